Source: an optimization exercise on an open RTL-to-GDS flow (aim: small area). Production flows keep margins and buffers that such runs may drop.
Function was checked by simulation only, so behaviour that the tests miss may differ from the original.
Order is by start time. A run may have started before the one above it ended, and the first run may already hold edits.
Not every run is shown, and edits may drop behaviour that the tests do not exercise.
In runs 6 to 12, 15 and 16 the design's own scripts or RTL, not TritonCTS, make the clock network.
The clock port is modelled as an ideal driver, which makes a skipped or thinned clock tree look cheaper than it is; a real chip needs a root buffer or a tree.
Power and IR drop assume default switching activity.

**flow/run.sh**
```bash
#!/bin/bash
# synth_recipe.tcl (not shown) runs the flow's synth.tcl, then flattens the netlist and writes it again
# the make line also repeats each setting of config.mk as NAME=value (left out here)
make -C /OpenROAD-flow-scripts/flow DESIGN_CONFIG=/design/flow/config.mk WORK_HOME=/design/flow/orfs CLKGATE_MAP_FILE= SYNTH_SCRIPT=/design/flow/synth_recipe.tcl finish
```
**flow/config.mk**
```make
export PLATFORM = sky130hd
export DESIGN_NAME = lowpass_pwm_uart
export DESIGN_NICKNAME = lowpass_pwm_uart
export VERILOG_FILES = /design/flow/design.v
export SDC_FILE = /design/flow/constraint.sdc
export NUM_CORES = 4
export LEC_CHECK = 0
export CAP_MARGIN = 20
export CORE_MARGIN = 2
export CORE_UTILIZATION = 40
export SLEW_MARGIN = 20
```
**flow/constraint.sdc**
```tcl
create_clock -name core_clock -period 10.0 [get_ports {CLK}]
set_input_delay 2.0000 -clock core_clock [delete_from_list [all_inputs] [get_ports {CLK}]]
set_output_delay 2.0000 -clock core_clock [all_outputs]
set_load 0.01 [all_outputs]
```
**flow/design.v**
```verilog
module lowpass_pwm_uart (
    input CLK,       
    input RST,       
    output B6,       
    output PMOD1,    
    output PMOD3,    
    output PMOD5,    
    output PMOD7,    
    output PMOD2,    
    output PMOD4,    
    output PMOD6,    
    output PMOD8     
);
    parameter CLK_FREQ = 12_000_000;
    parameter PWM_FREQ = 1000;
    parameter PWM_PERIOD = CLK_FREQ / PWM_FREQ;  
    parameter FILTER_ALPHA_SHIFT = 16;  
    reg [31:0] pwm_counter;  
    reg [7:0] duty_cycle;
    reg pwm_out;
    reg direction;
    always @(posedge CLK) begin
        if (RST) begin
            pwm_counter <= 0;
            duty_cycle <= 0;
            pwm_out <= 0;
            direction <= 0;
        end else begin
        if (pwm_counter < PWM_PERIOD - 1)
            pwm_counter <= pwm_counter + 1;
        else
            pwm_counter <= 0;
        pwm_out <= (pwm_counter < ((duty_cycle * PWM_PERIOD) >> 8));
        if (pwm_counter == 0) begin
            if (!direction) begin
                if (duty_cycle < 255) duty_cycle <= duty_cycle + 1;
                else direction <= 1;
            end else begin
                if (duty_cycle > 0) duty_cycle <= duty_cycle - 1;
                else direction <= 0;
            end
        end
        end
    end
    reg [23:0] filter_accum;
    always @(posedge CLK) begin
        if (RST)
            filter_accum <= 0;
        else
            filter_accum <= filter_accum - (filter_accum >> FILTER_ALPHA_SHIFT) + (pwm_out ? 8'd255 : 8'd0);
    end
    wire [7:0] filter_out = filter_accum >> FILTER_ALPHA_SHIFT;
    reg [31:0] led_pwm_counter;
    reg led_pwm_out;
    always @(posedge CLK) begin
        if (RST) begin
            led_pwm_counter <= 0;
            led_pwm_out <= 0;
        end else begin
        if (led_pwm_counter < PWM_PERIOD - 1)
            led_pwm_counter <= led_pwm_counter + 1;
        else
            led_pwm_counter <= 0;
        led_pwm_out <= (led_pwm_counter < ((filter_out * PWM_PERIOD) >> 8));
        end
    end
    assign B6 = led_pwm_out;
    reg [7:0] filter_sample;
    always @(posedge CLK) begin
        if (RST)
            filter_sample <= 0;
        else if (pwm_counter == 0)  
            filter_sample <= filter_out;
    end
    assign PMOD2 = (filter_sample >= 8'd32);    
    assign PMOD4 = (filter_sample >= 8'd64);    
    assign PMOD6 = (filter_sample >= 8'd96);    
    assign PMOD8 = (filter_sample >= 8'd128);   
    assign PMOD1 = (filter_sample >= 8'd160);   
    assign PMOD3 = (filter_sample >= 8'd192);   
    assign PMOD5 = (filter_sample >= 8'd224);   
    assign PMOD7 = (filter_sample >= 8'd255);   
endmodule
```
==> summary.txt, run 1 <==
outcome - finished clean
# placed instances - 1275
Avg Inst Size Synth - 9.00 um2
via count - 6259
Final Non-Filler Cells - 1291
Layout area overhead - 9.64%
Clock Tree Root - clkbuf_16
clk sinks - 107
unrepaired setup endpoints after global routing - false
Cell Chain, Critical Path - fa_1, fa_1, inv_1, fa_1, fa_1, inv_1, ha_1, or2_2, o41ai_4, o21ai_1, a21oi_1, xor2_1, ha_1, nand4_1, nor2_1, a221oi_1, o211ai_1, a31oi_1
H-tree depth - 3
CTS Hold Bufs - 0
initial drt markers - 218
Fin Setup TNS - 0 ps
Crit Path Category - register to register
final hold vios - 0
die width - 151 um
Yosys reg bits - 107
Layout Skew - 6.25 ps
row count - 53
DIE AREA - 22900 um2
Final Cycle Share - 52.9%
vias in the first global route - 6404
Post-synth top cells - inv_1, ha_1, nor2_1, dfxtp_1, fa_1
Worst slew margin - 65.0%
Finished Core Util - 45.1%
R2R Path Start - duty_cycle[4]
design area - 9530 um2
first-pass GRT wire length - 28900 um
CP bufs+invs - 2
drt first pass iters - 4
die height - 151 um
total grt overflow - 0
ranking of synthesized cells by area - dfxtp_1, ha_1, fa_1
Gate Count Post-Synth - 966
largest net degree at the start of global routing - 47
CTS tree - done
Worst-Skew Late Latency - 360 ps
Critical Path RT - 10290 ps
I/O pin count - 11
Placer Congestion - 0.808
proportion of synthesized area in mux cells - 1.42%
routed wire length - 16200 um
post-synthesis sequential area ratio - 24.6%
all-layer global routing usage - 15.8%
EDFF count, synth - 0
drt drc - 0
Top Family by Delay on Critical Path - adder cells
Yosys top cell area share - 24.6%
yosys warns - 1
DP Wirelength - 13100 um
per-cell routed wire length - 12.6 um
area leader, netlist - dfxtp_1
critical path peak fanout - 8
post-layout min period - 5290 ps
max-cap violation count - 0
Max Freq - 0.189 GHz
Slew Viols, Final - 0
ys flop type - dfxtp_1
CTS buffer count - 9
Worst Hold Class - register to register
Critical Path Source Type - register
CP endpoint kind - register
synth unique cells - 59
largest family of logic cells by synthesized area - adder cells
worst path arrival time - 5580 ps
Post-DRT Antenna Nets - 0
layout cells sized above 1 - 3.35%
clock buffer depth - 2
final-stage net count - 1212
Resize count post-CTS - 0
antenna diode count - 0
final setup vio count - 0
worst-margin pin slew - 526 ps
area of the core - 21200 um2
most used cell, CP - fa_1
Initial Util - 41.1%
post-synthesis adder-cell area fraction - 33.7%
clock-pin slew on the worst setup and hold paths - 80 ps
initial antenna violation count - 0
Worst path slowest cell - fa_1
Synth Cell Area - 8690 um2
Setup crit start - duty_cycle[4]
slowest stage delay, CP - 570 ps
worst hold start - pwm_counter[0]
Synth Area in Simple Gates - 12.8%
vias per inst - 4.85
Post-synth ARST share - 0%
area fraction in compound gates after synthesis - 12.8%
xor/xnor cell area share of the yosys netlist - 6.85%
most common cell in the netlist - inv_1
placed cell areas - 9230 um2
post-CTS setup repair buffer count - 0
input/output buffers - 10
-- logic make-up (layout without fill, tap and decap cells) --
family	after synthesis	after routing
AO/OA/AOI/OAI	160	160
adder cells (fa/ha/maj)	199	199
buffers and inverters	177	192
multiplexers	12	12
AND/OR/NAND/NOR	242	242
other	1	36
XOR/XNOR	68	68
flip-flops	107	107
-- sequential cells by signal, indices dropped and copies added, names as in the netlist --
register / flops
duty_cycle: 8
direction: 1
led_pwm_counter: 32
filter_accum: 24
filter_sample: 8
pwm_out: 1
pwm_counter: 32
led_pwm_out: 1
-- stage by stage --
step	setup WS, ps	hold WS, ps
2_1_floorplan	5090	433
3_3_place_gp	4870	463
3_5_place_dp	4750	474
4_1_cts	4730	495
5_1_grt	4370	521
6_report	4710	486
-- worst register-to-register path, stage by stage, from the launching register on --
cell and delay, ps:
dfxtp_1 540, fa_1 540, fa_1 570, inv_1 60, fa_1 510, fa_1 570, inv_1 50, ha_1 220
or2_2 330, o41ai_4 350, o21ai_1 130, a21oi_1 200, xor2_1 160, ha_1 260, nand4_1 110, nor2_1 60
a221oi_1 280, o211ai_1 140, a31oi_1 160
-- metal layers --
layer / part of all wire (%) / track usage, % / vias up
met5: 0 / 0 / -
met4: 1.1 / 3.83 / 0
met3: 2.8 / 2.71 / 12
met2: 47 / 27.5 / 44
li1: - / - / 3266
met1: 49 / 20.3 / 2937
-- cells in the final DEF (no fill, tap or decap), types with 3 or more instances in the layout --
master and n:
and3_1 8, o21ai_0 12, o21a_1 10, o2111ai_1 3, clkdlybuf4s50_1 9, nand2_1 39, inv_1 164, ha_1 140
nor4_1 10, or3_1 5, nand4_1 10, conb_1 36, nand2b_1 5, mux2i_1 9, fa_1 59, nor2b_1 8
a211oi_1 6, xnor2_1 29, and4_1 3, or2_2 3, nand3_1 19, clkbuf_16 9, nor2_1 109, a21oi_1 47
dfxtp_1 107, a21o_1 25, nor3_1 15, a31oi_1 5, and2_1 3, o211ai_1 4, xor2_1 39, mux2_1 3
a211oi_2 3, o21ai_1 16
-- final cells by class --
type	count	area, um2
repair buffers	12	110
fillers	2068	11600
clock buffers	9	225
clock inverters	7	77.6
well taps	275	344
multi-input cells	717	6020
flip-flops and latches	107	2140
inverters	164	616
-- worst paths after layout --
path | to | slack (ps) | cells past startpoint
min reg2reg | pwm_counter[0] | 490 | 1
max reg2reg | pwm_out | 4710 | 18
min | pwm_counter[0] | 490 | 1
max | pwm_out | 4710 | 18
Power of run 1 is not shown: the default activity estimate is doubtful for this run.
==> run 2, diff against run 1 <==
==> flow/design.v (replaced) <==
module lowpass_pwm_uart (
    input CLK,
    input RST,
    output B6,
    output PMOD1,
    output PMOD3,
    output PMOD5,
    output PMOD7,
    output PMOD2,
    output PMOD4,
    output PMOD6,
    output PMOD8
);
    reg [7:0] K;
    reg [5:0] r;
    reg z;             
    reg [8:0] u;
    reg p;
    reg [23:0] a;
    reg b6;
    reg [2:0] s3;
    reg sf;
    wire rw = r[5] & r[3] & r[2] & r[1];    
    wire [7:0] d = u[7:0] ^ {8{u[8]}};
    wire [7:0] f = a[23:16];
    wire [6:0] rc;
    wire [5:0] r1;
    assign rc[0] = 1'b1;
    wire [8:0] kc;
    wire [7:0] k1;
    assign kc[0] = rw;
    wire [9:0] uc;
    wire [8:0] u1;
    assign uc[0] = z;
    wire [8:0] ltd, ltf;
    assign ltd[0] = 1'b0;
    assign ltf[0] = 1'b0;
    wire [24:0] ac;
    wire [23:0] a1;
    wire [23:0] ab = {{16{~p}}, ~f};
    assign ac[0] = ~p;
    genvar i;
    generate
        for (i = 0; i < 6; i = i + 1) begin : g_r
            assign r1[i] = r[i] ^ rc[i];
            assign rc[i+1] = r[i] & rc[i];
        end
        for (i = 0; i < 8; i = i + 1) begin : g_k
            assign k1[i] = K[i] ^ kc[i];
            assign kc[i+1] = K[i] & kc[i];
            assign ltd[i+1] = (~K[i] & d[i]) | (~(K[i] ^ d[i]) & ltd[i]);
            assign ltf[i+1] = (~K[i] & f[i]) | (~(K[i] ^ f[i]) & ltf[i]);
        end
        for (i = 0; i < 9; i = i + 1) begin : g_u
            assign u1[i] = u[i] ^ uc[i];
            assign uc[i+1] = u[i] & uc[i];
        end
        for (i = 0; i < 24; i = i + 1) begin : g_a
            assign a1[i] = a[i] ^ ab[i] ^ ac[i];
            assign ac[i+1] = (a[i] & ab[i]) | (ac[i] & (a[i] ^ ab[i]));
        end
    endgenerate
    always @(posedge CLK) begin
        if (RST) begin
            K <= 8'd0;
            r <= 6'd1;
            z <= 1'b1;
            u <= 9'd0;
            p <= 1'b0;
            a <= 24'd0;
            b6 <= 1'b0;
            s3 <= 3'd0;
            sf <= 1'b0;
        end else begin
            r <= rw ? {5'd0, &K[2:0]} : r1;
            K <= k1;
            z <= kc[8];
            u <= u1;
            if (z) begin
                s3 <= f[7:5];
                sf <= &f;
            end
            p <= ltd[8];
            a <= a1;
            b6 <= ltf[8];
        end
    end
    assign B6 = b6;
    assign PMOD2 = |s3;
    assign PMOD4 = s3[2] | s3[1];
    assign PMOD6 = s3[2] | (s3[1] & s3[0]);
    assign PMOD8 = s3[2];
    assign PMOD1 = s3[2] & (s3[1] | s3[0]);
    assign PMOD3 = s3[2] & s3[1];
    assign PMOD5 = &s3;
    assign PMOD7 = sf;
endmodule
==> run 2 against run 1 <==
Compared with the run above:
- final area decreased by 69%
- sequential share of layout area increased by 14 points
- clock skew increased by 4.3 ps
- synthesized area decreased by 69%
- die area decreased by 68%
- largest cell class unchanged
- sequential cell count decreased by 53
- still clean
- register-to-register slack got worse by 4300 ps
==> summary.txt, run 2 <==
post-synthesis sequential area ratio - 39.9% (+15 points)
antenna diode count - 0 (unchanged)
outcome - finished clean
total grt overflow - 0 (unchanged)
clk sinks - 54 (-50%)
worst path arrival time - 9790 ps (+4210 ps)
Worst Hold Class - register to register
CTS tree - done
Worst path slowest cell - fa_1
post-layout min period - 9620 ps (+4330 ps)
initial drt markers - 65 (-70%)
Initial Util - 41.9% (+0.82 points)
clock buffer depth - 2 (unchanged)
flop2flop setup slack - 380 ps (-4330 ps)
M1 wire length - 2110 um (-74%)
most common cell in the netlist - dfxtp_1
largest net degree at the start of global routing - 51 (+8.5%)
initial antenna violation count - 0 (unchanged)
critical path peak fanout - 1 (-7)
row count - 29 (-45%)
Critical Path RT - 10170 ps (-120 ps)
DP Wirelength - 2980 um (-77%)
max-cap violation count - 0 (unchanged)
worst-margin pin slew - 891 ps (+365 ps)
area of the core - 6460 um2 (-69%)
final setup vio count - 0 (unchanged)
Worst slew margin - 40.6% (-24 points)
Cell Pwr Density - 230 nW/um2
Layout Skew - 10.6 ps (+4.33 ps)
I/O pin count - 11 (unchanged)
Yosys reg bits - 54 (-50%)
die width - 86.3 um (-43%)
Crit Path Category - register to register
synth unique cells - 31 (-47%)
H-tree depth - 2 (-1)
most used cell, CP - fa_1
EDFF count, synth - 0 (unchanged)
first-pass GRT wire length - 7440 um (-74%)
Final Cycle Share - 96.2% (+43 points)
reg2reg end - a[23]
routed wire length - 4000 um (-75%)
worst vdd ir - 0.0757 mV
metal3 WL - 126 um (-72%)
Clock Tree Root - clkbuf_8
DIE AREA - 7440 um2 (-68%)
Reg2Reg Depth - 27 (+9)
Leak - 1.37 nW
CP endpoint kind - register
CTS buffer count - 5 (-4)
Resize count post-CTS - 0 (unchanged)
yosys warns - 1 (unchanged)
Max Used Layer - met4
unrepaired setup endpoints after global routing - false
met2 wire length - 1700 um (-78%)
Worst Hold End - r[0]
Placer Congestion - 0.726 (-10%)
slowest stage delay, CP - 460 ps (-110 ps)
vias in the first global route - 1604 (-75%)
Critical Path Source Type - register
ys flop type - dfxtp_1
biggest regs - a x24, u x9, K x8
Max Freq - 0.104 GHz (-45%)
Gate Count Post-Synth - 249 (-74%)
layout cells sized above 1 - 7.28% (+3.9 points)
Slew Viols, Final - 0 (unchanged)
via count - 1578 (-75%)
area leader, netlist - dfxtp_1
final hold vios - 0 (unchanged)
max FFs per register - 24
Synth Cell Area - 2710 um2 (-69%)
input/output buffers - 10 (unchanged)
hold depth - 1 (unchanged)
worst hold start - r[0]
Final Non-Filler Cells - 338 (-74%)
Post-synth ARST share - 0% (unchanged)
drt drc - 0 (unchanged)
per-cell routed wire length - 11.8 um (-5.8%)
Layout area overhead - 10.1%
post-CTS setup repair buffer count - 0 (unchanged)
CTS Hold Bufs - 0 (unchanged)
Worst-Skew Late Latency - 310 ps (-50 ps)
final-stage net count - 319 (-74%)
all-layer global routing usage - 12.8% (-3.0 points)
commonest cells after routing, fill and taps aside - dfxtp_1, ha_1, inv_1
ranking of synthesized cells by area - dfxtp_1, fa_1, ha_1
vias per inst - 4.67 (-3.7%)
Post-DRT Antenna Nets - 0 (unchanged)
clock-pin slew on the worst setup and hold paths - 110 ps (+30 ps)
Yosys top cell area share - 39.9% (+15 points)
Avg Inst Size Synth - 10.9 um2 (+21%)
# placed instances - 330 (-74%)
R2R Path Start - a[0]
die height - 86.3 um (-43%)
Top reg by flops - a
Fin Setup TNS - 0 ps (unchanged)
commonest non-fill, non-tap cell in the layout - dfxtp_1
drt first pass iters - 4 (unchanged)
Post-synth top cells - dfxtp_1, ha_1, inv_1, nor2_1, fa_1
## run 2: cells by family after synthesis
logic type	Yosys count	synth area share, %
multiplexers	3	1.11
adder cells (fa/ha/maj)	57	32.7
buffers and inverters	40	5.91
XOR/XNOR	12	3.88
AND/OR/NAND/NOR	66	12.3
AO/OA/AOI/OAI	17	4.11
flip-flops	54	39.9
## run 2: worst max-delay path: cells and delay by family, from the launching register on
kind | cells | cell delay [ps]
and+or+nand+nor | 1 | 50
buffers and inverters | 1 | 50
DFF | 1 | 320
adders and majority gates | 23 | 8760
xor gates and xnor gates | 2 | 300
## run 2: metrics by stage
stage          instance area (um2)  hold slack (ps)  power, mW  setup slack (ps)  utilization (%)
2_1_floorplan                 2710              455      0.490              37.6                -
3_3_place_gp                  2870              468      0.556               290             44.4
3_5_place_dp                  2870              481      0.559              89.6             44.4
4_1_cts                       2960              505      0.688              58.7             45.9
5_1_grt                       2980              518      0.762              23.9             46.1
6_report                      2980              499      0.685               378             46.1
## run 2: cell type report
class,instances,area [um2]
Timing Repair Buffer,11,103
Tap cell,77,96.3
Clock buffer,5,68.8
Inverter,33,124
Clock inverter,3,23.8
Fill cell,611,3480
Sequential cell,54,1080
Multi-Input combinational cell,155,1480
## run 2: per-layer routing
layer	GRT usage [%]	vias up
met1	17.9	741
met2	19.2	18
li1	-	813
met3	3.43	6
met4	4.26	0
met5	0	-
## run 2: power by group
part / total, mW / switching (mW) / internal, mW
clock network: 0.126 / 0.0758 / 0.0502
registers: 0.298 / 0.0354 / 0.263
logic: 0.260 / 0.132 / 0.128
total: 0.685 / 0.243 / 0.442
## run 2: worst max-delay path by stage
stage          from  endpoint  slack (ps)  depth (start not counted)
5_1_grt        a[0]     a[23]          20                         27
2_1_floorplan     p     a[23]          40                         26
3_5_place_dp   a[0]     a[23]          90                         27
6_report       a[0]     a[23]         380                         27
4_1_cts        a[0]     a[23]          60                         27
3_3_place_gp   a[0]     a[23]         290                         27
==> run 3, diff against run 2 <==
==> flow/design.v (replaced) <==
module lowpass_pwm_uart (
    input CLK,
    input RST,
    output B6,
    output PMOD1,
    output PMOD3,
    output PMOD5,
    output PMOD7,
    output PMOD2,
    output PMOD4,
    output PMOD6,
    output PMOD8
);
    reg [7:0] K;
    reg [5:0] r;
    reg z;             
    reg [8:0] u;
    reg np;            
    reg [15:0] lo;     
    reg [7:0] nh;      
    reg b6;
    reg [2:0] ns3;     
    reg sf;            
    wire rw = r[5] & r[3] & r[2] & r[1];    
    wire [7:0] nd = ~(u[7:0] ^ {8{u[8]}});   
    wire [6:0] rc;
    wire [5:0] r1;
    assign rc[0] = 1'b1;
    wire [8:0] kc;
    wire [7:0] k1;
    assign kc[0] = rw;
    wire [9:0] uc;
    wire [8:0] u1;
    assign uc[0] = z;
    wire [8:0] n, m;
    assign n[0] = 1'b1;
    assign m[0] = 1'b1;
    wire [16:0] ac;
    wire [15:0] lo1;
    wire [15:0] ab = {{8{np}}, nh};
    assign ac[0] = np;
    wire [8:0] hc;
    wire [7:0] nh1;
    assign hc[0] = ~ac[16];
    genvar i;
    generate
        for (i = 0; i < 6; i = i + 1) begin : g_r
            assign r1[i] = r[i] ^ rc[i];
            assign rc[i+1] = r[i] & rc[i];
        end
        for (i = 0; i < 8; i = i + 1) begin : g_k
            assign k1[i] = K[i] ^ kc[i];
            assign kc[i+1] = K[i] & kc[i];
            assign n[i+1] = (K[i] & nd[i]) | (K[i] & n[i]) | (nd[i] & n[i]);
            assign m[i+1] = (K[i] & nh[i]) | (K[i] & m[i]) | (nh[i] & m[i]);
            assign nh1[i] = nh[i] ^ ~np ^ hc[i];
            assign hc[i+1] = (nh[i] & ~np) | (hc[i] & (nh[i] ^ ~np));
        end
        for (i = 0; i < 9; i = i + 1) begin : g_u
            assign u1[i] = u[i] ^ uc[i];
            assign uc[i+1] = u[i] & uc[i];
        end
        for (i = 0; i < 16; i = i + 1) begin : g_a
            assign lo1[i] = lo[i] ^ ab[i] ^ ac[i];
            assign ac[i+1] = (lo[i] & ab[i]) | (ac[i] & (lo[i] ^ ab[i]));
        end
    endgenerate
    always @(posedge CLK) begin
        if (RST) begin
            K <= 8'd0;
            r <= 6'd1;
            z <= 1'b1;
            u <= 9'd0;
            np <= 1'b1;
            lo <= 16'd0;
            nh <= 8'hff;
            b6 <= 1'b0;
            ns3 <= 3'b111;
            sf <= 1'b0;
        end else begin
            r <= rw ? {5'd0, &K[2:0]} : r1;
            K <= k1;
            z <= kc[8];
            u <= u1;
            if (z) begin
                ns3 <= nh[7:5];
                sf <= ~|nh;
            end
            np <= n[8];
            lo <= lo1;
            nh <= nh1;
            b6 <= ~m[8];
        end
    end
    assign B6 = b6;
    assign PMOD2 = ~&ns3;
    assign PMOD4 = ~(ns3[2] & ns3[1]);
    assign PMOD6 = ~(ns3[2] & (ns3[1] | ns3[0]));
    assign PMOD8 = ~ns3[2];
    assign PMOD1 = ~(ns3[2] | (ns3[1] & ns3[0]));
    assign PMOD3 = ~(ns3[2] | ns3[1]);
    assign PMOD5 = ~|ns3;
    assign PMOD7 = sf;
endmodule
==> run 3 against run 2 <==
Compared with the run above:
- clock skew hardly changed
- critical path depth is 1 lower
- first-iteration DRC count is 9.2% lower
- final cell count is 5.6% lower
- highest routed layer unchanged
- still clean on timing, DRC and antenna
- largest power group unchanged
- sequential cell count stayed put
- fmax is 0.23% lower
- via count is 3.0% lower
- die area is 3.8% lower
- final area is 4.0% lower
- critical endpoint is now nh[7]
- clock-buffer cell count is 1 higher
- synthesized cell count is 7.2% lower
- synthesized area is 4.0% lower
==> summary.txt, run 3 <==
Post-DRT Antenna Nets - 0 (unchanged)
Critical Path Source Type - register
Final Non-Filler Cells - 319 (-5.6%)
Yosys top cell area share - 41.6% (+1.7 points)
initial drt markers - 59 (-9.2%)
hold depth - 2 (+1)
final hold vios - 0 (unchanged)
most common cell in the netlist - dfxtp_1
CTS Hold Bufs - 0 (unchanged)
R2R Path Start - np
yosys warns - 1 (unchanged)
final setup vio count - 0 (unchanged)
via count - 1531 (-3.0%)
layout cells sized above 1 - 7.85% (+0.57 points)
post-layout min period - 9640 ps (+21.9 ps)
area of the core - 6310 um2 (-2.2%)
# placed instances - 312 (-5.5%)
Final Cycle Share - 96.4% (+0.22 points)
unrepaired setup endpoints after global routing - false
post-synthesis sequential area ratio - 41.6% (+1.7 points)
commonest non-fill, non-tap cell in the layout - dfxtp_1
Post-synth top cells - dfxtp_1, nor2b_1, fa_1, ha_1, nand2_1
flop2flop setup slack - 360 ps (-20 ps)
largest net degree at the start of global routing - 41 (-20%)
worst path arrival time - 9830 ps (+40 ps)
EDFF count, synth - 0 (unchanged)
commonest cells after routing, fill and taps aside - dfxtp_1, nor2b_1, ha_1
drt drc - 0 (unchanged)
Cell Pwr Density - 228 nW/um2 (-0.58%)
DP Worst Slack - 186 ps (+96.0 ps)
max FFs per register - 16 (-33%)
all-layer global routing usage - 12.4% (-0.35 points)
ranking of synthesized cells by area - dfxtp_1, fa_1, ha_1
Fin Setup TNS - 0 ps (unchanged)
Leak - 1.21 nW (-11%)
Critical Path RT - 10180 ps (about the same)
Worst Hold End - sf
input/output buffers - 10 (unchanged)
worst vdd ir - 0.0851 mV (+12%)
Avg Inst Size Synth - 11.3 um2 (+3.5%)
per-cell routed wire length - 12.0 um (+1.0%)
routed wire length - 3820 um (-4.7%)
Top reg by flops - lo
outcome - finished clean
Synth Cell Area - 2600 um2 (-4.0%)
area leader, netlist - dfxtp_1
Worst path slowest cell - fa_1
Yosys reg bits - 54 (unchanged)
vias in the first global route - 1534 (-4.4%)
Final WS setup - 356 ps (-21.9 ps)
most used cell, CP - fa_1
DP Wirelength - 2730 um (-8.3%)
max-cap violation count - 0 (unchanged)
clk sinks - 54 (unchanged)
Initial Util - 41.2% (-0.74 points)
biggest regs - lo x16, u x9
CTS buffer count - 5 (unchanged)
post-CTS setup repair buffer count - 0 (unchanged)
Worst-Skew Late Latency - 300 ps (about the same)
die width - 84.6 um (-1.9%)
reg2reg end - nh[7]
clock-pin slew on the worst setup and hold paths - 90 ps (-20 ps)
H-tree depth - 2 (unchanged)
ys flop type - dfxtp_1
antenna diode count - 0 (unchanged)
Clock Tree Root - clkbuf_8
worst-margin pin slew - 623 ps (-268 ps)
vias per inst - 4.80 (+2.8%)
critical path peak fanout - 2 (+1)
row count - 29 (unchanged)
CP endpoint kind - register
Crit Path Category - register to register
die height - 84.6 um (-1.9%)
first-pass GRT wire length - 7170 um (-3.6%)
clock buffer depth - 2 (unchanged)
final-stage net count - 287 (-10%)
slowest stage delay, CP - 430 ps (-30 ps)
I/O pin count - 11 (unchanged)
Slew Viols, Final - 0 (unchanged)
CTS tree - done
Gate Count Post-Synth - 231 (-7.2%)
Layout area overhead - 10.0% (about the same)
Max Freq - 0.104 GHz (-0.23%)
synth unique cells - 35 (+13%)
total grt overflow - 0 (unchanged)
drt first pass iters - 4 (unchanged)
worst hold start - sf
Placer Congestion - 0.714 (-1.6%)
Worst Hold Class - register to register
Reg2Reg Depth - 26 (-3.7%)
DIE AREA - 7160 um2 (-3.8%)
initial antenna violation count - 0 (unchanged)
Post-synth ARST share - 0% (unchanged)
Worst slew margin - 58.4% (+18 points)
Layout Skew - 10.8 ps (+0.184 ps)
run 3: layer usage:
metal	wire length [um]	vias to the layer above	track usage (%)
met3	105	5	2.75
met2	1710	28	19.2
met4	61	0	4.33
met1	1940	714	17.3
li1	-	784	-
met5	0	-	0
run 3: report_power, final:
group | switching [mW] | internal [mW]
Sequential | 0.0433 | 0.263
Clock | 0.0654 | 0.0481
Combinational | 0.102 | 0.132
Total | 0.211 | 0.443
run 3: worst max-delay path by stage:
stage          startpoint     to  cells past startpoint
6_report               np  nh[7]                     26
2_1_floorplan          np  nh[7]                     26
3_3_place_gp           np  nh[7]                     26
3_5_place_dp           np  nh[7]                     26
5_1_grt                np  nh[7]                     26
4_1_cts                np  nh[7]                     26
run 3: cells by family after synthesis:
group | after synthesis | synth area share (%)
and+or+nand+nor | 74 | 15.3
adders and majority gates | 45 | 28.2
AOI/OAI and AO/OA | 23 | 6.21
xor gates and xnor gates | 12 | 4.33
muxes | 2 | 0.770
buffers and inverters | 21 | 3.66
DFF | 54 | 41.6
run 3: timing repair:
action	in CTS	in global routing
hold endpoints to repair	0	0
endpoints found under the setup margin	0	1
gates resized for setup	0	4
run 3: critical path, delay by kind of cell (launching register included):
family	cells	cell delay, ps
XOR/XNOR	2	300
AND/OR/NAND/NOR	1	60
adder cells (fa/ha/maj)	23	8840
flip-flops	1	340
run 3: through the flow:
stage	hold slack [ps]	power [mW]	area [um2]	util, %
2_1_floorplan	455	0.482	2600	-
5_1_grt	489	0.733	2860	45.3
6_report	479	0.654	2860	45.3
4_1_cts	481	0.664	2850	45.1
3_3_place_gp	456	0.548	2770	43.9
3_5_place_dp	468	0.545	2770	43.9
run 3: final cells by class:
| type | instances | area, um2 |
|---|---|---|
| Sequential cell | 54 | 1080 |
| Multi-Input combinational cell | 156 | 1430 |
| Clock inverter | 1 | 7.51 |
| Tap cell | 77 | 96.3 |
| Inverter | 12 | 45.0 |
| Timing Repair Buffer | 13 | 123 |
| Clock buffer | 6 | 72.6 |
| Fill cell | 611 | 3450 |
==> run 4, diff against run 3 <==
==> flow/design.v (replaced) <==
module lowpass_pwm_uart (
    input CLK,
    input RST,
    output B6,
    output PMOD1,
    output PMOD3,
    output PMOD5,
    output PMOD7,
    output PMOD2,
    output PMOD4,
    output PMOD6,
    output PMOD8
);
    reg [7:0] K;
    reg [5:0] r;
    reg z;             
    reg [8:0] u;
    reg p;
    reg [7:0] lo;      
    reg [7:0] nm;      
    reg [7:0] nh;      
    reg b6;
    reg [2:0] ns3;     
    reg sf;            
    wire k7 = &K[2:0];
    wire kz = ~|K[2:0];
    wire rw = r[0] & ~r[1] & r[3] & ~r[5];    
    wire [7:0] nd = ~(u[7:0] ^ {8{u[8]}});   
    wire [8:0] kc;
    wire [7:0] k1;
    assign kc[0] = rw;
    wire [9:0] uc;
    wire [8:0] u1;
    assign uc[0] = z;
    wire [8:0] n, m;
    assign n[0] = 1'b1;
    assign m[0] = 1'b1;
    wire [8:0] ac;
    wire [7:0] lo1;
    assign ac[0] = np;
    wire np = ~p;
    wire [16:0] hc;
    wire [15:0] nx = {nh, nm};
    wire [15:0] nx1;
    assign hc[0] = ~ac[8];
    genvar i;
    generate
        for (i = 0; i < 8; i = i + 1) begin : g_k
            assign k1[i] = K[i] ^ kc[i];
            assign kc[i+1] = K[i] & kc[i];
            assign n[i+1] = (K[i] & nd[i]) | (K[i] & n[i]) | (nd[i] & n[i]);
            assign m[i+1] = (K[i] & nh[i]) | (K[i] & m[i]) | (nh[i] & m[i]);
            assign lo1[i] = lo[i] ^ nh[i] ^ ac[i];
            assign ac[i+1] = (lo[i] & nh[i]) | (ac[i] & (lo[i] ^ nh[i]));
        end
        for (i = 0; i < 9; i = i + 1) begin : g_u
            assign u1[i] = u[i] ^ uc[i];
            assign uc[i+1] = u[i] & uc[i];
        end
        for (i = 0; i < 16; i = i + 1) begin : g_a
            assign nx1[i] = nx[i] ^ p ^ hc[i];
            assign hc[i+1] = (nx[i] & p) | (hc[i] & (nx[i] ^ p));
        end
    endgenerate
    always @(posedge CLK) begin
        if (RST) begin
            K <= 8'd0;
            r <= 6'd53;
            z <= 1'b1;
            u <= 9'd0;
            p <= 1'b0;
            lo <= 8'd0;
            nm <= 8'hff;
            nh <= 8'hff;
            b6 <= 1'b0;
            ns3 <= 3'b111;
            sf <= 1'b0;
        end else begin
            r <= rw ? {k7, 1'b1, ~k7, k7, ~k7, k7} : {r[4:0], r[5] ^ r[4]};
            K <= k1;
            z <= kc[8];
            u <= u1;
            if (z) begin
                ns3 <= nh[7:5];
                sf <= ~|nh;
            end
            p <= ~n[8];
            lo <= lo1;
            {nh, nm} <= nx1;
            b6 <= ~m[8];
        end
    end
    assign B6 = b6;
    assign PMOD2 = ~&ns3;
    assign PMOD4 = ~(ns3[2] & ns3[1]);
    assign PMOD6 = ~(ns3[2] & (ns3[1] | ns3[0]));
    assign PMOD8 = ~ns3[2];
    assign PMOD1 = ~(ns3[2] | (ns3[1] & ns3[0]));
    assign PMOD3 = ~(ns3[2] | ns3[1]);
    assign PMOD5 = ~|ns3;
    assign PMOD7 = sf;
endmodule
==> run 4 against run 3 <==
Compared with the run above:
- die area is 3.0% lower
- register-to-register slack better by 1100 ps
- worst setup slack improved by 1100 ps
- worst hold slack worse by 25 ps
- non-clock buffer count fell by 1
- critical endpoint unchanged
- first-iteration DRC count is 6.8% higher
- final cell count shrank 4.4%
- synthesized cell count is 6.1% lower
- still clean
- clock skew decreased by 3.4 ps
- critical path depth increased by 1
- fmax grew 12%
- clock-buffer cell count is the same
==> summary.txt, run 4 <==
outcome - finished clean
input/output buffers - 10 (unchanged)
clock buffer depth - 2 (unchanged)
Reg2Reg Depth - 27 (+3.8%)
die height - 83.4 um (-1.5%)
worst vdd ir - 0.103 mV (+21%)
total power - 683 uW (+4.5%)
final setup vio count - 0 (unchanged)
CTS tree - done
first-pass GRT wire length - 6880 um (-4.0%)
area of the core - 5990 um2 (-5.1%)
max FFs per register - 9 (-7)
final-stage net count - 270 (-5.9%)
via count - 1450 (-5.3%)
unrepaired setup endpoints after global routing - false
H-tree depth - 2 (unchanged)
Synth Cell Area - 2520 um2 (-3.1%)
Cell Pwr Density - 243 nW/um2 (+6.6%)
Avg Inst Size Synth - 11.6 um2 (+3.1%)
per-cell routed wire length - 12.5 um (+4.3%)
vias per inst - 4.75 (-0.94%)
Resize count post-CTS - 0 (unchanged)
antenna diode count - 0 (unchanged)
fillers - 548 (-10%)
largest net degree at the start of global routing - 51 (+24%)
drt drc - 0 (unchanged)
EDFF count, synth - 0 (unchanged)
drt first pass iters - 4 (unchanged)
R2R Path Start - nh[0]
flop2flop setup slack - 1410 ps (+1060 ps)
critical path peak fanout - 5 (+3)
clock-pin slew on the worst setup and hold paths - 100 ps (about the same)
Post-synth ARST share - 0% (unchanged)
commonest cells after routing, fill and taps aside - dfxtp_1, nor2b_1, fa_1
placed cell areas - 2690 um2 (-2.8%)
Worst Hold Class - register to register
total grt overflow - 0 (unchanged)
Finished Core Util - 46.8% (+1.5 points)
DIE AREA - 6950 um2 (-3.0%)
initial antenna violation count - 0 (unchanged)
Crit Path Category - register to register
Layout Skew - 7.39 ps (-3.38 ps)
Yosys top cell area share - 42.9% (+1.3 points)
worst-margin pin slew - 522 ps (-100 ps)
CTS buffer count - 5 (unchanged)
hold depth - 1 (-1)
Worst-Skew Late Latency - 300 ps (about the same)
commonest non-fill, non-tap cell in the layout - dfxtp_1
vias in the first global route - 1360 (-11%)
# placed instances - 297 (-4.8%)
Layout area overhead - 11.3%
die width - 83.4 um (-1.5%)
Fin Setup TNS - 0 ps (unchanged)
post-layout min period - 8590 ps (-1060 ps)
post-synthesis sequential area ratio - 42.9% (+1.3 points)
Critical Path Source Type - register
area leader, netlist - dfxtp_1
post-CTS setup repair buffer count - 0 (unchanged)
all-layer global routing usage - 12.2% (-0.17 points)
max-cap violation count - 0 (unchanged)
Placer Congestion - 0.752 (+5.2%)
Gate Count Post-Synth - 217 (-6.1%)
CTS Hold Bufs - 0 (unchanged)
row count - 28 (-3.4%)
Post-DRT Antenna Nets - 0 (unchanged)
Leak - 1.16 nW (-4.1%)
yosys warns - 1 (unchanged)
most common cell in the netlist - dfxtp_1
Final Cycle Share - 85.9% (-11 points)
reg2reg end - nh[7]
Critical Path RT - 10210 ps (+30 ps)
Final WS setup - 1410 ps (+1060 ps)
initial drt markers - 63 (+6.8%)
Initial Util - 42.0% (+0.86 points)
routed wire length - 3810 um (-0.26%)
Yosys reg bits - 54 (unchanged)
worst path arrival time - 8800 ps (-1030 ps)
Top reg by flops - u
Final Non-Filler Cells - 305 (-4.4%)
ys flop type - dfxtp_1
ranking of synthesized cells by area - dfxtp_1, fa_1, ha_1
Max Freq - 0.116 GHz (+12%)
Slew Viols, Final - 0 (unchanged)
design area - 2800 um2 (-2.0%)
Post-synth top cells - dfxtp_1, fa_1, nor2b_1, or2_2, ha_1
Worst slew margin - 65.1% (+6.7 points)
DP Worst Slack - 1390 ps (+1210 ps)
Worst Hold End - r[2]
synth unique cells - 33 (-5.7%)
CP endpoint kind - register
worst hold start - r[1]
I/O pin count - 11 (unchanged)
DP Wirelength - 2670 um (-2.2%)
final hold vios - 0 (unchanged)
Clock Tree Root - clkbuf_8
worst hold slack - 454 ps (-24.6 ps)
clk sinks - 54 (unchanged)
layout cells sized above 1 - 12.6% (+4.8 points)
## run 4: cells by family after synthesis
| logic type | share of synthesized area (%) |
|---|---|
| compound gates | 7.45 |
| xor+xnor | 4.47 |
| fa+ha+maj | 26.2 |
| buf+inv | 2.38 |
| flops | 42.9 |
| mux | 0.795 |
| simple gates | 15.7 |
## run 4: critical path, cell delays in order (launching register included)
cell	delay, ps
dfxtp_1	470
fa_1	230
fa_1	180
fa_1	180
fa_1	190
fa_1	180
fa_1	180
fa_1	160
inv_1	50
fa_1	370
fa_1	390
fa_1	380
fa_1	380
fa_1	390
fa_1	380
fa_1	390
fa_1	390
fa_1	420
fa_1	390
fa_1	380
fa_1	380
fa_1	390
fa_1	410
fa_1	400
fa_1	390
xnor2_1	230
xnor2_1	150
nand2_1	60
## run 4: cell type report
cell class	instances	area, um2	share of cell area, %
timing repair buffer	12	115	4.11
clock inverter	2	37.5	1.34
tap	75	93.8	3.35
inverter	7	26.3	0.937
clock buffer	6	72.6	2.59
sequential	54	1080	38.6
multi-input combinational	149	1380	49.1
## run 4: per-layer routing
metal,GRT usage [%],routed length [um],up-vias
met5,0,0,-
met4,4.02,40,0
met3,2.98,143,4
met2,15.9,1520,23
met1,19.4,2100,677
li1,-,-,746
## run 4: how the worst max path moves through the flow
stage / depth (start not counted) / end / slack [ps] / start
CTS: 27 / nh[7] / 1390 / nh[0]
finish: 27 / nh[7] / 1410 / nh[0]
detailed placement: 27 / nh[7] / 1390 / nh[0]
floorplan: 28 / nh[7] / 1350 / p
global route: 27 / nh[7] / 1040 / nh[0]
global placement: 27 / nh[7] / 1510 / nh[0]
## run 4: where the power goes
| group | internal [mW] | leakage [nW] | total (mW) | switching, mW |
|---|---|---|---|---|
| Combinational | 0.130 | 0.665 | 0.225 | 0.0953 |
| Sequential | 0.264 | 0.446 | 0.310 | 0.0466 |
| Clock | 0.0748 | 0.0514 | 0.147 | 0.0723 |
| Total | 0.468 | 1.16 | 0.683 | 0.214 |
==> run 5, diff against run 4 <==
==> flow/flow/run.sh (new file) <==
#!/bin/bash
set -euo pipefail
bash standard.sh \
  "BUFFER_PORTS_ARGS=-buffer_cell sky130_fd_sc_hd__buf_1" \
  "CTS_ARGS=-sink_clustering_enable -repair_clock_nets -dont_use_dummy_load" \
  finish > standard.log 2>&1
==> flow/standard.sh (new file) <==
#!/bin/bash
# synth_recipe.tcl (not shown) runs the flow's synth.tcl, then flattens the netlist and writes it again
# the make line also repeats each setting of config.mk as NAME=value (left out here)
make -C /OpenROAD-flow-scripts/flow DESIGN_CONFIG=/design/flow/config.mk WORK_HOME=/design/flow/orfs CLKGATE_MAP_FILE= SYNTH_SCRIPT=/design/flow/synth_recipe.tcl "${@:-finish}"
removed: flow/run.sh
==> run 5 against run 4 <==
Compared with the run above:
- critical path type unchanged
- power decreased by 6.6%
- still clean on timing, DRC and antenna
- largest power group unchanged
- synthesized area unchanged
- non-clock buffer count decreased by 1
- final cell count decreased by 1.3%
- core utilization decreased by 1.8 points
- sequential power about the same
- die area unchanged
- worst hold slack got worse by 3.7 ps
==> summary.txt, run 5 <==
Leak - 1.12 nW (-3.6%)
Max Freq - 0.115 GHz (-0.96%)
Final Cycle Share - 86.7% (+0.83 points)
area fraction in compound gates after synthesis - 7.45% (unchanged)
Synth Area in Simple Gates - 15.7% (unchanged)
Critical Path RT - 10200 ps (about the same)
final setup vio count - 0 (unchanged)
Crit Path Category - register to register
all-layer global routing usage - 12.2% (-0.074 points)
post-CTS setup repair buffer count - 0 (unchanged)
largest family of logic cells by synthesized area - adder cells
worst vdd ir - 0.119 mV (+16%)
EDFF count, synth - 0 (unchanged)
Layout area overhead - 6.95%
slowest stage delay, CP - 460 ps (about the same)
Placer Congestion - 0.686 (-8.8%)
final-stage net count - 269 (-0.37%)
row count - 28 (unchanged)
unrepaired setup endpoints after global routing - false
max-cap violation count - 0 (unchanged)
Synth Cell Area - 2520 um2 (unchanged)
most common cell in the netlist - dfxtp_1
largest net degree at the start of global routing - 51 (unchanged)
post-synthesis adder-cell area fraction - 26.2% (unchanged)
Critical Path Source Type - register
final hold vios - 0 (unchanged)
Cell Pwr Density - 237 nW/um2 (-2.8%)
area of the core - 5990 um2 (unchanged)
Slew Viols, Final - 0 (unchanged)
hold depth - 1 (unchanged)
max FFs per register - 9 (unchanged)
CTS Hold Bufs - 0 (unchanged)
clock-pin slew on the worst setup and hold paths - 90 ps (about the same)
worst hold slack - 451 ps (-3.66 ps)
Layout Skew - 17.2 ps (+9.76 ps)
clock buffer depth - 2 (unchanged)
DIE AREA - 6950 um2 (unchanged)
total grt overflow - 0 (unchanged)
CP bufs+invs - 1 (unchanged)
worst-margin pin slew - 941 ps (+419 ps)
Initial Util - 42.0% (unchanged)
drt drc - 0 (unchanged)
Avg Inst Size Synth - 11.6 um2 (unchanged)
DP Wirelength - 2630 um (-1.5%)
post-layout min period - 8670 ps (+82.9 ps)
critical path peak fanout - 5 (unchanged)
initial antenna violation count - 0 (unchanged)
area leader, netlist - dfxtp_1
CP endpoint kind - register
outcome - finished clean
Yosys top cell area share - 42.9% (unchanged)
proportion of synthesized area in mux cells - 0.795% (unchanged)
Post-DRT Antenna Nets - 0 (unchanged)
post-synthesis sequential area ratio - 42.9% (unchanged)
most used cell, CP - fa_1
xor/xnor cell area share of the yosys netlist - 4.47% (unchanged)
design area - 2690 um2 (-3.9%)
routed wire length - 3750 um (-1.6%)
Stages on worst setup path - 27 (unchanged)
commonest non-fill, non-tap cell in the layout - dfxtp_1
worst path arrival time - 8870 ps (+70 ps)
per-cell routed wire length - 12.4 um (-0.24%)
Reg2Reg Depth - 27 (unchanged)
Worst slew margin - 37.2% (-28 points)
Post-synth ARST share - 0% (unchanged)
layout cells sized above 1 - 11.9% (-0.66 points)
synth unique cells - 33 (unchanged)
Clock Tree Root - clkbuf_8
via count - 1426 (-1.7%)
commonest cells after routing, fill and taps aside - dfxtp_1, nor2b_1, fa_1
I/O pin count - 11 (unchanged)
Gate Count Post-Synth - 217 (unchanged)
placed cell areas - 2630 um2 (-2.6%)
drt first pass iters - 4 (unchanged)
first-pass GRT wire length - 6670 um (-3.0%)
yosys warns - 1 (unchanged)
Top reg by flops - u
Worst-Skew Late Latency - 300 ps (about the same)
Worst Hold Class - register to register
Fin Setup TNS - 0 ps (unchanged)
H-tree depth - 2 (unchanged)
Worst path slowest cell - dfxtp_1
antenna diode count - 0 (unchanged)
CTS tree - done
Post-synth top cells - dfxtp_1, fa_1, nor2b_1, or2_2, ha_1
vias in the first global route - 1360 (unchanged)
CTS buffer count - 5 (unchanged)
die width - 83.4 um (unchanged)
input/output buffers - 10 (unchanged)
ys flop type - dfxtp_1
Top Family by Delay on Critical Path - adder cells
initial drt markers - 61 (-3.2%)
clk sinks - 54 (unchanged)
ranking of synthesized cells by area - dfxtp_1, fa_1, ha_1
Resize count post-CTS - 0 (unchanged)
Yosys reg bits - 54 (unchanged)
die height - 83.4 um (unchanged)
vias per inst - 4.74 (-0.35%)
fillers - 571 (+4.2%)
==> run 5: kinds of logic after synthesis <==
family | Yosys count
mux | 2
fa+ha+maj | 39
flops | 54
simple gates | 69
buf+inv | 14
xor+xnor | 12
compound gates | 27
==> run 5: area by class of cell <==
type / instances / area (um2) / share of cell area (%)
flip-flops and latches: 54 / 1080 / 40.1
repair buffers: 11 / 46.3 / 1.72
inverters: 7 / 26.3 / 0.975
well taps: 75 / 93.8 / 3.48
multi-input cells: 149 / 1380 / 51.1
clock buffers: 5 / 68.8 / 2.55
==> run 5: per-stage QoR <==
stage | power, mW | instances | utilization [%] | worst slack (ps)
2_1_floorplan | 0.482 | 217 | - | 1350
3_3_place_gp | 0.533 | 296 | 43.8 | 1360
3_5_place_dp | 0.536 | 296 | 43.8 | 1360
4_1_cts | 0.648 | 301 | 45.0 | 1320
5_1_grt | 0.706 | 301 | 45.0 | 989
6_report | 0.638 | 301 | 45.0 | 1330
==> run 5: worst register-to-register path, delay by kind of cell, from the launching register on <==
| kind | cells | cell delay (ps) |
|---|---|---|
| DFF | 1 | 460 |
| and+or+nand+nor | 1 | 60 |
| buffers and inverters | 1 | 50 |
| adders and majority gates | 23 | 7650 |
| xor gates and xnor gates | 2 | 360 |
==> run 5: worst paths after layout <==
check | from | end | slack, ps
max reg2reg | nh[0] | nh[7] | 1330
min reg2reg | r[1] | r[2] | 450
max | nh[0] | nh[7] | 1330
min | r[1] | r[2] | 450
==> run 5: where the power goes <==
| group | switching, mW | internal [mW] |
|---|---|---|
| Clock | 0.0633 | 0.0453 |
| Combinational | 0.0952 | 0.124 |
| Sequential | 0.0458 | 0.264 |
==> run 5: layer usage <==
metal | track usage (%) | up-vias | wire length (um)
li1 | - | 740 | -
met1 | 17.9 | 656 | 1990
met2 | 16.5 | 23 | 1510
met3 | 3.38 | 7 | 174
met4 | 5.37 | 0 | 68
met5 | 0 | - | 0
==> run 6, diff against run 5 <==
==> flow/flow/run.sh (replaced) <==
#!/bin/bash
# The standard layout (standard.sh, standard synthesis unchanged) with two
# changes: the ports are buffered with buf_1, and the clock tree is a few
# clock buffers fed by the clock port, each driving the flip-flops of one
# part of the die (flow/clock_tree.tcl, run in place of TritonCTS).
# make's full output goes to standard.log here; ORFS's per-step logs stay
# under orfs/logs.
set -euo pipefail
here=$(pwd)
bash standard.sh \
  "BUFFER_PORTS_ARGS=-buffer_cell sky130_fd_sc_hd__buf_1" \
  "PRE_CTS_TCL=$here/flow/clock_tree.tcl" \
  finish > standard.log 2>&1
==> flow/flow/clock_tree.tcl (new file) <==
# Clock tree for a small design, run as ORFS's PRE_CTS_TCL hook: split the
# clock sinks into groups along x, and drive each group from its own clock
# buffer, placed at the group's centre and fed by the clock port. TritonCTS
# is then skipped; the rest of the CTS step (legalisation, timing repair)
# runs as usual.
set cts_cell sky130_fd_sc_hd__clkbuf_8
set cts_groups 3

set block [ord::get_db_block]
set master [[ord::get_db] findMaster $cts_cell]
set clknet [$block findNet CLK]
set sinks {}
foreach it [$clknet getITerms] {
  set loc [[$it getInst] getLocation]
  lappend sinks [list [lindex $loc 0] [lindex $loc 1] $it]
}
set sinks [lsort -integer -index 0 $sinks]
set n [llength $sinks]
for {set g 0} {$g < $cts_groups} {incr g} {
  set lo [expr {$g * $n / $cts_groups}]
  set hi [expr {($g + 1) * $n / $cts_groups - 1}]
  set inst [odb::dbInst_create $block $master clkbuf_leaf_$g]
  set net [odb::dbNet_create $block clknet_leaf_$g]
  $net setSigType CLOCK
  set sx 0
  set sy 0
  set m 0
  foreach s [lrange $sinks $lo $hi] {
    incr sx [lindex $s 0]
    incr sy [lindex $s 1]
    incr m
    set it [lindex $s 2]
    $it disconnect
    $it connect $net
  }
  [$inst findITerm A] connect $clknet
  [$inst findITerm X] connect $net
  $inst setLocation [expr {$sx / $m}] [expr {$sy / $m}]
  $inst setPlacementStatus PLACED
  puts "clock_tree: group $g, $m sinks, [$master getName]"
}

rename clock_tree_synthesis {}
proc clock_tree_synthesis { args } {
  puts "clock_tree: TritonCTS skipped"
}
==> run 6 against run 5 <==
Compared with the run above:
- worst setup slack better by 2.4 ps
- final cell count decreased by 0.66%
- clock power is 26% lower
- critical path type unchanged
- highest routed layer unchanged
==> summary.txt, run 6 <==
outcome - finished clean
I/O pin count - 11 (unchanged)
routed wire length - 3680 um (-1.7%)
total power - 608 uW (-4.6%)
final setup vio count - 0 (unchanged)
input/output buffers - 10 (unchanged)
Placer Congestion - 0.686 (unchanged)
Final WS setup - 1330 ps (+2.41 ps)
# placed instances - 296 (unchanged)
DP Wirelength - 2630 um (unchanged)
Layout area overhead - 5.86%
Critical Path Source Type - register
Yosys top cell area share - 42.9% (unchanged)
antenna diode count - 0 (unchanged)
most common cell in the netlist - dfxtp_1
post-CTS setup repair buffer count - 0 (unchanged)
DIE AREA - 6950 um2 (unchanged)
vias in the first global route - 1357 (-0.22%)
worst path arrival time - 8730 ps (-140 ps)
post-synthesis sequential area ratio - 42.9% (unchanged)
area of the core - 5990 um2 (unchanged)
commonest non-fill, non-tap cell in the layout - dfxtp_1
Fin Setup TNS - 0 ps (unchanged)
Worst slew margin - 37.6% (+0.33 points)
Post-synth top cells - dfxtp_1, fa_1, nor2b_1, or2_2, ha_1
Worst path slowest cell - dfxtp_1
Final Non-Filler Cells - 299 (-0.66%)
first-pass GRT wire length - 6610 um (-0.93%)
Critical Path RT - 10060 ps (-140 ps)
drt drc - 0 (unchanged)
layout cells sized above 1 - 11.2% (-0.79 points)
initial drt markers - 65 (+6.6%)
via count - 1410 (-1.1%)
Yosys reg bits - 54 (unchanged)
CP endpoint kind - register
ranking of synthesized cells by area - dfxtp_1, fa_1, ha_1
Slew Viols, Final - 0 (unchanged)
Avg Inst Size Synth - 11.6 um2 (unchanged)
total grt overflow - 0 (unchanged)
final-stage net count - 267 (-0.74%)
die width - 83.4 um (unchanged)
EDFF count, synth - 0 (unchanged)
Leak - 1.11 nW (-1.3%)
vias per inst - 4.72 (-0.46%)
Worst-Skew Late Latency - 160 ps (-140 ps)
Final Cycle Share - 86.7% (about the same)
final hold vios - 0 (unchanged)
CTS Hold Bufs - 0 (unchanged)
ys flop type - dfxtp_1
most used cell, CP - fa_1
die height - 83.4 um (unchanged)
CP bufs+invs - 1 (unchanged)
Cell Pwr Density - 228 nW/um2 (-3.6%)
max FFs per register - 9 (unchanged)
Resize count post-CTS - 0 (unchanged)
Top reg by flops - u
per-cell routed wire length - 12.3 um (-1.1%)
commonest cells after routing, fill and taps aside - dfxtp_1, nor2b_1, fa_1
flop2flop setup slack - 1330 ps (about the same)
Post-DRT Antenna Nets - 0 (unchanged)
Worst Hold Class - register to register
post-layout min period - 8670 ps (-2.41 ps)
Crit Path Category - register to register
Synth Cell Area - 2520 um2 (unchanged)
row count - 28 (unchanged)
clock-pin slew on the worst setup and hold paths - 100 ps (about the same)
Max Freq - 0.115 GHz (about the same)
drt first pass iters - 4 (unchanged)
Top Family by Delay on Critical Path - adder cells
Initial Util - 42.0% (unchanged)
worst vdd ir - 0.132 mV (+11%)
yosys warns - 1 (unchanged)
critical path peak fanout - 5 (unchanged)
Gate Count Post-Synth - 217 (unchanged)
worst-margin pin slew - 936 ps (-4.94 ps)
DP Worst Slack - 1360 ps (unchanged)
max-cap violation count - 0 (unchanged)
area leader, netlist - dfxtp_1
slowest stage delay, CP - 470 ps (about the same)
all-layer global routing usage - 11.1% (-1.1 points)
Post-synth ARST share - 0% (unchanged)
unrepaired setup endpoints after global routing - false
Layout Skew - 1.98 ps (-15.2 ps)
initial antenna violation count - 0 (unchanged)
synth unique cells - 33 (unchanged)
largest net degree at the start of global routing - 51 (unchanged)
## run 6: changes by cell type in the layout (fill, tap and decap cells not counted), sizes merged
cell | previous run | this run
clkbuf | 6 | 4
## run 6: through the flow
stage | hold WS (ps) | cell area (um2) | utilization, %
after floorplan | 403 | 2520 | -
after global placement | 431 | 2630 | 43.8
after detailed placement | 426 | 2630 | 43.8
after CTS | 434 | 2670 | 44.5
after global routing | 482 | 2670 | 44.5
final | 455 | 2670 | 44.5
## run 6: kinds of logic (layout without fill, tap and decap cells)
group,after synthesis,in the layout,synth area share [%]
AO/OA/AOI/OAI,27,27,7.45
XOR/XNOR,12,12,4.47
adder cells (fa/ha/maj),39,39,26.2
buffers and inverters,14,21,2.38
flip-flops,54,54,42.9
multiplexers,2,2,0.795
AND/OR/NAND/NOR,69,69,15.7
## run 6: power by group
part | internal, mW | switching (mW) | total (mW)
Sequential | 0.264 | 0.0454 | 0.309
Clock | 0.0280 | 0.0527 | 0.0806
Combinational | 0.124 | 0.0947 | 0.219
## run 6: final timing paths
| kind | startpoint | to | cells past startpoint |
|---|---|---|---|
| min reg2reg | r[1] | r[2] | 1 |
| max | nh[0] | nh[7] | 27 |
| max reg2reg | nh[0] | nh[7] | 27 |
| min | r[1] | r[2] | 1 |
## run 6: cell type report
cell class	count	area [um2]
Buffer	3	41.3
Fill cell	574	3320
Inverter	7	26.3
Multi-Input combinational cell	149	1380
Sequential cell	54	1080
Tap cell	75	93.8
Timing Repair Buffer	11	46.3
## run 6: metal layers
| layer | share of wire [%] | global-route usage (%) | vias to the layer above |
|---|---|---|---|
| met1 | 53 | 17.3 | 655 |
| met3 | 3.4 | 0.994 | 3 |
| met5 | 0 | 0 | - |
| met4 | 0.87 | 0.745 | 0 |
| li1 | - | - | 736 |
| met2 | 43 | 17.4 | 16 |
==> run 7, diff against run 6 <==
==> flow/flow/run.sh (replaced) <==
#!/bin/bash
# The standard layout (standard.sh) with three changes:
#  1. after the standard synthesis, the logic between the registers is
#     re-mapped by ABC for area (flow/resynth.ys); registers, full and half
#     adder cells are kept as the standard synthesis made them;
#  2. the ports are buffered with buf_1;
#  3. the clock tree is four buffers fed by the clock port, each driving the
#     flip-flops of one quarter of the die (flow/clock_tree.tcl, run in place
#     of TritonCTS).
# Each tool's full output goes to a log file here.
set -euo pipefail
here=$(pwd)
res=$here/orfs/results/$FLOW_PLATFORM/lowpass_pwm_uart/base
yosys_exe=$(command -v yosys || echo "$FLOW_HOME/../tools/install/yosys/bin/yosys")

bash standard.sh synth > standard_synth.log 2>&1

cp "$res/1_2_yosys.v" "$here/synth_standard.v"
RESYNTH_IN="$here/synth_standard.v" RESYNTH_OUT="$here/synth_resynth.v" \
  RESYNTH_LIB="$FLOW_HOME/platforms/$FLOW_PLATFORM/lib/sky130_fd_sc_hd__tt_025C_1v80.lib" \
  "$yosys_exe" -c "$here/flow/resynth.tcl" > resynth.log 2>&1
cp "$here/synth_resynth.v" "$res/1_2_yosys.v"
rm -f "$res/1_synth.odb" "$res/1_synth.sdc"

bash standard.sh \
  "BUFFER_PORTS_ARGS=-buffer_cell sky130_fd_sc_hd__buf_1" \
  "PRE_CTS_TCL=$here/flow/clock_tree.tcl" \
  finish > standard.log 2>&1
==> flow/flow/clock_tree.tcl (replaced) <==
# Clock tree for a small design, run as ORFS's PRE_CTS_TCL hook: split the
# clock sinks into four balanced groups (halves along x, each halved along
# y) and drive each group from its own buffer, placed at the group's centre
# and fed by the clock port. TritonCTS is then skipped; the rest of the CTS
# step (legalisation, timing repair) runs as usual.
set cts_cell sky130_fd_sc_hd__buf_4

set block [ord::get_db_block]
set master [[ord::get_db] findMaster $cts_cell]
set clknet [$block findNet CLK]
set sinks {}
foreach it [$clknet getITerms] {
  set loc [[$it getInst] getLocation]
  lappend sinks [list [lindex $loc 0] [lindex $loc 1] $it]
}
set sinks [lsort -integer -index 0 $sinks]
set h [expr {[llength $sinks] / 2}]
set groups {}
foreach half [list [lrange $sinks 0 [expr {$h - 1}]] [lrange $sinks $h end]] {
  set half [lsort -integer -index 1 $half]
  set q [expr {[llength $half] / 2}]
  lappend groups [lrange $half 0 [expr {$q - 1}]] [lrange $half $q end]
}
set g 0
foreach grp $groups {
  set inst [odb::dbInst_create $block $master clkbuf_leaf_$g]
  set net [odb::dbNet_create $block clknet_leaf_$g]
  $net setSigType CLOCK
  set sx 0
  set sy 0
  set m 0
  foreach s $grp {
    incr sx [lindex $s 0]
    incr sy [lindex $s 1]
    incr m
    set it [lindex $s 2]
    $it disconnect
    $it connect $net
  }
  [$inst findITerm A] connect $clknet
  [$inst findITerm X] connect $net
  $inst setLocation [expr {$sx / $m}] [expr {$sy / $m}]
  $inst setPlacementStatus PLACED
  puts "clock_tree: group $g, $m sinks, [$master getName]"
  incr g
}

rename clock_tree_synthesis {}
proc clock_tree_synthesis { args } {
  puts "clock_tree: TritonCTS skipped"
}
==> flow/flow/resynth.tcl (new file) <==
# Re-map the combinational logic of the standard synthesis for area.
# Registers, full and half adders and tie cells are kept as they are.
yosys read_liberty -ignore_miss_func $::env(RESYNTH_LIB)
yosys read_verilog $::env(RESYNTH_IN)
yosys hierarchy -top lowpass_pwm_uart
yosys stat -liberty $::env(RESYNTH_LIB)
yosys setattr -mod -set blackbox 1 sky130_fd_sc_hd__dfxtp_1 sky130_fd_sc_hd__fa_1 sky130_fd_sc_hd__ha_1 sky130_fd_sc_hd__conb_1
yosys flatten
yosys opt_clean
set dont_use {}
foreach c {
  probe_p_8 probec_p_8 lpflow_bleeder_1
  lpflow_clkbufkapwr_1 lpflow_clkbufkapwr_16 lpflow_clkbufkapwr_2 lpflow_clkbufkapwr_4 lpflow_clkbufkapwr_8
  lpflow_clkinvkapwr_1 lpflow_clkinvkapwr_16 lpflow_clkinvkapwr_2 lpflow_clkinvkapwr_4 lpflow_clkinvkapwr_8
  lpflow_inputiso0n_1 lpflow_inputiso0p_1 lpflow_inputiso1n_1 lpflow_inputiso1p_1 lpflow_inputisolatch_1
  lpflow_isobufsrc_1 lpflow_isobufsrc_16 lpflow_isobufsrc_2 lpflow_isobufsrc_4 lpflow_isobufsrc_8
  lpflow_isobufsrckapwr_16
  lpflow_lsbuf_lh_hl_isowell_tap_1 lpflow_lsbuf_lh_hl_isowell_tap_2 lpflow_lsbuf_lh_hl_isowell_tap_4
  lpflow_lsbuf_lh_isowell_4 lpflow_lsbuf_lh_isowell_tap_1 lpflow_lsbuf_lh_isowell_tap_2
  lpflow_lsbuf_lh_isowell_tap_4
} {
  lappend dont_use -dont_use sky130_fd_sc_hd__$c
}
yosys abc -liberty $::env(RESYNTH_LIB) {*}$dont_use -script "+strash;&get,-n;&dc2;&dch,-f;&nf,-R,1000;&put;strash;&get,-n;&dch,-f;&nf,-R,1000;&put;topo"
yosys opt_clean -purge
yosys stat -liberty $::env(RESYNTH_LIB)
yosys write_verilog -noattr -nohex -nodec $::env(RESYNTH_OUT)
--- a/flow/config.mk
+++ b/flow/config.mk
@@ -8,4 +8,4 @@
 export CAP_MARGIN = 20
 export CORE_MARGIN = 2
-export CORE_UTILIZATION = 40
+export CORE_UTILIZATION = 70
 export SLEW_MARGIN = 20
==> run 7 against run 6 <==
Compared with the run above:
- still clean
- register-to-register slack improved by 50 ps
- global-route usage up 11 points
- final area decreased by 4.0%
- largest power group unchanged
==> summary.txt, run 7 <==
worst-margin pin slew - 928 ps (-8.18 ps)
drt drc - 0 (unchanged)
Critical Path Source Type - register
post-CTS setup repair buffer count - 0 (unchanged)
first-pass GRT wire length - 7290 um (+10%)
worst path arrival time - 8670 ps (-60 ps)
part of the power in the clock network - 11.9% (-1.4 points)
vias in the first global route - 1631 (+20%)
internal power - 404 uW (-2.8%)
Gate Count Post-Synth - 203 (-6.5%)
GRT met3 Usage - 1.80% (+0.81 points)
drt first pass iters - 4 (unchanged)
total grt overflow - 0 (unchanged)
outcome - finished clean
unrepaired setup endpoints after global routing - false
met2 GRT Util - 41.5% (+24 points)
Finished Core Util - 76.7% (+32 points)
clock-pin slew on the worst setup and hold paths - 120 ps (+20 ps)
Setup crit start - nh[0]
Synth Cell Area - 2430 um2 (-3.7%)
max FFs per register - 9 (unchanged)
Initial Util - 72.7% (+31 points)
Comb power frac - 37.0% (+1.1 points)
Layout area overhead - 5.52%
die width - 62.9 um (-25%)
final-stage net count - 261 (-2.2%)
initial antenna violation count - 0 (unchanged)
final setup vio count - 0 (unchanged)
Net Sw Frac - 33.3% (+1.6 points)
die height - 62.9 um (-25%)
post-layout min period - 8620 ps (-52.3 ps)
antenna diode count - 0 (unchanged)
CP endpoint kind - register
via count - 1448 (+2.7%)
yosys warns - 1 (unchanged)
Crit Path Category - register to register
per-cell routed wire length - 14.9 um (+21%)
Resize count post-CTS - 0 (unchanged)
met1 usage - 29.4% (+12 points)
CTS Hold Bufs - 0 (unchanged)
worst hold start - r[2]
hold depth - 1 (unchanged)
Placer Congestion - 0.802 (+17%)
DP Wirelength - 2800 um (+6.5%)
Worst slew margin - 38.1% (+0.55 points)
design area - 2560 um2 (-4.0%)
max-cap violation count - 0 (unchanged)
layout cells sized above 1 - 2.75% (-8.4 points)
commonest non-fill, non-tap cell in the layout - dfxtp_1
largest net degree at the start of global routing - 53 (+3.9%)
area of the core - 3340 um2 (-44%)
I/O pin count - 11 (unchanged)
input/output buffers - 10 (unchanged)
busiest grt layer - met2
Final Cycle Share - 86.2% (-0.52 points)
Top reg by flops - u
R2R Path Start - nh[0]
Fin Setup TNS - 0 ps (unchanged)
Slew Viols, Final - 0 (unchanged)
row count - 21 (-25%)
Critical Path RT - 10050 ps (about the same)
critical path peak fanout - 4 (-1)
Avg Inst Size Synth - 12.0 um2 (+3.0%)
Layout Skew - 11.7 ps (+9.76 ps)
DIE AREA - 3950 um2 (-43%)
placed cell areas - 2530 um2 (-3.6%)
Post-DRT Antenna Nets - 0 (unchanged)
Cell Pwr Density - 236 nW/um2 (+3.6%)
worst hold slack - 469 ps (+13.5 ps)
vias per inst - 5.48 (+16%)
Reg2Reg Depth - 25 (-7.4%)
sw power - 201 uW (+4.5%)
initial drt markers - 44 (-32%)
worst vdd ir - 0.130 mV (-1.5%)
total power - 605 uW (-0.51%)
Worst-Skew Late Latency - 150 ps (about the same)
Max Freq - 0.116 GHz (+0.61%)
routed wire length - 3930 um (+6.8%)
all-layer global routing usage - 22.4% (+11 points)
commonest cells after routing, fill and taps aside - dfxtp_1, fa_1, nor2b_1
Worst Hold Class - register to register
final hold vios - 0 (unchanged)
Leak - 1.03 nW (-7.1%)
Flop pwr share - 51.1% (+0.3 points)
## run 7: stage by stage
stage,std cells,setup WS (ps)
2_1_floorplan,203,1500
3_3_place_gp,260,1580
3_5_place_dp,260,1430
4_1_cts,264,1390
5_1_grt,264,1070
6_report,264,1380
## run 7: area by class of cell
type | instances | area, um2
Tap cell | 46 | 57.6
Sequential cell | 54 | 1080
Fill cell | 220 | 777
Buffer | 4 | 30.0
Multi-Input combinational cell | 142 | 1320
Timing Repair Buffer | 11 | 46.3
Inverter | 7 | 26.3
## run 7: final timing paths
kind,endpoint,slack [ps]
worst min register to register,r[3],470
worst max-delay path,nh[6],1380
worst max register to register,nh[6],1380
worst min-delay path,r[3],470
## run 7: layer usage
metal,vias to the layer above,wire [um]
met1,712,1770
met5,-,0
met3,2,90
met4,0,17
li1,719,-
met2,15,2060
## run 7: critical path: stages (launching register included)
cell and delay, ps:
dfxtp_1 440, fa_1 220, fa_1 200, fa_1 220
fa_1 200, fa_1 190, fa_1 190, fa_1 180
clkinv_1 70, fa_1 390, fa_1 420, fa_1 400
fa_1 390, fa_1 390, fa_1 390, fa_1 390
fa_1 390, fa_1 410, fa_1 400, fa_1 390
fa_1 390, fa_1 410, fa_1 390, fa_1 400
fa_1 430, or2_0 220
## run 7: power groups by stage
| stage | registers (mW) | logic, mW | clock network, mW |
|---|---|---|---|
| 4_1_cts | 0.316 | 0.228 | 0.0538 |
| 2_1_floorplan | 0.307 | 0.160 | 0 |
| 3_5_place_dp | 0.314 | 0.223 | 0 |
| 3_3_place_gp | 0.312 | 0.202 | 0 |
| 5_1_grt | 0.319 | 0.268 | 0.0830 |
| 6_report | 0.309 | 0.224 | 0.0722 |
==> run 8, diff against run 7 <==
--- a/flow/design.v
+++ b/flow/design.v
@@ -25,5 +25,5 @@
     wire k7 = &K[2:0];
     wire kz = ~|K[2:0];
-    wire rw = r[0] & ~r[1] & r[3] & ~r[5];    
+    wire rw = r[0] & r[1] & r[3] & r[5];    
     wire [7:0] nd = ~(u[7:0] ^ {8{u[8]}});   
     wire [8:0] kc;
@@ -66,5 +66,5 @@
         if (RST) begin
             K <= 8'd0;
-            r <= 6'd53;
+            r <= 6'd56;
             z <= 1'b1;
             u <= 9'd0;
@@ -77,5 +77,5 @@
             sf <= 1'b0;
         end else begin
-            r <= rw ? {k7, 1'b1, ~k7, k7, ~k7, k7} : {r[4:0], r[5] ^ r[4]};
+            r <= rw ? {1'b1, 1'b1, 1'b1, ~k7, 1'b0, 1'b0} : {r[4:0], r[5] ^ r[4]};
             K <= k1;
             z <= kc[8];
==> run 8 against run 7 <==
Compared with the run above:
- die area is 0.43% lower
- sequential cell count stayed put
- routed wire length decreased by 0.84%
- first-iteration DRC count is 70% higher
- final cell count did not move
- worst setup slack got worse by 97 ps
- clock power barely moved
- critical path depth grew 3
- largest power group unchanged
==> summary.txt, run 8 <==
die width - 62.7 um (-0.21%)
final hold vios - 0 (unchanged)
Avg Inst Size Synth - 11.9 um2 (-0.46%)
input/output buffers - 10 (unchanged)
post-CTS setup repair buffer count - 0 (unchanged)
outcome - finished clean
CTS Hold Bufs - 0 (unchanged)
# placed instances - 260 (unchanged)
Placer Congestion - 0.752 (-6.2%)
vias per inst - 5.53 (+0.83%)
CP endpoint kind - register
I/O pin count - 11 (unchanged)
commonest non-fill, non-tap cell in the layout - dfxtp_1
Layout Skew - 5.34 ps (-6.40 ps)
flop2flop setup slack - 1290 ps (-100 ps)
slowest stage delay, CP - 420 ps (-20 ps)
post-layout min period - 8710 ps (+96.8 ps)
DIE AREA - 3940 um2 (-0.43%)
row count - 21 (unchanged)
all-layer global routing usage - 22.4% (about the same)
Worst Hold Class - register to register
final setup vio count - 0 (unchanged)
Cell Pwr Density - 238 nW/um2 (+0.48%)
largest net degree at the start of global routing - 55 (+3.8%)
Worst-Skew Late Latency - 150 ps (about the same)
max FFs per register - 9 (unchanged)
most used cell, CP - fa_1
antenna diode count - 0 (unchanged)
max-cap violation count - 0 (unchanged)
Worst path slowest cell - fa_1
initial antenna violation count - 0 (unchanged)
die height - 62.7 um (-0.21%)
via count - 1460 (+0.83%)
reg2reg end - nh[7]
area of the core - 3340 um2 (unchanged)
R2R Path Start - p
Leak - 1.04 nW (+1.0%)
DP Worst Slack - 1310 ps (-115 ps)
Top reg by flops - u
Initial Util - 72.4% (-0.34 points)
Layout area overhead - 5.54% (about the same)
unrepaired setup endpoints after global routing - false
total power - 606 uW (about the same)
Setup crit start - p
Synth Cell Area - 2410 um2 (-0.46%)
vias in the first global route - 1539 (-5.6%)
Finished Core Util - 76.4% (-0.34 points)
Critical Path RT - 10050 ps (about the same)
Crit Path Category - register to register
crit path to - nh[7]
DP Wirelength - 2860 um (+2.0%)
drt drc - 0 (unchanged)
worst-margin pin slew - 928 ps (-0.250 ps)
per-cell routed wire length - 14.8 um (-0.84%)
commonest cells after routing, fill and taps aside - dfxtp_1, fa_1, nor2b_1
Worst slew margin - 38.1% (about the same)
drt first pass iters - 5 (+1)
Final Cycle Share - 87.1% (+0.97 points)
Critical Path Source Type - register
routed wire length - 3900 um (-0.84%)
final-stage net count - 261 (unchanged)
Max Freq - 0.115 GHz (-1.1%)
first-pass GRT wire length - 7120 um (-2.4%)
Post-DRT Antenna Nets - 0 (unchanged)
Gate Count Post-Synth - 203 (unchanged)
worst hold start - r[2]
initial drt markers - 75 (+70%)
critical path peak fanout - 17 (+13)
total grt overflow - 0 (unchanged)
Final WS setup - 1290 ps (-96.8 ps)
clock-pin slew on the worst setup and hold paths - 120 ps (about the same)
worst path arrival time - 8760 ps (+90 ps)
layout cells sized above 1 - 2.75% (unchanged)
Fin Setup TNS - 0 ps (unchanged)
yosys warns - 1 (unchanged)
Final Non-Filler Cells - 264 (unchanged)
Resize count post-CTS - 0 (unchanged)
Slew Viols, Final - 0 (unchanged)
worst vdd ir - 0.187 mV (+43%)
Reg2Reg Depth - 28 (+12%)
## run 8: cell types whose count changed in the layout (fill, tap and decap cells not counted), moves of 2 or more
cell	delta
nor2_1	+4
a211oi_1	-2
o21ai_0	-3
a21oi_1	+2
a22oi_1	-2
## run 8: through the flow
step | hold WS, ps | area [um2]
2_1_floorplan | 390 | 2410
3_3_place_gp | 392 | 2520
6_report | 429 | 2550
5_1_grt | 454 | 2550
4_1_cts | 406 | 2550
3_5_place_dp | 406 | 2520
## run 8: per-layer routing
layer	vias to the layer above	share of wire [%]	global-route usage, %
li1	714	-	-
met1	705	45	31.9
met2	36	50	39.4
met3	5	3.7	1.44
met4	0	1.1	2.50
met5	-	0	0
## run 8: cell type report
type,instances,area [um2]
fill,251,788
tap,46,57.6
timing repair buffer,11,46.3
inverter,6,22.5
multi-input combinational,143,1310
buffer,4,30.0
sequential,54,1080
## run 8: worst min-delay path by stage
stage	end	slack, ps	cells past startpoint
after floorplan	r[3]	390	1
after global placement	r[3]	390	1
after detailed placement	r[3]	410	1
after CTS	r[3]	410	1
after global routing	r[3]	450	1
final	r[3]	430	1
## run 8: power breakdown
group / total (mW) / switching, mW / internal (mW)
Clock: 0.0722 / 0.0510 / 0.0212
Sequential: 0.310 / 0.0470 / 0.263
Combinational: 0.223 / 0.105 / 0.118
Total: 0.606 / 0.203 / 0.403
## run 8: critical path: cells and delay by family (launching register included)
kind	cells	cell delay, ps
buffers and inverters	3	420
xor gates and xnor gates	1	200
DFF	1	320
adders and majority gates	23	7610
and+or+nand+nor	1	70
==> run 9, diff against run 8 <==
--- a/flow/flow/run.sh
+++ b/flow/flow/run.sh
@@ -2,6 +2,6 @@
 # The standard layout (standard.sh) with three changes:
 #  1. after the standard synthesis, the logic between the registers is
-#     re-mapped by ABC for area (flow/resynth.ys); registers, full and half
-#     adder cells are kept as the standard synthesis made them;
+#     re-mapped by ABC for area (flow/resynth.tcl); registers and full adder
+#     cells are kept as the standard synthesis made them;
 #  2. the ports are buffered with buf_1;
 #  3. the clock tree is four buffers fed by the clock port, each driving the
--- a/flow/flow/resynth.tcl
+++ b/flow/flow/resynth.tcl
@@ -1,9 +1,10 @@
 # Re-map the combinational logic of the standard synthesis for area.
-# Registers, full and half adders and tie cells are kept as they are.
+# Registers, full adders and tie cells are kept as they are; half adders
+# are re-mapped with the rest of the logic.
 yosys read_liberty -ignore_miss_func $::env(RESYNTH_LIB)
 yosys read_verilog $::env(RESYNTH_IN)
 yosys hierarchy -top lowpass_pwm_uart
 yosys stat -liberty $::env(RESYNTH_LIB)
-yosys setattr -mod -set blackbox 1 sky130_fd_sc_hd__dfxtp_1 sky130_fd_sc_hd__fa_1 sky130_fd_sc_hd__ha_1 sky130_fd_sc_hd__conb_1
+yosys setattr -mod -set blackbox 1 sky130_fd_sc_hd__dfxtp_1 sky130_fd_sc_hd__fa_1 sky130_fd_sc_hd__conb_1
 yosys flatten
 yosys opt_clean
==> run 9 against run 8 <==
Compared with the run above:
- critical path type unchanged
- power down 0.87%
- sequential cell count unchanged
- highest routed layer unchanged
- clock skew is 2.3 ps lower
- still clean on timing, DRC and antenna
==> summary.txt, run 9 <==
Placer Congestion - 0.783 (+4.0%)
fillers - 239 (-4.8%)
vias in the first global route - 1441 (-6.4%)
commonest non-fill, non-tap cell in the layout - dfxtp_1
I/O pin count - 11 (unchanged)
final hold vios - 0 (unchanged)
internal power - 401 uW (-0.52%)
sw power - 200 uW (-1.6%)
worst vdd ir - 0.159 mV (-15%)
flop2flop setup slack - 1450 ps (+170 ps)
reg2reg end - nh[6]
area of the core - 3280 um2 (-1.6%)
Critical Path Source Type - register
Resize count post-CTS - 0 (unchanged)
input/output buffers - 10 (unchanged)
Layout area overhead - 5.72%
Net Sw Frac - 33.2% (-0.24 points)
Final WS setup - 1450 ps (+168 ps)
commonest cells after routing, fill and taps aside - dfxtp_1, fa_1, a21oi_1
yosys warns - 1 (unchanged)
CP endpoint kind - register
worst path arrival time - 8600 ps (-160 ps)
initial drt markers - 119 (+59%)
Final Cycle Share - 85.5% (-1.7 points)
post-CTS setup repair buffer count - 0 (unchanged)
routed wire length - 3810 um (-2.2%)
Setup crit start - nh[0]
drt first pass iters - 6 (+1)
Worst Hold Class - register to register
final setup vio count - 0 (unchanged)
Worst slew margin - 41.5% (+3.4 points)
drt drc - 0 (unchanged)
outcome - finished clean
Top reg by flops - u
CTS Hold Bufs - 0 (unchanged)
DP Wirelength - 2730 um (-4.5%)
DIE AREA - 3820 um2 (-2.8%)
Synth Cell Area - 2340 um2 (-3.0%)
layout cells sized above 1 - 2.67% (-0.086 points)
Leak - 0.903 nW (-13%)
Layout Skew - 3.05 ps (-2.29 ps)
Max Freq - 0.117 GHz (+2.0%)
Critical Path RT - 10050 ps (about the same)
Crit Path Category - register to register
DP Worst Slack - 1450 ps (+145 ps)
Fin Setup TNS - 0 ps (unchanged)
die height - 61.8 um (-1.4%)
row count - 21 (unchanged)
total power - 600 uW (-0.87%)
post-layout min period - 8550 ps (-168 ps)
unrepaired setup endpoints after global routing - false
die width - 61.8 um (-1.4%)
part of the power in the clock network - 12.2% (+0.3 points)
critical path peak fanout - 4 (-13)
largest net degree at the start of global routing - 53 (-3.6%)
slowest stage delay, CP - 450 ps (+30 ps)
Worst path slowest cell - dfxtp_1
antenna diode count - 0 (unchanged)
clock-pin slew on the worst setup and hold paths - 120 ps (about the same)
worst-margin pin slew - 878 ps (-50.3 ps)
all-layer global routing usage - 21.6% (-0.73 points)
max-cap violation count - 0 (unchanged)
Avg Inst Size Synth - 11.2 um2 (-6.2%)
initial antenna violation count - 0 (unchanged)
Worst-Skew Late Latency - 150 ps (about the same)
R2R Path Start - nh[0]
Reg2Reg Depth - 25 (-11%)
Gate Count Post-Synth - 210 (+3.4%)
per-cell routed wire length - 14.1 um (-4.8%)
Initial Util - 71.3% (-1.1 points)
most used cell, CP - fa_1
first-pass GRT wire length - 6310 um (-11%)
Post-DRT Antenna Nets - 0 (unchanged)
crit path to - nh[6]
via count - 1535 (+5.1%)
total grt overflow - 0 (unchanged)
Cell Pwr Density - 242 nW/um2 (+2.0%)
vias per inst - 5.66 (+2.4%)
max FFs per register - 9 (unchanged)
Comb power frac - 36.6% (-0.2 points)
Flop pwr share - 51.2% (about the same)
Slew Viols, Final - 0 (unchanged)
final-stage net count - 252 (-3.4%)
run 9: cell count changes in the layout (fill, tap and decap cells not counted), sizes merged, moves of 2 or more:
cell,delta
ha,-16
and3,+6
o21a,+7
nor2b,-16
and2,+2
nor3,+7
a22oi,+2
a21oi,+17
run 9: worst min-delay path by stage:
stage | end | depth (start not counted) | slack [ps] | start
after floorplan | r[3] | 1 | 390 | r[2]
after global placement | r[3] | 1 | 400 | r[2]
after detailed placement | r[3] | 1 | 410 | r[2]
after CTS | r[3] | 1 | 410 | r[2]
after global routing | r[3] | 1 | 460 | r[2]
final | r[3] | 1 | 430 | r[2]
run 9: cell type report:
class,instances,area (um2),area share (%)
buffer,4,30.0,1.21
inverter,7,26.3,1.06
multi-input combinational,149,1230,49.9
sequential,54,1080,43.7
tap,46,57.6,2.32
timing repair buffer,11,46.3,1.87
run 9: routing by layer:
| metal | global-route usage [%] | vias up | wire (um) |
|---|---|---|---|
| met5 | 0 | - | 0 |
| met4 | 2.43 | 0 | 42 |
| met1 | 29.3 | 723 | 1690 |
| met2 | 38.6 | 44 | 1890 |
| met3 | 2.69 | 5 | 194 |
| li1 | - | 763 | - |
run 9: per-stage QoR:
stage | std cells | cell area (um2) | utilization (%) | hold slack, ps
3_5_place_dp | 267 | 2450 | 74.5 | 408
3_3_place_gp | 267 | 2450 | 74.5 | 404
5_1_grt | 271 | 2480 | 75.4 | 462
2_1_floorplan | 210 | 2340 | - | 390
6_report | 271 | 2480 | 75.4 | 431
4_1_cts | 271 | 2480 | 75.4 | 410
run 9: worst max-delay path: cells and delay by family (launching register included):
| kind | cells | cell delay [ps] |
|---|---|---|
| fa+ha+maj | 23 | 7730 |
| flops | 1 | 450 |
| simple gates | 1 | 200 |
| buf+inv | 1 | 80 |
run 9: power by group through the flow:
stage | clock network (mW) | logic (mW) | registers [mW]
detailed placement | 0 | 0.222 | 0.312
global route | 0.0828 | 0.259 | 0.317
finish | 0.0734 | 0.219 | 0.307
global placement | 0 | 0.192 | 0.311
CTS | 0.0538 | 0.225 | 0.314
floorplan | 0 | 0.157 | 0.305
==> run 10, diff against run 9 <==
--- a/flow/config.mk
+++ b/flow/config.mk
@@ -9,3 +9,4 @@
 export CORE_MARGIN = 2
 export CORE_UTILIZATION = 70
+export GPL_TIMING_DRIVEN = 0
 export SLEW_MARGIN = 20
==> run 10 against run 9 <==
Compared with the run above:
- final area is 0.25% lower
- sequential cell count unchanged
- sequential share of layout area grew 0.16 points
- combinational power down 6%
- largest cell class unchanged
- largest power group unchanged
- highest routed layer unchanged
==> summary.txt, run 10 <==
initial antenna violation count - 0 (unchanged)
Worst slew margin - 47.2% (+5.7 points)
first-pass GRT wire length - 6240 um (-1.1%)
per-cell routed wire length - 13.1 um (-7.0%)
worst-margin pin slew - 793 ps (-85.1 ps)
most used cell, CP - fa_1
clock-pin slew on the worst setup and hold paths - 120 ps (about the same)
Layout Skew - 6.55 ps (+3.50 ps)
yosys warns - 1 (unchanged)
Gate Count Post-Synth - 210 (unchanged)
Cell Pwr Density - 238 nW/um2 (-1.7%)
Layout area overhead - 5.45%
final hold vios - 0 (unchanged)
Worst path slowest cell - dfxtp_2
outcome - finished clean
I/O pin count - 11 (unchanged)
Initial Util - 71.3% (unchanged)
Max Freq - 0.115 GHz (-1.6%)
layout cells sized above 1 - 2.68% (+0.012 points)
Final Non-Filler Cells - 270 (-0.37%)
commonest cells after routing, fill and taps aside - dfxtp_1, fa_1, a21oi_1
DP Wirelength - 2500 um (-8.5%)
DIE AREA - 3820 um2 (unchanged)
total grt overflow - 0 (unchanged)
initial drt markers - 87 (-27%)
row count - 21 (unchanged)
Worst-Skew Late Latency - 150 ps (about the same)
vias in the first global route - 1455 (+0.97%)
Slew Viols, Final - 0 (unchanged)
Leak - 0.898 nW (-0.57%)
commonest non-fill, non-tap cell in the layout - dfxtp_1
die height - 61.8 um (unchanged)
Crit Path Category - register to register
hold depth - 1 (unchanged)
Worst Hold Class - register to register
CP endpoint kind - register
Critical Path RT - 10050 ps (about the same)
input/output buffers - 10 (unchanged)
vias per inst - 5.64 (-0.35%)
all-layer global routing usage - 21.0% (-0.65 points)
max-cap violation count - 0 (unchanged)
max FFs per register - 9 (unchanged)
Top reg by flops - u
Resize count post-CTS - 0 (unchanged)
final-stage net count - 251 (-0.40%)
Reg2Reg Depth - 26 (+4.0%)
slowest stage delay, CP - 530 ps (+80 ps)
die width - 61.8 um (unchanged)
final setup vio count - 0 (unchanged)
Critical Path Source Type - register
fillers - 229 (-4.2%)
Fin Setup TNS - 0 ps (unchanged)
drt drc - 0 (unchanged)
Placer Congestion - 0.753 (-3.8%)
worst vdd ir - 0.156 mV (-2.0%)
post-CTS setup repair buffer count - 0 (unchanged)
# placed instances - 266 (-0.37%)
area of the core - 3280 um2 (unchanged)
drt first pass iters - 4 (-2)
Final Cycle Share - 86.8% (+1.4 points)
post-layout min period - 8680 ps (+139 ps)
via count - 1524 (-0.72%)
unrepaired setup endpoints after global routing - false
antenna diode count - 0 (unchanged)
Avg Inst Size Synth - 11.2 um2 (unchanged)
critical path peak fanout - 17 (+13)
routed wire length - 3530 um (-7.3%)
total power - 589 uW (-1.9%)
Synth Cell Area - 2340 um2 (unchanged)
Post-DRT Antenna Nets - 0 (unchanged)
FF/Latch Area - 1080 um2 (+0.12%)
CTS Hold Bufs - 0 (unchanged)
worst path arrival time - 8740 ps (+140 ps)
multi-input logic area - 1230 um2 (unchanged)
largest net degree at the start of global routing - 53 (unchanged)
[run 10: critical path, delay by kind of cell, from the launching register on]
family                   cells  cell delay, ps
buffers and inverters        2             210
AND/OR/NAND/NOR              1             200
flip-flops                   1             530
adder cells (fa/ha/maj)     23            7640
[run 10: worst paths after layout]
path	slack, ps	from	to
worst max-delay path	1320	p	nh[6]
worst min-delay path	440	r[2]	r[3]
worst max register to register	1320	p	nh[6]
worst min register to register	440	r[2]	r[3]
[run 10: metrics by stage]
| step | worst slack (ps) | utilization (%) | hold slack, ps | cell area, um2 |
|---|---|---|---|---|
| after floorplan | 1500 | - | 390 | 2340 |
| after global placement | 1160 | 74.2 | 399 | 2440 |
| after detailed placement | 1300 | 74.3 | 418 | 2440 |
| after CTS | 1270 | 75.2 | 413 | 2470 |
| after global routing | 852 | 75.2 | 466 | 2470 |
| final | 1320 | 75.2 | 435 | 2470 |
[run 10: routing by layer]
| metal | GRT usage, % | routed length (um) | vias up |
|---|---|---|---|
| li1 | - | - | 765 |
| met3 | 1.45 | 91 | 4 |
| met2 | 35.6 | 1690 | 15 |
| met1 | 30.6 | 1710 | 740 |
| met4 | 3.04 | 48 | 0 |
| met5 | 0 | 0 | - |
[run 10: where the power goes]
part | switching [mW] | internal [mW]
logic | 0.0926 | 0.113
clock network | 0.0516 | 0.0212
registers | 0.0475 | 0.263
[run 10: cell type report]
| class | count | share of cell area [%] |
|---|---|---|
| inverters | 7 | 1.06 |
| well taps | 46 | 2.33 |
| plain buffers | 4 | 1.22 |
| multi-input cells | 149 | 50.0 |
| flip-flops and latches | 54 | 43.8 |
| repair buffers | 10 | 1.57 |
==> run 11, diff against run 10 <==
--- a/flow/config.mk
+++ b/flow/config.mk
@@ -6,7 +6,7 @@
 export NUM_CORES = 4
 export LEC_CHECK = 0
-export CAP_MARGIN = 20
+export CAP_MARGIN = 0
 export CORE_MARGIN = 2
 export CORE_UTILIZATION = 70
 export GPL_TIMING_DRIVEN = 0
-export SLEW_MARGIN = 20
+export SLEW_MARGIN = 0
==> run 11 against run 10 <==
Compared with the run above:
- still clean
- clock power shrank 1%
- final cell count unchanged
- sequential share of layout area barely moved
- final area about the same
- sequential cell count is the same
- worst setup slack worse by 260 ps
- critical path depth unchanged
- fmax decreased by 2.9%
- sequential power hardly changed
- combinational power about the same
- clock skew up 1.4 ps
- critical endpoint unchanged
- largest cell class unchanged
==> summary.txt, run 11 <==
outcome - finished clean
Worst Hold Class - register to register
vias in the first global route - 1409 (-3.2%)
Max Freq - 0.112 GHz (-2.9%)
antenna diode count - 0 (unchanged)
commonest non-fill, non-tap cell in the layout - dfxtp_1
busiest grt layer - met2
Critical Path Source Type - register
worst path arrival time - 8990 ps (+250 ps)
post-layout min period - 8940 ps (+257 ps)
drt first pass iters - 4 (unchanged)
Layout Skew - 7.94 ps (+1.39 ps)
final hold vios - 0 (unchanged)
initial drt markers - 65 (-25%)
yosys warns - 1 (unchanged)
initial antenna violation count - 0 (unchanged)
worst-margin pin slew - 1160 ps (+367 ps)
Reg2Reg Depth - 26 (unchanged)
die width - 61.8 um (unchanged)
Crit Path Category - register to register
all-layer global routing usage - 20.8% (-0.14 points)
slowest stage delay, CP - 710 ps (+180 ps)
vias per inst - 5.53 (-2.0%)
R2R Path Start - p
post-CTS setup repair buffer count - 0 (unchanged)
Placer Congestion - 0.753 (unchanged)
first-pass GRT wire length - 6200 um (-0.77%)
met1 usage - 31.0% (+0.37 points)
worst vdd ir - 0.147 mV (-6.2%)
input/output buffers - 10 (unchanged)
per-cell routed wire length - 13.0 um (-1.0%)
final-stage net count - 251 (unchanged)
Critical Path RT - 10050 ps (about the same)
die height - 61.8 um (unchanged)
flop2flop setup slack - 1060 ps (-260 ps)
commonest cells after routing, fill and taps aside - dfxtp_1, fa_1, a21oi_1
CP endpoint kind - register
hold depth - 1 (unchanged)
multi-input logic area - 1230 um2 (unchanged)
reg2reg end - nh[6]
Initial Util - 71.3% (unchanged)
layout cells sized above 1 - 2.23% (-0.45 points)
worst hold slack - 435 ps (-0.0960 ps)
Fin Setup TNS - 0 ps (unchanged)
final setup vio count - 0 (unchanged)
FF/Latch Area - 1080 um2 (-0.12%)
CP bufs+invs - 2 (unchanged)
Layout area overhead - 5.40% (about the same)
Worst Hold End - r[3]
met2 GRT Util - 34.9% (-0.75 points)
Post-DRT Antenna Nets - 0 (unchanged)
clock-pin slew on the worst setup and hold paths - 120 ps (about the same)
Worst slew margin - 22.6% (-25 points)
worst hold start - r[2]
critical path peak fanout - 17 (unchanged)
Slew Viols, Final - 0 (unchanged)
largest net degree at the start of global routing - 53 (unchanged)
CTS Hold Bufs - 0 (unchanged)
DIE AREA - 3820 um2 (unchanged)
Setup crit start - p
Avg Inst Size Synth - 11.2 um2 (unchanged)
Resize count post-CTS - 0 (unchanged)
drt drc - 0 (unchanged)
Top reg by flops - u
Leak - 0.898 nW (about the same)
max FFs per register - 9 (unchanged)
Cell Pwr Density - 238 nW/um2 (-0.35%)
unrepaired setup endpoints after global routing - false
most used cell, CP - fa_1
Synth Cell Area - 2340 um2 (unchanged)
Final Cycle Share - 89.4% (+2.6 points)
I/O pin count - 11 (unchanged)
GRT met3 Usage - 1.45% (unchanged)
Worst path slowest cell - dfxtp_1
Top Family by Delay on Critical Path - adder cells
Worst-Skew Late Latency - 150 ps (about the same)
via count - 1494 (-2.0%)
fillers - 233 (+1.7%)
area of the core - 3280 um2 (unchanged)
routed wire length - 3500 um (-1.0%)
total grt overflow - 0 (unchanged)
DP Wirelength - 2470 um (-1.3%)
row count - 21 (unchanged)
max-cap violation count - 0 (unchanged)
Gate Count Post-Synth - 210 (unchanged)
[run 11: where the power goes]
group / internal, mW / switching (mW) / total [mW]
logic: 0.112 / 0.0920 / 0.204
clock network: 0.0212 / 0.0507 / 0.0720
registers: 0.262 / 0.0477 / 0.310
[run 11: area by class of cell]
class	instances	area share [%]
well taps	46	2.33
flip-flops and latches	54	43.8
plain buffers	4	1.22
repair buffers	10	1.57
multi-input cells	149	50.0
inverters	7	1.06
[run 11: through the flow]
step	cells	power, mW	instance area, um2	worst slack, ps	util, %
after detailed placement	266	0.520	2440	1020	74.2
final	270	0.586	2470	1060	75.2
after global placement	266	0.503	2440	1160	74.2
after floorplan	210	0.462	2340	1500	-
after CTS	270	0.580	2470	1000	75.2
after global routing	270	0.654	2470	544	75.2
[run 11: layer usage]
metal / wire, um / part of all wire [%] / up-vias
met5: 0 / 0 / -
met4: 47 / 1.3 / 0
met3: 84 / 2.4 / 5
met2: 1660 / 47 / 13
met1: 1710 / 49 / 715
li1: - / - / 761
[run 11: how the worst max path moves through the flow]
stage / end / cells past startpoint
after floorplan: nh[6] / 26
after global placement: nh[6] / 26
after detailed placement: nh[6] / 26
after CTS: nh[7] / 27
after global routing: nh[7] / 27
final: nh[6] / 26
==> run 12, diff against run 11 <==
--- a/flow/flow/run.sh
+++ b/flow/flow/run.sh
@@ -6,6 +6,7 @@
 #  2. the ports are buffered with buf_1;
 #  3. the clock tree is four buffers fed by the clock port, each driving the
-#     flip-flops of one quarter of the die (flow/clock_tree.tcl, run in place
-#     of TritonCTS).
+#     flip-flops of one quarter of the die, each the smallest of buf_4, buf_6
+#     and buf_8 that keeps the estimated clock-pin slew under 127 ps
+#     (flow/clock_tree.tcl, run in place of TritonCTS).
 # Each tool's full output goes to a log file here.
 set -euo pipefail
--- a/flow/flow/clock_tree.tcl
+++ b/flow/flow/clock_tree.tcl
@@ -2,10 +2,12 @@
 # clock sinks into four balanced groups (halves along x, each halved along
 # y) and drive each group from its own buffer, placed at the group's centre
-# and fed by the clock port. TritonCTS is then skipped; the rest of the CTS
-# step (legalisation, timing repair) runs as usual.
-set cts_cell sky130_fd_sc_hd__buf_4
+# and fed by the clock port. A group whose estimated clock-pin slew is high
+# gets a stronger buffer. TritonCTS is then skipped; the rest of the CTS step
+# (legalisation, timing repair) runs as usual.
+set cts_cells {sky130_fd_sc_hd__buf_4 sky130_fd_sc_hd__buf_6 sky130_fd_sc_hd__buf_8}
+set cts_slew_target 0.127
 
+set db [ord::get_db]
 set block [ord::get_db_block]
-set master [[ord::get_db] findMaster $cts_cell]
 set clknet [$block findNet CLK]
 set sinks {}
@@ -22,7 +24,8 @@
   lappend groups [lrange $half 0 [expr {$q - 1}]] [lrange $half $q end]
 }
+set bufs {}
 set g 0
 foreach grp $groups {
-  set inst [odb::dbInst_create $block $master clkbuf_leaf_$g]
+  set inst [odb::dbInst_create $block [$db findMaster [lindex $cts_cells 0]] clkbuf_leaf_$g]
   set net [odb::dbNet_create $block clknet_leaf_$g]
   $net setSigType CLOCK
@@ -30,4 +33,5 @@
   set sy 0
   set m 0
+  set pins {}
   foreach s $grp {
     incr sx [lindex $s 0]
@@ -37,4 +41,5 @@
     $it disconnect
     $it connect $net
+    lappend pins "[[$it getInst] getName]/[[$it getMTerm] getName]"
   }
   [$inst findITerm A] connect $clknet
@@ -42,7 +47,34 @@
   $inst setLocation [expr {$sx / $m}] [expr {$sy / $m}]
   $inst setPlacementStatus PLACED
-  puts "clock_tree: group $g, $m sinks, [$master getName]"
+  lappend bufs [list $inst $pins]
   incr g
 }
+
+# Estimate each group's worst clock-pin slew from the placement and move to
+# the next stronger buffer until it is below the target.
+proc group_slew { pins } {
+  set worst 0
+  foreach p $pins {
+    set s [get_property [get_pins $p] slew_max]
+    if { $s > $worst } {
+      set worst $s
+    }
+  }
+  return $worst
+}
+set_propagated_clock [all_clocks]
+foreach b $bufs {
+  lassign $b inst pins
+  foreach cell $cts_cells {
+    $inst swapMaster [$db findMaster $cell]
+    estimate_parasitics -placement
+    set slew [group_slew $pins]
+    if { $slew <= $cts_slew_target } {
+      break
+    }
+  }
+  puts "clock_tree: [$inst getName], [llength $pins] sinks, [[$inst getMaster] getName], estimated slew [format %.1f [expr {$slew * 1000}]] ps"
+}
+unset_propagated_clock [all_clocks]
 
 rename clock_tree_synthesis {}
--- a/flow/config.mk
+++ b/flow/config.mk
@@ -6,7 +6,7 @@
 export NUM_CORES = 4
 export LEC_CHECK = 0
-export CAP_MARGIN = 0
+export CAP_MARGIN = 20
 export CORE_MARGIN = 2
 export CORE_UTILIZATION = 70
 export GPL_TIMING_DRIVEN = 0
-export SLEW_MARGIN = 0
+export SLEW_MARGIN = 20
==> run 12 against run 11 <==
Compared with the run above:
- still clean on timing, DRC and antenna
- fmax rose by 3.0%
- sequential share of layout area barely moved
- worst setup slack improved by 260 ps
- via count rose by 2.0%
- synthesized cell count did not move
- routed wire length rose by 1.1%
- sequential cell count did not move
- clock skew fell by 1.4 ps
- clock power rose by 1%
- critical endpoint unchanged
- highest routed layer unchanged
==> summary.txt, run 12 <==
antenna diode count - 0 (unchanged)
I/O pin count - 11 (unchanged)
yosys warns - 1 (unchanged)
layout cells sized above 1 - 2.68% (+0.45 points)
hold depth - 1 (unchanged)
Gate Count Post-Synth - 210 (unchanged)
initial antenna violation count - 0 (unchanged)
drt first pass iters - 4 (unchanged)
most used cell, CP - fa_1
Finished Core Util - 75.2% (about the same)
Reg2Reg Depth - 26 (unchanged)
Slew Viols, Final - 0 (unchanged)
Top Family by Delay on Critical Path - adder cells
Worst Hold End - r[3]
DIE AREA - 3820 um2 (unchanged)
post-CTS setup repair buffer count - 0 (unchanged)
CP bufs+invs - 2 (unchanged)
Fin Setup TNS - 0 ps (unchanged)
reg2reg end - nh[6]
Resize count post-CTS - 0 (unchanged)
DP Wirelength - 2500 um (+1.3%)
Worst path slowest cell - dfxtp_2
worst vdd ir - 0.156 mV (+6.6%)
vias in the first global route - 1455 (+3.3%)
Cell Pwr Density - 238 nW/um2 (+0.35%)
worst path arrival time - 8740 ps (-250 ps)
area of the core - 3280 um2 (unchanged)
Layout Skew - 6.55 ps (-1.39 ps)
per-cell routed wire length - 13.1 um (+1.1%)
largest net degree at the start of global routing - 53 (unchanged)
slowest stage delay, CP - 530 ps (-180 ps)
post-layout min period - 8680 ps (-257 ps)
row count - 21 (unchanged)
Top reg by flops - u
all-layer global routing usage - 21.0% (+0.14 points)
Worst slew margin - 47.2% (+25 points)
outcome - finished clean
worst hold start - r[2]
max-cap violation count - 0 (unchanged)
commonest non-fill, non-tap cell in the layout - dfxtp_1
routed wire length - 3530 um (+1.1%)
Placer Congestion - 0.753 (unchanged)
Avg Inst Size Synth - 11.2 um2 (unchanged)
Worst Hold Class - register to register
final hold vios - 0 (unchanged)
Critical Path Source Type - register
CTS Hold Bufs - 0 (unchanged)
clock-pin slew on the worst setup and hold paths - 120 ps (about the same)
critical path peak fanout - 17 (unchanged)
unrepaired setup endpoints after global routing - false
Worst-Skew Late Latency - 150 ps (about the same)
Critical Path RT - 10050 ps (about the same)
first-pass GRT wire length - 6240 um (+0.77%)
input/output buffers - 10 (unchanged)
die width - 61.8 um (unchanged)
R2R Path Start - p
Leak - 0.898 nW (about the same)
via count - 1524 (+2.0%)
vias per inst - 5.64 (+2.0%)
Post-DRT Antenna Nets - 0 (unchanged)
final setup vio count - 0 (unchanged)
flop2flop setup slack - 1320 ps (+260 ps)
initial drt markers - 87 (+34%)
commonest cells after routing, fill and taps aside - dfxtp_1, fa_1, a21oi_1
Synth Cell Area - 2340 um2 (unchanged)
worst-margin pin slew - 793 ps (-367 ps)
Crit Path Category - register to register
Layout area overhead - 5.45% (about the same)
CP endpoint kind - register
final-stage net count - 251 (unchanged)
die height - 61.8 um (unchanged)
Max Freq - 0.115 GHz (+3.0%)
drt drc - 0 (unchanged)
max FFs per register - 9 (unchanged)
total grt overflow - 0 (unchanged)
Initial Util - 71.3% (unchanged)
Final Cycle Share - 86.8% (-2.6 points)
[run 12: changes by cell type in the layout (fill, tap and decap cells not counted)]
cell / delta
dfxtp_1: -1
dfxtp_2: +1
[run 12: per-layer routing]
metal  track usage (%)  share of wire [%]  vias up
met5                 0                  0        -
met4              3.04                1.4        0
met3              1.45                2.6        4
met2              35.6                 48       15
met1              30.6                 48      740
li1                  -                  -      765
[run 12: power breakdown]
group          switching [mW]  leakage [nW]  internal [mW]
combinational          0.0926         0.433          0.113
clock                  0.0516        0.0192         0.0212
sequential             0.0475         0.445          0.263
total                   0.192         0.898          0.397
[run 12: final cells by class]
type | count | area [um2]
multi-input cells | 149 | 1230
flip-flops and latches | 54 | 1080
fillers | 229 | 815
well taps | 46 | 57.6
repair buffers | 10 | 38.8
plain buffers | 4 | 30.0
inverters | 7 | 26.3
[run 12: how the worst max path moves through the flow]
stage                     start  endpoint  slack, ps  cells past startpoint
after global placement        p     nh[6]       1160                     26
after detailed placement      p     nh[6]       1300                     26
after global routing          p     nh[7]        850                     27
after CTS                     p     nh[6]       1270                     26
after floorplan               p     nh[6]       1500                     26
final                         p     nh[6]       1320                     26
[run 12: through the flow]
stage / setup WS (ps) / area (um2) / hold slack [ps] / total power, mW / std cells
global placement: 1160 / 2440 / 399 / 0.503 / 266
finish: 1320 / 2470 / 435 / 0.589 / 270
global route: 852 / 2470 / 466 / 0.658 / 270
CTS: 1270 / 2470 / 413 / 0.582 / 270
detailed placement: 1300 / 2440 / 418 / 0.523 / 266
floorplan: 1500 / 2340 / 390 / 0.462 / 210
==> run 13, diff against run 12 <==
==> flow/run.sh (new file) <==
#!/bin/bash
# synth_recipe.tcl (not shown) runs the flow's synth.tcl, then flattens the netlist and writes it again
# the make line also repeats each setting of config.mk as NAME=value (left out here)
make -C /OpenROAD-flow-scripts/flow DESIGN_CONFIG=/design/flow/config.mk WORK_HOME=/design/flow/orfs CLKGATE_MAP_FILE= SYNTH_SCRIPT=/design/flow/synth_recipe.tcl finish
--- a/flow/config.mk
+++ b/flow/config.mk
@@ -8,5 +8,5 @@
 export CAP_MARGIN = 20
 export CORE_MARGIN = 2
-export CORE_UTILIZATION = 70
+export CORE_UTILIZATION = 40
 export GPL_TIMING_DRIVEN = 0
 export SLEW_MARGIN = 20
removed: flow/flow/run.sh
removed: flow/flow/clock_tree.tcl
removed: flow/flow/resynth.tcl
removed: flow/standard.sh
==> run 13 against run 12 <==
Compared with the run above:
- still clean
- routed wire length grew 22%
- clock skew grew 9.2 ps
- via count grew 6.0%
- synthesized cell count grew 8.6%
- worst setup slack lost 190 ps
- first-iteration DRC count shrank 10%
- sequential cell count is the same
- sequential share of layout area shrank 6.6 points
- largest cell class unchanged
- largest power group unchanged
==> summary.txt, run 13 <==
I/O pin count - 11 (unchanged)
ys flop type - dfxtp_1
die height - 84.5 um (+37%)
final hold vios - 0 (unchanged)
Yosys reg bits - 54
R2R Path Start - p
slowest stage delay, CP - 530 ps (about the same)
Clock Tree Root - clkbuf_8
Yosys top cell area share - 41.7%
synth unique cells - 41
largest net degree at the start of global routing - 19 (-64%)
Post-DRT Antenna Nets - 0 (unchanged)
CP endpoint kind - register
per-cell routed wire length - 13.4 um (+2.4%)
Finished Core Util - 46.1% (-29 points)
Post-synth top cells - dfxtp_1, fa_1, nor2b_1, or2_2, ha_1
post-layout min period - 8880 ps (+194 ps)
worst-margin pin slew - 626 ps (-166 ps)
Gate Count Post-Synth - 228 (+8.6%)
Leak - 1.22 nW (+36%)
unrepaired setup endpoints after global routing - false
drt first pass iters - 4 (unchanged)
input/output buffers - 10 (unchanged)
total power - 699 uW (+19%)
Worst slew margin - 58.3% (+11 points)
clock-pin slew on the worst setup and hold paths - 110 ps (about the same)
worst hold start - r[2]
DIE AREA - 7150 um2 (+87%)
routed wire length - 4330 um (+22%)
Crit Path Category - register to register
outcome - finished clean
most used cell, CP - fa_1
fillers - 607 (+170%)
Critical Path RT - 10210 ps (+160 ps)
total grt overflow - 0 (unchanged)
area leader, netlist - dfxtp_1
max-cap violation count - 0 (unchanged)
H-tree depth - 2
die width - 84.5 um (+37%)
flop2flop setup slack - 1120 ps (-190 ps)
initial drt markers - 78 (-10%)
CTS Hold Bufs - 0 (unchanged)
clock buffer depth - 2
vias in the first global route - 1593 (+9.5%)
Post-synth ARST share - 0%
via count - 1616 (+6.0%)
design area - 2910 um2 (+18%)
Avg Inst Size Synth - 11.4 um2 (+2.0%)
initial antenna violation count - 0 (unchanged)
Synth Cell Area - 2590 um2 (+11%)
Layout area overhead - 12.1%
max FFs per register - 9 (unchanged)
post-synthesis sequential area ratio - 41.7%
area of the core - 6310 um2 (+92%)
vias per inst - 5.00 (-11%)
first-pass GRT wire length - 7730 um (+24%)
Top reg by flops - u
final setup vio count - 0 (unchanged)
final-stage net count - 286 (+14%)
Worst Hold Class - register to register
commonest non-fill, non-tap cell in the layout - dfxtp_1
Worst-Skew Late Latency - 310 ps (+160 ps)
Cell Pwr Density - 240 nW/um2 (+0.86%)
Initial Util - 41.1% (-30 points)
drt drc - 0 (unchanged)
Max Freq - 0.113 GHz (-2.2%)
Critical Path Source Type - register
Reg2Reg Depth - 28 (+7.7%)
reg2reg end - nh[7]
placed cell areas - 2790 um2 (+14%)
Placer Congestion - 0.714 (-5.2%)
worst path arrival time - 9090 ps (+350 ps)
layout cells sized above 1 - 13.0% (+10 points)
ranking of synthesized cells by area - dfxtp_1, fa_1, ha_1
antenna diode count - 0 (unchanged)
all-layer global routing usage - 13.8% (-7.2 points)
Layout Skew - 15.7 ps (+9.17 ps)
crit path to - nh[7]
Fin Setup TNS - 0 ps (unchanged)
Resize count post-CTS - 0 (unchanged)
Slew Viols, Final - 0 (unchanged)
CTS tree - done
clk sinks - 54
worst vdd ir - 0.103 mV (-34%)
critical path peak fanout - 17 (unchanged)
most common cell in the netlist - dfxtp_1
DP Wirelength - 3160 um (+27%)
Final Cycle Share - 88.8% (+1.9 points)
post-CTS setup repair buffer count - 0 (unchanged)
commonest cells after routing, fill and taps aside - dfxtp_1, nor2b_1, fa_1
Worst path slowest cell - dfxtp_2
EDFF count, synth - 0
row count - 29 (+38%)
yosys warns - 1 (unchanged)
Setup crit start - p
CTS buffer count - 5
## run 13: area by class of cell
type	instances	area (um2)	share of cell area [%]
clock inverter	3	47.5	1.63
timing repair buffer	10	100	3.44
multi-input combinational	158	1430	49.2
sequential	54	1080	37.2
tap	77	96.3	3.31
clock buffer	5	68.8	2.37
inverter	7	26.3	0.903
buffer	9	57.6	1.98
## run 13: report_power, final
part / leakage (nW) / switching, mW / internal, mW
combinational: 0.714 / 0.0979 / 0.135
clock: 0.0587 / 0.0742 / 0.0760
sequential: 0.445 / 0.0517 / 0.265
## run 13: routing by layer
layer  part of all wire, %  track usage [%]  vias up
li1                      -                -      801
met1                    52             19.7      787
met2                    43             19.6       23
met3                   3.1             4.23        5
met4                   1.6             5.05        0
met5                     0                0        -
## run 13: through the flow
stage / hold slack [ps] / worst slack (ps) / instances
final: 422 / 1120 / 323
after global routing: 438 / 744 / 323
after CTS: 428 / 1070 / 323
after detailed placement: 401 / 1120 / 315
after global placement: 393 / 831 / 315
after floorplan: 390 / 1350 / 228
## run 13: kinds of logic (layout without fill, tap and decap cells)
family | Yosys count | after routing | synth area share, %
AO/OA/AOI/OAI | 27 | 27 | 7.67
XOR/XNOR | 12 | 12 | 4.05
adder cells (fa/ha/maj) | 39 | 39 | 25.5
buffers and inverters | 16 | 34 | 3.23
flip-flops | 54 | 54 | 41.7
multiplexers | 2 | 2 | 0.771
AND/OR/NAND/NOR | 78 | 78 | 17.2
## run 13: worst min-delay path by stage
stage	depth (start not counted)	to
3_5_place_dp	1	r[3]
2_1_floorplan	1	r[3]
3_3_place_gp	1	r[3]
6_report	1	r[3]
4_1_cts	1	r[3]
5_1_grt	1	r[3]
## run 13: critical path: cells and delay by family (launching register included)
kind,cells,cell delay [ps]
and+or+nand+nor,1,60
xor gates and xnor gates,2,380
buffers and inverters,2,220
DFF,1,530
adders and majority gates,23,7620
==> run 14, diff against run 13 <==
--- a/flow/config.mk
+++ b/flow/config.mk
@@ -9,4 +9,3 @@
 export CORE_MARGIN = 2
 export CORE_UTILIZATION = 40
-export GPL_TIMING_DRIVEN = 0
 export SLEW_MARGIN = 20
==> run 14 against run 13 <==
Compared with the run above:
- worst hold slack better by 1.8 ps
- worst setup slack better by 120 ps
- via count is 4.2% lower
- clock power is 4% lower
- sequential cell count stayed put
- critical endpoint unchanged
- final area is 1.7% lower
- final cell count is 2.2% lower
- synthesized area stayed put
- combinational power is 2% higher
- critical path depth is 1 higher
- global-route usage is 1.2 points lower
==> summary.txt, run 14 <==
Resize count post-CTS - 0 (unchanged)
most common cell in the netlist - dfxtp_1
Initial Util - 41.1% (unchanged)
die width - 84.5 um (unchanged)
area leader, netlist - dfxtp_1
commonest cells after routing, fill and taps aside - dfxtp_1, nor2b_1, fa_1
post-layout min period - 8760 ps (-119 ps)
Yosys top cell area share - 41.7% (unchanged)
clock-pin slew on the worst setup and hold paths - 100 ps (about the same)
Post-synth ARST share - 0% (unchanged)
Top Family by Delay on Critical Path - adder cells
clock buffer depth - 2 (unchanged)
CP endpoint kind - register
flop2flop setup slack - 1240 ps (+120 ps)
Fin Setup TNS - 0 ps (unchanged)
post-synthesis sequential area ratio - 41.7% (unchanged)
ys flop type - dfxtp_1
Gate Count Post-Synth - 228 (unchanged)
fillers - 601 (-0.99%)
Cell Pwr Density - 242 nW/um2 (+0.56%)
max-cap violation count - 0 (unchanged)
Reg2Reg Depth - 29 (+3.6%)
placed cell areas - 2750 um2 (-1.6%)
Slew Viols, Final - 0 (unchanged)
Worst path slowest cell - fa_1
Clock Tree Root - clkbuf_8
Critical Path RT - 10200 ps (about the same)
Finished Core Util - 45.3% (-0.79 points)
DP Wirelength - 2850 um (-9.9%)
DIE AREA - 7150 um2 (unchanged)
most used cell, CP - fa_1
Worst slew margin - 57.7% (-0.52 points)
die height - 84.5 um (unchanged)
input/output buffers - 10 (unchanged)
drt first pass iters - 4 (unchanged)
initial antenna violation count - 0 (unchanged)
total grt overflow - 0 (unchanged)
drt drc - 0 (unchanged)
Critical Path Source Type - register
worst-margin pin slew - 633 ps (+6.86 ps)
slowest stage delay, CP - 420 ps (-110 ps)
area of the core - 6310 um2 (unchanged)
Top reg by flops - u
Synth Cell Area - 2590 um2 (unchanged)
Worst-Skew Late Latency - 310 ps (about the same)
Post-synth top cells - dfxtp_1, fa_1, nor2b_1, or2_2, ha_1
Crit Path Category - register to register
M1 wire length - 1950 um (-14%)
H-tree depth - 2 (unchanged)
routed wire length - 3920 um (-9.4%)
Setup crit start - p
Yosys reg bits - 54 (unchanged)
layout cells sized above 1 - 12.6% (-0.46 points)
yosys warns - 1 (unchanged)
met2 wire length - 1730 um (-6.6%)
largest net degree at the start of global routing - 53 (+34)
vias per inst - 4.90 (-2.1%)
Post-DRT Antenna Nets - 0 (unchanged)
unrepaired setup endpoints after global routing - false
hold depth - 1 (unchanged)
EDFF count, synth - 0 (unchanged)
clk sinks - 54 (unchanged)
Leak - 1.20 nW (-1.7%)
final-stage net count - 279 (-2.4%)
I/O pin count - 11 (unchanged)
reg2reg end - nh[7]
Max Freq - 0.114 GHz (+1.4%)
Avg Inst Size Synth - 11.4 um2 (unchanged)
Max Used Layer - met4
Placer Congestion - 0.756 (+5.9%)
metal3 WL - 133 um (-0.75%)
first-pass GRT wire length - 7160 um (-7.3%)
vias in the first global route - 1588 (-0.31%)
Layout Skew - 6.76 ps (-8.96 ps)
all-layer global routing usage - 12.5% (-1.2 points)
synth unique cells - 41 (unchanged)
ranking of synthesized cells by area - dfxtp_1, fa_1, ha_1
CP bufs+invs - 3 (+1)
outcome - finished clean
Layout area overhead - 10.2%
per-cell routed wire length - 12.4 um (-7.3%)
Final Cycle Share - 87.6% (-1.2 points)
row count - 29 (unchanged)
worst hold start - r[2]
critical path peak fanout - 17 (unchanged)
Worst Hold Class - register to register
CTS buffer count - 5 (unchanged)
commonest non-fill, non-tap cell in the layout - dfxtp_1
CTS Hold Bufs - 0 (unchanged)
final setup vio count - 0 (unchanged)
CTS tree - done
R2R Path Start - p
final hold vios - 0 (unchanged)
antenna diode count - 0 (unchanged)
design area - 2860 um2 (-1.7%)
worst path arrival time - 8960 ps (-130 ps)
initial drt markers - 52 (-33%)
Worst Hold End - r[3]
via count - 1548 (-4.2%)
max FFs per register - 9 (unchanged)
post-CTS setup repair buffer count - 0 (unchanged)
worst vdd ir - 0.122 mV (+19%)
## run 14: cell types whose count changed in the layout (fill, tap and decap cells not counted), sizes merged
cell / previous run / this run
clkbuf: 12 / 6
clkinvlp: 0 / 1
inv: 8 / 7
clkinv: 1 / 0
## run 14: cell type report
cell class	count	area [um2]	area share [%]
clock buffer	6	72.6	2.54
sequential	54	1080	37.8
multi-input combinational	158	1430	50.0
timing repair buffer	12	115	4.03
inverter	7	26.3	0.919
clock inverter	2	37.5	1.31
tap	77	96.3	3.37
## run 14: per-stage QoR
stage	hold slack, ps	cells	total power [mW]	setup slack [ps]
floorplan	390	228	0.489	1350
global placement	400	308	0.548	1320
detailed placement	403	308	0.554	1210
CTS	427	316	0.705	1170
global route	460	316	0.760	854
finish	424	316	0.691	1240
## run 14: worst reg2reg max path: cells and delay by family, from the launching register on
family | cells | cell delay (ps)
adders and majority gates | 23 | 7560
buffers and inverters | 3 | 400
xor gates and xnor gates | 2 | 320
DFF | 1 | 310
and+or+nand+nor | 1 | 60
## run 14: layer usage
layer / up-vias / global-route usage (%)
met3: 9 / 2.65
met5: - / 0
met4: 0 / 6.20
met2: 29 / 19.2
li1: 787 / -
met1: 723 / 16.9
## run 14: worst max-delay path by stage
| stage | endpoint | cells after the start |
|---|---|---|
| after floorplan | nh[7] | 28 |
| after global placement | nh[7] | 29 |
| after detailed placement | nh[7] | 29 |
| after CTS | nh[7] | 29 |
| after global routing | nh[7] | 29 |
| final | nh[7] | 29 |
## run 14: power by group
group / switching, mW / internal [mW]
sequential: 0.0447 / 0.265
combinational: 0.101 / 0.136
clock: 0.0695 / 0.0747
total: 0.215 / 0.476
## run 14: cell families after synthesis
kind of cell,synth area share (%)
AND/OR/NAND/NOR,17.2
XOR/XNOR,4.05
adder cells (fa/ha/maj),25.5
multiplexers,0.771
AO/OA/AOI/OAI,7.67
flip-flops,41.7
buffers and inverters,3.23
==> run 15, diff against run 14 <==
==> flow/flow/run.sh (new file) <==
#!/bin/bash
# The standard layout (standard.sh) with three changes:
#  1. after the standard synthesis, full adders whose three inputs are all
#     inverted take the uninverted inputs and invert their outputs instead
#     (flow/fa_flip.py), and the logic between the registers and full adders
#     is re-mapped by ABC for area, keeping the smallest of a few scripts
#     (flow/resynth.tcl); registers keep the cells and names the standard
#     synthesis gave them;
#  2. the ports are buffered with buf_1;
#  3. the clock tree is four buffers fed by the clock port, each driving the
#     flip-flops of one quarter of the die, each the smallest of buf_4, buf_6
#     and buf_8 that keeps the estimated clock-pin slew under 127 ps
#     (flow/clock_tree.tcl, run in place of TritonCTS).
# Each tool's full output goes to a log file here.
set -euo pipefail
here=$(pwd)
res=$here/orfs/results/$FLOW_PLATFORM/lowpass_pwm_uart/base
yosys_exe=$(command -v yosys || echo "$FLOW_HOME/../tools/install/yosys/bin/yosys")

bash standard.sh synth > standard_synth.log 2>&1

cp "$res/1_2_yosys.v" "$here/synth_standard.v"
python3 "$here/flow/fa_flip.py" "$here/synth_standard.v" "$here/synth_flip.v" > fa_flip.log 2>&1
RESYNTH_IN="$here/synth_flip.v" RESYNTH_OUT="$here/synth_resynth.v" \
  RESYNTH_LIB="$FLOW_HOME/platforms/$FLOW_PLATFORM/lib/sky130_fd_sc_hd__tt_025C_1v80.lib" \
  "$yosys_exe" -c "$here/flow/resynth.tcl" > resynth.log 2>&1
cp "$here/synth_resynth.v" "$res/1_2_yosys.v"
rm -f "$res/1_synth.odb" "$res/1_synth.sdc"

bash standard.sh \
  "BUFFER_PORTS_ARGS=-buffer_cell sky130_fd_sc_hd__buf_1" \
  "PRE_CTS_TCL=$here/flow/clock_tree.tcl" \
  finish > standard.log 2>&1
==> flow/flow/clock_tree.tcl: back to that of run 12 <==
==> flow/flow/fa_flip.py (new file) <==
#!/usr/bin/env python3
"""Push inverters through full adders in a mapped netlist.

A full adder whose three inputs all come from inverters computes the
complement of a full adder of the inverters' inputs (the full adder is
self-dual): FA(~a, ~b, ~c) = (~sum, ~cout) of FA(a, b, c). Such a cell is
rewired to take a, b and c directly, and its two outputs go through new
inverters to the nets they drove. Unused inverters are left for synthesis
to remove. Usage: fa_flip.py IN.v OUT.v
"""
import re
import sys

src = open(sys.argv[1]).read()
inst_re = re.compile(r"(\s*)(sky130_fd_sc_hd__\w+)\s+(\S+)\s*\((.*?)\);", re.S)
port_re = re.compile(r"\.(\w+)\(([^()]*)\)")

cells = []
for m in inst_re.finditer(src):
    ports = {p: n.strip() for p, n in port_re.findall(m.group(4))}
    cells.append((m, m.group(2), m.group(3), ports))

inv_of = {}
for m, typ, name, ports in cells:
    if re.fullmatch(r"sky130_fd_sc_hd__(clk)?inv_\d+", typ):
        inv_of[ports["Y"]] = ports["A"]

def net(n):
    # escaped identifiers need their terminating space back
    return n + " " if n.startswith("\\") else n

out = []
pos = 0
new_wires = []
flips = 0
for m, typ, name, ports in cells:
    if not re.fullmatch(r"sky130_fd_sc_hd__fa_\d+", typ):
        continue
    if not all(ports[p] in inv_of for p in ("A", "B", "CIN")):
        continue
    flips += 1
    co, s = "fa_flip_%d_co" % flips, "fa_flip_%d_s" % flips
    new_wires += [co, s]
    ind = m.group(1)
    text = (
        "%s%s %s (.A(%s), .B(%s), .CIN(%s), .COUT(%s), .SUM(%s));"
        % (ind, typ, name, net(inv_of[ports["A"]]), net(inv_of[ports["B"]]),
           net(inv_of[ports["CIN"]]), co, s)
        + "%ssky130_fd_sc_hd__inv_1 fa_flip_%d_ico (.A(%s), .Y(%s));" % (ind, flips, co, net(ports["COUT"]))
        + "%ssky130_fd_sc_hd__inv_1 fa_flip_%d_is (.A(%s), .Y(%s));" % (ind, flips, s, net(ports["SUM"]))
    )
    out.append(src[pos:m.start()])
    out.append(text)
    pos = m.end()
out.append(src[pos:])
res = "".join(out)
if new_wires:
    first = inst_re.search(res)
    decl = "".join("\n  wire %s;" % w for w in new_wires) + "\n"
    res = res[:first.start()] + decl + res[first.start():]
open(sys.argv[2], "w").write(res)
print("fa_flip: %d full adders rewired" % flips)
==> flow/flow/resynth.tcl (new file) <==
# Re-map the combinational logic of the standard synthesis for area.
# Registers, full adders and tie cells are kept as they are; half adders
# are re-mapped with the rest of the logic. A few ABC scripts are tried and
# the smallest result is kept.
set lib $::env(RESYNTH_LIB)
yosys read_liberty -ignore_miss_func $lib
yosys read_verilog $::env(RESYNTH_IN)
yosys hierarchy -top lowpass_pwm_uart
yosys stat -liberty $lib
yosys setattr -mod -set blackbox 1 sky130_fd_sc_hd__dfxtp_1 sky130_fd_sc_hd__fa_1 sky130_fd_sc_hd__conb_1
yosys flatten
yosys opt_clean
yosys design -save flat
set dont_use {}
foreach c {
  probe_p_8 probec_p_8 lpflow_bleeder_1
  lpflow_clkbufkapwr_1 lpflow_clkbufkapwr_16 lpflow_clkbufkapwr_2 lpflow_clkbufkapwr_4 lpflow_clkbufkapwr_8
  lpflow_clkinvkapwr_1 lpflow_clkinvkapwr_16 lpflow_clkinvkapwr_2 lpflow_clkinvkapwr_4 lpflow_clkinvkapwr_8
  lpflow_inputiso0n_1 lpflow_inputiso0p_1 lpflow_inputiso1n_1 lpflow_inputiso1p_1 lpflow_inputisolatch_1
  lpflow_isobufsrc_1 lpflow_isobufsrc_16 lpflow_isobufsrc_2 lpflow_isobufsrc_4 lpflow_isobufsrc_8
  lpflow_isobufsrckapwr_16
  lpflow_lsbuf_lh_hl_isowell_tap_1 lpflow_lsbuf_lh_hl_isowell_tap_2 lpflow_lsbuf_lh_hl_isowell_tap_4
  lpflow_lsbuf_lh_isowell_4 lpflow_lsbuf_lh_isowell_tap_1 lpflow_lsbuf_lh_isowell_tap_2
  lpflow_lsbuf_lh_isowell_tap_4
} {
  lappend dont_use -dont_use sky130_fd_sc_hd__$c
}
set scripts {
  "+strash;&get,-n;&dc2;&dch,-f;&nf,-R,1000;&put;strash;&get,-n;&dch,-f;&nf,-R,1000;&put;topo"
  "+strash;&get,-n;&dch,-f;&nf,-R,1000;&put;topo"
  "+strash;dch,-f;amap;topo"
  "+strash;&get,-n;&dc2;&dch,-f;&nf,-R,1000;&put;strash;&get,-n;&dc2;&dch,-f;&nf,-R,1000;&put;strash;&get,-n;&dch,-f;&nf,-R,1000;&put;topo"
  "+strash;&get,-n;&syn2;&dch,-f;&nf,-R,1000;&put;topo"
  "+strash;&get,-n;&dc2;&dch,-f,-x;&nf,-R,1000;&put;strash;&get,-n;&dch,-f,-x;&nf,-R,1000;&put;topo"
}
set best_area 1e30
set best_i -1
set i 0
foreach s $scripts {
  yosys design -load flat
  yosys abc -liberty $lib {*}$dont_use -script $s
  yosys opt_clean -purge
  set st [yosys tee -q -s result.string stat -liberty $lib]
  regexp {Chip area for module [^:]*: ([0-9.]+)} $st -> area
  puts "resynth: script $i area $area"
  if { $area < $best_area } {
    set best_area $area
    set best_i $i
    yosys design -save best
  }
  incr i
}
puts "resynth: kept script $best_i, area $best_area"
yosys design -load best
yosys stat -liberty $lib
yosys write_verilog -noattr -nohex -nodec $::env(RESYNTH_OUT)
==> flow/standard.sh (new file) <==
#!/bin/bash
# synth_recipe.tcl (not shown) runs the flow's synth.tcl, then flattens the netlist and writes it again
# the make line also repeats each setting of config.mk as NAME=value (left out here)
make -C /OpenROAD-flow-scripts/flow DESIGN_CONFIG=/design/flow/config.mk WORK_HOME=/design/flow/orfs CLKGATE_MAP_FILE= SYNTH_SCRIPT=/design/flow/synth_recipe.tcl "${@:-finish}"
--- a/flow/config.mk
+++ b/flow/config.mk
@@ -8,4 +8,5 @@
 export CAP_MARGIN = 20
 export CORE_MARGIN = 2
-export CORE_UTILIZATION = 40
+export CORE_UTILIZATION = 70
+export GPL_TIMING_DRIVEN = 0
 export SLEW_MARGIN = 20
removed: flow/run.sh
==> run 15 against run 14 <==
Compared with the run above:
- highest routed layer unchanged
- worst hold slack better by 20 ps
- still clean on timing, DRC and antenna
- worst setup slack better by 120 ps
- clock power shrank 48%
==> summary.txt, run 15 <==
Worst slew margin - 46.3% (-11 points)
Worst path slowest cell - dfxtp_2
input/output buffers - 10 (unchanged)
drt first pass iters - 4 (unchanged)
Resize count post-CTS - 0 (unchanged)
fillers - 202 (-66%)
antenna diode count - 0 (unchanged)
Layout area overhead - 5.51%
most used cell, CP - fa_1
flop2flop setup slack - 1360 ps (+120 ps)
Top reg by flops - u
DP Wirelength - 2910 um (+2.2%)
placed cell areas - 2430 um2 (-12%)
vias in the first global route - 1509 (-5.0%)
routed wire length - 4070 um (+3.6%)
drt drc - 0 (unchanged)
via count - 1534 (-0.90%)
Final Cycle Share - 86.4% (-1.2 points)
layout cells sized above 1 - 2.70% (-9.8 points)
Gate Count Post-Synth - 208 (-8.8%)
Slew Viols, Final - 0 (unchanged)
Crit Path Category - register to register
initial drt markers - 97 (+87%)
commonest cells after routing, fill and taps aside - dfxtp_1, fa_1, a21oi_1
yosys warns - 1 (unchanged)
CP endpoint kind - register
slowest stage delay, CP - 520 ps (+100 ps)
clock-pin slew on the worst setup and hold paths - 120 ps (+20 ps)
I/O pin count - 11 (unchanged)
Cell Pwr Density - 248 nW/um2 (+2.7%)
max FFs per register - 9 (unchanged)
final-stage net count - 249 (-11%)
final setup vio count - 0 (unchanged)
worst-margin pin slew - 805 ps (+172 ps)
Avg Inst Size Synth - 11.2 um2 (-1.3%)
Layout Skew - 38.8 ps (+32.1 ps)
critical path peak fanout - 17 (unchanged)
die height - 61.8 um (-27%)
Worst-Skew Late Latency - 150 ps (-160 ps)
post-CTS setup repair buffer count - 0 (unchanged)
Post-DRT Antenna Nets - 0 (unchanged)
Max Freq - 0.116 GHz (+1.4%)
Critical Path Source Type - register
unrepaired setup endpoints after global routing - false
worst path arrival time - 8690 ps (-270 ps)
max-cap violation count - 0 (unchanged)
initial antenna violation count - 0 (unchanged)
# placed instances - 262 (-15%)
vias per inst - 5.77 (+18%)
commonest non-fill, non-tap cell in the layout - dfxtp_1
final hold vios - 0 (unchanged)
row count - 20 (-31%)
Final Non-Filler Cells - 266 (-16%)
Worst Hold Class - register to register
Fin Setup TNS - 0 ps (unchanged)
post-layout min period - 8640 ps (-120 ps)
per-cell routed wire length - 15.3 um (+23%)
outcome - finished clean
CTS Hold Bufs - 0 (unchanged)
total grt overflow - 0 (unchanged)
Critical Path RT - 10050 ps (-150 ps)
Synth Cell Area - 2340 um2 (-9.9%)
DIE AREA - 3820 um2 (-47%)
first-pass GRT wire length - 6840 um (-4.4%)
worst vdd ir - 0.151 mV (+24%)
Finished Core Util - 79.5% (+34 points)
all-layer global routing usage - 23.7% (+11 points)
largest net degree at the start of global routing - 53 (unchanged)
Initial Util - 75.3% (+34 points)
Placer Congestion - 0.781 (+3.3%)
design area - 2470 um2 (-14%)
area of the core - 3100 um2 (-51%)
die width - 61.8 um (-27%)
Leak - 0.896 nW (-25%)
==> run 15: final timing paths <==
check | from | end | cells past startpoint
max | p | nh[6] | 26
min | r[2] | r[3] | 1
max reg2reg | p | nh[6] | 26
min reg2reg | r[2] | r[3] | 1
==> run 15: where the power goes <==
group / total [mW] / internal (mW) / switching, mW
clock: 0.0742 / 0.0239 / 0.0502
sequential: 0.313 / 0.263 / 0.0506
combinational: 0.225 / 0.121 / 0.104
total: 0.612 / 0.407 / 0.205
==> run 15: area by class of cell <==
class	count	area, um2	area share [%]
Multi-Input combinational cell	149	1240	50.2
Sequential cell	54	1080	43.9
Tap cell	44	55.1	2.23
Timing Repair Buffer	10	38.8	1.57
Buffer	4	33.8	1.37
Inverter	5	18.8	0.761
==> run 15: critical path, delay by kind of cell (launching register included) <==
kind	cells	cell delay (ps)
flops	1	520
fa+ha+maj	23	7590
buf+inv	2	250
simple gates	1	200
==> run 15: routing by layer <==
layer / up-vias / part of all wire [%] / wire length, um / global-route usage (%)
li1: 756 / - / - / -
met1: 738 / 45 / 1810 / 30.8
met2: 31 / 50 / 2030 / 44.1
met3: 9 / 3.4 / 137 / 2.28
met4: 0 / 2.1 / 84 / 3.65
met5: - / 0 / 0 / 0
==> run 15: per-stage QoR <==
stage / total power [mW] / hold slack [ps] / worst slack [ps]
floorplan: 0.462 / 390 / 1710
global placement: 0.503 / 397 / 1360
detailed placement: 0.540 / 417 / 1310
CTS: 0.602 / 417 / 1290
global route: 0.669 / 465 / 1010
finish: 0.612 / 444 / 1360
==> run 16, diff against run 15 <==
--- a/flow/flow/run.sh
+++ b/flow/flow/run.sh
@@ -9,7 +9,8 @@
 #  2. the ports are buffered with buf_1;
 #  3. the clock tree is four buffers fed by the clock port, each driving the
-#     flip-flops of one quarter of the die, each the smallest of buf_4, buf_6
-#     and buf_8 that keeps the estimated clock-pin slew under 127 ps
-#     (flow/clock_tree.tcl, run in place of TritonCTS).
+#     flip-flops of one quarter of the die (the better of two ways to quarter
+#     it), each the smallest of buf_4, buf_6 and buf_8 that keeps the
+#     estimated clock-pin slew under 127 ps (flow/clock_tree.tcl, run in
+#     place of TritonCTS).
 # Each tool's full output goes to a log file here.
 set -euo pipefail
==> flow/flow/clock_tree.tcl (replaced) <==
# Clock tree for a small design, run as ORFS's PRE_CTS_TCL hook: split the
# clock sinks into four balanced groups and drive each group from its own
# buffer, placed at the group's centre and fed by the clock port. Two splits
# are tried (halves along x then y, and along y then x) and the one with the
# lower estimated worst clock-pin slew is kept; a group still above the slew
# target gets a stronger buffer. TritonCTS is then skipped; the rest of the
# CTS step (legalisation, timing repair) runs as usual.
set cts_cells {sky130_fd_sc_hd__buf_4 sky130_fd_sc_hd__buf_6 sky130_fd_sc_hd__buf_8}
set cts_slew_target 0.127

set db [ord::get_db]
set block [ord::get_db_block]
set clknet [$block findNet CLK]
set sinks {}
foreach it [$clknet getITerms] {
  set loc [[$it getInst] getLocation]
  lappend sinks [list [lindex $loc 0] [lindex $loc 1] $it]
}

# Four balanced groups: halves along axis a, each halved along axis b.
proc split4 { sinks a b } {
  set sinks [lsort -integer -index $a $sinks]
  set h [expr {[llength $sinks] / 2}]
  set groups {}
  foreach half [list [lrange $sinks 0 [expr {$h - 1}]] [lrange $sinks $h end]] {
    set half [lsort -integer -index $b $half]
    set q [expr {[llength $half] / 2}]
    lappend groups [lrange $half 0 [expr {$q - 1}]] [lrange $half $q end]
  }
  return $groups
}

# Worst slew over the given clock pins.
proc group_slew { pins } {
  set worst 0
  foreach p $pins {
    set s [get_property [get_pins $p] slew_max]
    if { $s > $worst } {
      set worst $s
    }
  }
  return $worst
}

# Wire the groups to buffers of the first cell type; returns {inst pins} per group.
proc build { groups clknet cell } {
  set db [ord::get_db]
  set block [ord::get_db_block]
  set bufs {}
  set g 0
  foreach grp $groups {
    set inst [odb::dbInst_create $block [$db findMaster $cell] clkbuf_leaf_$g]
    set net [odb::dbNet_create $block clknet_leaf_$g]
    $net setSigType CLOCK
    set sx 0
    set sy 0
    set m 0
    set pins {}
    foreach s $grp {
      incr sx [lindex $s 0]
      incr sy [lindex $s 1]
      incr m
      set it [lindex $s 2]
      $it disconnect
      $it connect $net
      lappend pins "[[$it getInst] getName]/[[$it getMTerm] getName]"
    }
    [$inst findITerm A] connect $clknet
    [$inst findITerm X] connect $net
    $inst setLocation [expr {$sx / $m}] [expr {$sy / $m}]
    $inst setPlacementStatus PLACED
    lappend bufs [list $inst $net $pins]
    incr g
  }
  return $bufs
}

# Undo build: sinks back on the clock net, buffers and their nets removed.
proc unbuild { bufs clknet } {
  foreach b $bufs {
    lassign $b inst net pins
    foreach it [$net getITerms] {
      if { [$it getInst] != $inst } {
        $it disconnect
        $it connect $clknet
      }
    }
    odb::dbInst_destroy $inst
    odb::dbNet_destroy $net
  }
}

set_propagated_clock [all_clocks]
set best_slew 1e9
set best_axes {}
foreach axes {{0 1} {1 0}} {
  set bufs [build [split4 $sinks {*}$axes] $clknet [lindex $cts_cells 0]]
  estimate_parasitics -placement
  set worst 0
  foreach b $bufs {
    set s [group_slew [lindex $b 2]]
    if { $s > $worst } {
      set worst $s
    }
  }
  puts "clock_tree: split $axes, worst estimated slew [format %.1f [expr {$worst * 1000}]] ps"
  if { $worst < $best_slew } {
    set best_slew $worst
    set best_axes $axes
  }
  unbuild $bufs $clknet
}
set bufs [build [split4 $sinks {*}$best_axes] $clknet [lindex $cts_cells 0]]
foreach b $bufs {
  lassign $b inst net pins
  foreach cell $cts_cells {
    $inst swapMaster [$db findMaster $cell]
    estimate_parasitics -placement
    set slew [group_slew $pins]
    if { $slew <= $cts_slew_target } {
      break
    }
  }
  puts "clock_tree: [$inst getName], [llength $pins] sinks, [[$inst getMaster] getName], estimated slew [format %.1f [expr {$slew * 1000}]] ps"
}
unset_propagated_clock [all_clocks]

rename clock_tree_synthesis {}
proc clock_tree_synthesis { args } {
  puts "clock_tree: TritonCTS skipped"
}
==> run 16 against run 15 <==
Compared with the run above:
- sequential share of layout area increased by 0.067 points
- synthesized cell count is the same
- power about the same
- sequential cell count is the same
- worst setup slack worse by 58 ps
- combinational power about the same
- global-route usage increased by 0.31 points
- first-iteration DRC count decreased by 28%
- largest cell class unchanged
- largest power group unchanged
==> summary.txt, run 16 <==
outcome - finished clean
post-layout min period - 8700 ps (+57.7 ps)
antenna diode count - 0 (unchanged)
initial drt markers - 70 (-28%)
final hold vios - 0 (unchanged)
Critical Path Source Type - register
per-cell routed wire length - 15.6 um (+1.8%)
total grt overflow - 0 (unchanged)
vias per inst - 5.72 (-0.78%)
critical path peak fanout - 17 (unchanged)
Layout area overhead - 5.35%
Finished Core Util - 79.4% (-0.12 points)
DP Wirelength - 2910 um (unchanged)
Resize count post-CTS - 0 (unchanged)
die height - 61.8 um (unchanged)
Flop pwr share - 51.2% (about the same)
largest net degree at the start of global routing - 53 (unchanged)
die width - 61.8 um (unchanged)
Gate Count Post-Synth - 208 (unchanged)
unrepaired setup endpoints after global routing - false
post-CTS setup repair buffer count - 0 (unchanged)
CP endpoint kind - register
final-stage net count - 249 (unchanged)
Max Freq - 0.115 GHz (-0.66%)
Final Cycle Share - 87.0% (+0.58 points)
first-pass GRT wire length - 6890 um (+0.72%)
input/output buffers - 10 (unchanged)
commonest cells after routing, fill and taps aside - dfxtp_1, fa_1, a21oi_1
Post-DRT Antenna Nets - 0 (unchanged)
internal power - 405 uW (-0.69%)
worst path arrival time - 8750 ps (+60 ps)
clock-pin slew on the worst setup and hold paths - 120 ps (about the same)
Crit Path Category - register to register
yosys warns - 1 (unchanged)
sw power - 208 uW (+1.4%)
drt drc - 0 (unchanged)
Placer Congestion - 0.781 (unchanged)
Worst slew margin - 45.7% (-0.67 points)
Net Sw Frac - 33.9% (+0.45 points)
Cell Pwr Density - 249 nW/um2 (+0.15%)
DP Worst Slack - 1310 ps (unchanged)
area of the core - 3100 um2 (unchanged)
Avg Inst Size Synth - 11.2 um2 (unchanged)
vias in the first global route - 1492 (-1.1%)
Leak - 0.895 nW (-0.14%)
DIE AREA - 3820 um2 (unchanged)
I/O pin count - 11 (unchanged)
part of the power in the clock network - 12.0% (about the same)
Synth Cell Area - 2340 um2 (unchanged)
design area - 2460 um2 (-0.15%)
Initial Util - 75.3% (unchanged)
routed wire length - 4140 um (+1.8%)
Final WS setup - 1300 ps (-57.7 ps)
Comb power frac - 36.8% (about the same)
max-cap violation count - 0 (unchanged)
Top reg by flops - u
via count - 1522 (-0.78%)
final setup vio count - 0 (unchanged)
Layout Skew - 8.68 ps (-30.2 ps)
Worst-Skew Late Latency - 160 ps (about the same)
Slew Viols, Final - 0 (unchanged)
drt first pass iters - 5 (+1)
all-layer global routing usage - 24.1% (+0.31 points)
worst vdd ir - 0.210 mV (+39%)
CTS Hold Bufs - 0 (unchanged)
layout cells sized above 1 - 2.70% (unchanged)
Final Non-Filler Cells - 266 (unchanged)
row count - 20 (unchanged)
placed cell areas - 2430 um2 (unchanged)
initial antenna violation count - 0 (unchanged)
commonest non-fill, non-tap cell in the layout - dfxtp_1
worst-margin pin slew - 815 ps (+10.0 ps)
max FFs per register - 9 (unchanged)
Fin Setup TNS - 0 ps (unchanged)
Worst Hold Class - register to register
# placed instances - 262 (unchanged)
Critical Path RT - 10060 ps (about the same)
## run 16: cell count changes in the layout (fill, tap and decap cells not counted)
cell / delta
buf_6: -1
buf_4: +1
## run 16: worst paths after layout
| path | startpoint | to | slack (ps) | cells after the start |
|---|---|---|---|---|
| min reg2reg | r[2] | r[3] | 450 | 1 |
| max | p | nh[6] | 1300 | 26 |
| max reg2reg | p | nh[6] | 1300 | 26 |
| min | r[2] | r[3] | 450 | 1 |
## run 16: per-layer routing
layer / routed length [um] / GRT usage, %
met1: 1900 / 32.4
met2: 2060 / 43.9
met3: 92 / 1.24
met4: 87 / 3.95
met5: 0 / 0
## run 16: metrics by stage
| stage | hold WS, ps | power (mW) |
|---|---|---|
| 4_1_cts | 417 | 0.601 |
| 6_report | 447 | 0.612 |
| 3_3_place_gp | 397 | 0.503 |
| 2_1_floorplan | 390 | 0.462 |
| 5_1_grt | 465 | 0.668 |
| 3_5_place_dp | 417 | 0.540 |
## run 16: layout make-up
cell class / instances / area, um2
well taps: 44 / 55.1
plain buffers: 4 / 30.0
repair buffers: 10 / 38.8
flip-flops and latches: 54 / 1080
inverters: 5 / 18.8
fillers: 204 / 641
multi-input cells: 149 / 1240
## run 16: worst max-delay path, cell delays in order (launching register included)
cell and delay (ps):
dfxtp_2 540, clkinv_1 150, fa_1 210, fa_1 190, fa_1 180, fa_1 200, fa_1 180, fa_1 180
fa_1 180, fa_1 180, clkinv_1 110, fa_1 400, fa_1 420, fa_1 400, fa_1 400, fa_1 390
fa_1 410, fa_1 400, fa_1 420, fa_1 440, fa_1 410, fa_1 410, fa_1 390, fa_1 400
fa_1 390, fa_1 440, or2_0 200
## run 16: power groups by stage
stage | logic, mW | registers (mW) | clock network, mW
final | 0.226 | 0.313 | 0.0735
after global routing | 0.264 | 0.322 | 0.0826
after CTS | 0.227 | 0.320 | 0.0538
after detailed placement | 0.221 | 0.319 | 0
after global placement | 0.188 | 0.315 | 0
after floorplan | 0.156 | 0.306 | 0

## afterwards: timing with drivers on the ports
In the flow no input, the clock included, has a driving cell. The finished layouts below were timed again as built, in two steps. Step 1 (the two cells are an assumption about what drives the block):
set clk [get_ports {CLK}]
set_driving_cell -lib_cell sky130_fd_sc_hd__clkbuf_16 $clk
set_driving_cell -lib_cell sky130_fd_sc_hd__buf_2 [delete_from_list [all_inputs] $clk]
Step 2 times the ports against the registers' clock, not the clock port: input delays grow and output delays shrink by t, the midpoint of the rising clock arrivals with the driver on. a / b / c = ideal ports / drivers / drivers and shift; a / b = the first two.
run | t, ns | setup slack, ns | worst register clock-pin slew, ns | worst data-port slew with drivers (ns)
run 1 | 0.403 | 4.711 / 4.711 / 4.711 | 0.08 / 0.08 | 0.02
run 2 | 0.336 | 0.378 / 0.378 / 0.378 | 0.11 / 0.11 | 0.02
run 3 | 0.325 | 0.356 / 0.356 / 0.356 | 0.09 / 0.09 | 0.03
run 4 | 0.330 | 1.412 / 1.412 / 1.412 | 0.10 / 0.10 | 0.03
run 5 | 0.326 | 1.329 / 1.329 / 1.329 | 0.09 / 0.09 | 0.03
run 6 | 0.206 | 1.331 / 1.331 / 1.331 | 0.10 / 0.10 | 0.03
run 7 | 0.194 | 1.383 / 1.383 / 1.383 | 0.12 / 0.12 | 0.03
run 8 | 0.193 | 1.287 / 1.287 / 1.287 | 0.12 / 0.12 | 0.03
run 9 | 0.199 | 1.454 / 1.454 / 1.454 | 0.12 / 0.12 | 0.03
run 10 | 0.196 | 1.315 / 1.315 / 1.315 | 0.12 / 0.12 | 0.02
run 11 | 0.197 | 1.058 / 1.058 / 1.058 | 0.12 / 0.12 | 0.02
run 12 | 0.196 | 1.315 / 1.315 / 1.315 | 0.12 / 0.12 | 0.02
run 13 | 0.329 | 1.122 / 1.122 / 1.122 | 0.11 / 0.11 | 0.03
run 14 | 0.333 | 1.241 / 1.241 / 1.241 | 0.10 / 0.10 | 0.03
run 15 | 0.183 | 1.361 / 1.361 / 1.361 | 0.12 / 0.12 | 0.02
run 16 | 0.200 | 1.303 / 1.303 / 1.303 | 0.12 / 0.12 | 0.02
After both steps every run listed still meets setup and hold.
